From an optimization exercise on the open Yosys and OpenROAD flow, aimed at small area; shortcuts taken in it are not production practice. Only simulation tests tie the RTL to the original design; equivalence was not proved. Runs are listed by start time; runs that overlapped did not see each other's results, and the first one shown may already differ from the original design. Some runs may be left out. An edit can pass the tests and still lose a function that they never use. The flow treats the clock pin as an ideal source, which a real chip does not have. Power figures rest on the tool's default switching activity, not on a simulated workload.

**flow/design.v**
```verilog
`timescale 1ns / 1ps
module FreqCounter(
    input mclk,
    input rst,
    input signal,
    output [15:0] freq
);
reg [15:0] cnt;      
reg [12:0] fc;       
reg        old;
reg [2:0]  av;
reg [14:0] acc;      
reg [12:0] h7;       
reg [14:0] fq;       
wire gate_end = (cnt == 16'd49999);
wire [12:0] fcn = fc + (signal != old);
always @(posedge mclk) begin
    if (rst) begin
        cnt <= 0; fc <= 0; old <= 0; av <= 0; acc <= 0; h7 <= 0; fq <= 0;
    end else begin
        old <= signal;
        cnt <= gate_end ? 16'd0 : cnt + 16'd1;
        fc  <= gate_end ? 13'd0 : fcn;
        if (gate_end) begin
            av <= av + 3'd1;
            if (av == 3'd7)
                acc <= fcn;
            else
                acc <= acc + fcn;
            if (av == 3'd6) begin
                h7 <= fcn;
                fq <= acc + ((fcn + h7) >> 1);
            end
        end else if (av == 3'd7)
            fq <= acc;
    end
end
assign freq = {1'b0, fq};
endmodule
```
**flow/run.sh**
```bash
#!/bin/bash
# synth_recipe.tcl (not shown) runs the flow's synth.tcl, then flattens the netlist and writes it again
# the make line also repeats each setting of config.mk as NAME=value (left out here)
make -C /OpenROAD-flow-scripts/flow DESIGN_CONFIG=/design/flow/config.mk WORK_HOME=/design/flow/orfs CLKGATE_MAP_FILE= SYNTH_SCRIPT=/design/flow/synth_recipe.tcl finish
```
**flow/config.mk**
```make
export PLATFORM = sky130hd
export DESIGN_NAME = FreqCounter
export DESIGN_NICKNAME = FreqCounter
export VERILOG_FILES = /design/flow/design.v
export SDC_FILE = /design/flow/constraint.sdc
export NUM_CORES = 4
export LEC_CHECK = 0
export CAP_MARGIN = 20
export CORE_MARGIN = 2
export CORE_UTILIZATION = 40
export SLEW_MARGIN = 20
```
**flow/constraint.sdc**
```tcl
create_clock -name core_clock -period 10.0 [get_ports {mclk}]
set_input_delay 2.0000 -clock core_clock [delete_from_list [all_inputs] [get_ports {mclk}]]
set_output_delay 2.0000 -clock core_clock [all_outputs]
set_load 0.01 [all_outputs]
```
==> results of run 1 <==
[flip-flops by register name, summed over array words and instances, names as in the netlist]
signal,flops
cnt,16
acc,15
fq,15
fc,13
h7,13
av,3
old,1
[synthesized netlist by cell type (all sizes together), types with 5 or more instances]
master | instances | area (um2)
or3 | 5 | 31.3
o21a | 7 | 52.6
nand4 | 9 | 56.3
xor2 | 18 | 158
a21oi | 52 | 264
o21ai | 29 | 145
nor3 | 13 | 76.3
a211oi | 23 | 178
and2 | 11 | 68.8
inv | 20 | 75.1
clkbuf | 15 | 56.3
ha | 46 | 576
nand2b | 6 | 37.5
a311oi | 6 | 52.6
buf | 8 | 50.0
a31oi | 7 | 43.8
xnor2 | 32 | 280
a21o | 11 | 82.6
nand2 | 65 | 244
dfxtp | 76 | 1520
nor2 | 72 | 280
and3 | 5 | 31.3
o311ai | 5 | 43.8
nand3 | 16 | 80.1
o211ai | 5 | 37.5
[cells by family after synthesis]
kind of cell | count (synthesis) | share of synthesized area
simple gates | 228 | 0.221
compound gates | 171 | 0.222
flops | 76 | 0.301
xor+xnor | 50 | 0.0866
fa+ha+maj | 49 | 0.126
buf+inv | 44 | 0.0366
mux | 3 | 0.00618
other cells | 1 | 0.000741
[final cells by class]
type	count	area, um2
Multi-Input combinational cell	502	3380
Clock inverter	7	73.8
Inverter	21	78.8
Sequential cell	76	1520
Fill cell	1242	6780
Tap cell	172	215
Timing Repair Buffer	21	195
Clock buffer	9	225
[layer usage]
| layer | global-route usage | routed length (um) | up-vias |
|---|---|---|---|
| li1 | - | - | 2274 |
| met4 | 0.0841 | 236 | 0 |
| met1 | 0.262 | 6230 | 2094 |
| met2 | 0.324 | 5890 | 95 |
| met5 | 0 | 0 | - |
| met3 | 0.0405 | 602 | 18 |
[power breakdown]
part | switching, mW | total, mW | internal (mW)
sequential | 0.00212 | 0.307 | 0.305
clock | 0.138 | 0.333 | 0.194
combinational | 0.0161 | 0.0243 | 0.00814
[through the flow]
step,instance area [um2],power (mW),setup WS (ns)
floorplan,5060,0.332,4.06
global placement,5380,0.338,3.19
detailed placement,5380,0.338,3.05
CTS,5680,0.674,3.39
global route,5690,0.688,2.98
finish,5690,0.664,3.36
[worst paths after layout]
check,end,slack [ns],cells past startpoint
setup / recovery,fq[13],3.36,20
hold reg to reg,cnt[0],0.45,1
hold / removal,cnt[0],0.45,1
setup reg to reg,fq[13],5.19,19
[cells in the final DEF, fill, tap and decap left out, drive strengths merged, types with 4 or more instances in the layout]
| cell | instances |
|---|---|
| dfxtp | 76 |
| nor2 | 72 |
| nand2 | 65 |
| a21oi | 52 |
| ha | 46 |
| xnor2 | 32 |
| o21ai | 29 |
| a211oi | 23 |
| inv | 22 |
| xor2 | 18 |
| nand3 | 16 |
| clkdlybuf4s50 | 16 |
| nor3 | 13 |
| and2 | 11 |
| a21o | 11 |
| nand4 | 9 |
| clkbuf | 9 |
| o21a | 7 |
| a31oi | 7 |
| nand2b | 6 |
| a311oi | 6 |
| and3 | 5 |
| or3 | 5 |
| o211ai | 5 |
| o311ai | 5 |
| buf | 5 |
| and4 | 4 |
| nor2b | 4 |
| o21bai | 4 |
| or4 | 4 |
| clkinv | 4 |
==> impl_metrics.json, run 1 <==
{
  "overflow": 0,
  "fin_hold_ws_ns": 0.450,
  "io_buffers": 17,
  "finalCritPeriodShare": 0.664,
  "post_cts_buffers": 0,
  "layout-drive-gt1-share": 0.0582,
  "critPathMaxStageDelay_ns": 0.53,
  "crit_path_max_fanout": 7,
  "numCtsBuffers": 9,
  "startpoint": "signal",
  "drt_first_pass_iters": 5,
  "drtIter0Drc": 264,
  "start_kind": "primary input",
  "ios": 19,
  "grt_max_degree": 53,
  "p_per_area_mw_per_mm2": 117,
  "rr_startpoint": "old",
  "vias_per_cell": 5.55,
  "cp_common_cell": "ha_1",
  "vdd_drop_max_v": 0.0000594,
  "avgSynthCellArea_um2": 8.13,
  "endpoint_kind": "flip-flop",
  "areaGrowthSynthToFinish_pct": 12.4,
  "clkSinkCount": 76,
  "clk_pin_slew_ns": 0.06,
  "yosys_most_used_dff": "dfxtp_1",
  "leakage_nw": 2.25,
  "cap_viol_max_count": 0,
  "dieArea_mm2": 0.0136,
  "fin_tns_setup_ns": 0,
  "min_path_type": "flip-flop to flip-flop",
  "drt-wirelength-per-cell_um": 16.0,
  "gp_congestion": 0.963,
  "setup_violations": 0,
  "yosys_warnings": 1,
  "hold_viol": 0,
  "timing.fmax_mhz": 151,
  "final_nets": 683,
  "dp.cells": 792,
  "async_flop_share": 0,
  "utilization": 0.456,
  "skew_ns": 0.0131,
  "rsz0062_at_grt": "false",
  "crit_type": "primary input to flip-flop",
  "syn_inst": 622,
  "ctsHtreeMaxLevel": 3,
  "grt_pass1_wl_mm": 20.9,
  "grt_pass1_vias": 4181,
  "routed_wl_mm": 13.0,
  "num_vias": 4481,
  "antenna_cells": 0,
  "ys_seq_elements": 76,
  "clock_latency_ns": 0.35,
  "crit_family": "compound AO/OA/AOI/OAI gates",
  "netlist_area_mm2": 0.00506,
  "cts_root_buffer": "clkbuf_16",
  "slew_viol_final": 0,
  "worst_pin_slew_ns": 0.853,
  "crit_required_ns": 10.27,
  "post-dp-hpwl_mm": 9.61,
  "cts_tree": "built",
  "ctsResizeCount": 0,
  "synth_cell_types": 68,
  "crit_path_cell_trace": "clkdlybuf4s50_1 > xor2_1 > ha_1 > nand3_1 > nor2_1 > nand2_1 > xor2_1 > inv_1 > ha_1 > a21oi_1 > o21ai_0 > o41ai_1 > xnor2_1 > ha_1 > a21o_1 > a221o_1 > a211oi_1 > nor3_4 > xnor2_1 > a211oi_2",
  "cp_num_buf_inv": 2,
  "core_area_mm2": 0.0125,
  "die_w_um": 116,
  "min_period_ns": 6.64,
  "num_rows": 41,
  "fin_cells": 808,
  "antenna_found_initial": 0,
  "maxSlewHeadroom": 0.431,
  "grtUsageTotal": 0.201,
  "die_y_um": 116,
  "drtAntennaViolNets": 0,
  "status": "complete, no violations",
  "max-clock-path-buffers": 2,
  "synth-seq-area-share": 0.301,
  "critPathSlowestCell": "o41ai_1",
  "arrival_ns": 6.91,
  "start_util": 0.406,
  "hp-start": "cnt[0]",
  "ctsHoldBuffers": 0,
  "syn_nets": 674,
  "synth-edff-count": 0,
  "drt_drc_violations_left": 0
}
==> run 2, diff against run 1 <==
==> flow/design.v (replaced) <==
`timescale 1ns / 1ps
module FreqCounter(
    input mclk,
    input rst,
    input signal,
    output [15:0] freq
);
reg [15:0] lfsr;     
reg [12:0] fc;       
reg        old;
reg [2:0]  av;
reg [14:0] sa;
reg [14:0] sm;
reg        p;
reg        m;        
reg [14:0] fq;       
wire gate_end = (lfsr == 16'h9487);
wire e = signal ^ old;
wire in6 = (av == 3'd6);
wire fin = gate_end & in6;
wire [13:0] fci;
inc #(13) i0(.a(fc), .ci(e), .s(fci));
wire wrap = fci[13];
wire [12:0] fcn = fci[12:0];
wire [15:0] sai;
inc #(15) i1(.a(sa), .ci(e), .s(sai));
wire [14:0] san = {sai[14:13] - wrap, sai[12:0]};
wire [15:0] smi;
inc #(15) i2(.a(sm), .ci(in6 ? e & p : e), .s(smi));
wire [14:0] smn = {smi[14:12] - (wrap ? (in6 ? 3'd1 : 3'd2) : 3'd0), smi[11:0]};
always @(posedge mclk) begin
    if (rst) begin
        lfsr <= 0; fc <= 0; old <= 0; av <= 0; sa <= 0; sm <= 0; p <= 0; m <= 0; fq <= 0;
    end else begin
        old <= signal;
        lfsr <= gate_end ? 16'd0 : {lfsr[14:0], ~(lfsr[15] ^ lfsr[14] ^ lfsr[12] ^ lfsr[3])};
        fc  <= gate_end ? 13'd0 : fcn;
        if (gate_end)
            av <= av + 3'd1;
        m <= fin;
        sa <= m ? {14'd0, e} : san;
        if (fin) begin
            sm <= {3'd0, fcn[12:1]};
            p <= fcn[0];
        end else begin
            sm <= smn;
            if (in6)
                p <= p ^ e;
        end
        if (fin)
            fq <= smn;
        else if (m)
            fq <= sa;
    end
end
assign freq = {1'b0, fq};
endmodule
module inc #(parameter W = 8) (input [W-1:0] a, input ci, output [W:0] s);
wire [W:0] c;
assign c[0] = ci;
genvar i;
generate for (i = 0; i < W; i = i + 1) begin : g
    assign s[i] = a[i] ^ c[i];
    assign c[i+1] = a[i] & c[i];
end endgenerate
assign s[W] = c[W];
endmodule
==> run 2 against run 1 <==
  * Sequential power rose by 6%
  * Critical path depth up 4
  * Worst setup slack improved by 0.18 ns
  * First-iteration DRC count shrank 87%
  * Flip-flop and latch count up 4
  * Still clean
  * Non-clock buffer count decreased by 2
  * Total power down 8.4%
  * Clock skew down 0.0022 ns
  * Highest routed layer unchanged
  * Largest cell class unchanged
  * Cell area decreased by 32%
  * Clock power shrank about 20%
==> impl_metrics.json, run 2 <==
{
  "status": "complete, no violations",
  "slew_viol_final": 0,
  "gr-usage-met1": 0.166,
  "r2r_setup_slack_ns": 5.22,
  "cts_root_buffer": "clkbuf_8",
  "finalWorstSetupSlack_ns": 3.54,
  "netlist_area_mm2": 0.00341,
  "crit_path_cell_trace": "clkdlybuf4s50_1 > xnor2_1 > inv_1 > ha_1 > nor2_1 > a21oi_1 > ha_1 > ha_1 > ha_1 > ha_1 > ha_1 > ha_1 > ha_1 > ha_1 > ha_1 > ha_1 > ha_1 > ha_1 > ha_1 > ha_1 > fa_1 > xnor2_1 > xnor2_1 > a211oi_1",
  "fin_hold_ws_ns": 0.452,
  "yosys_most_used_dff": "dfxtp_1",
  "hold_end": "lfsr[12]",
  "avgSynthCellArea_um2": 10.6,
  "worst_pin_slew_ns": 0.930,
  "antenna_cells": 0,
  "hp-start": "lfsr[11]",
  "synth_most_common_cell": "dfxtp_1",
  "r2r_cells": 23,
  "start_kind": "primary input",
  "comb_power_share": 0.030,
  "timing.fmax_mhz": 155,
  "power_frac_clock": 0.436,
  "rr_startpoint": "av[0]",
  "grt_pass1_wl_mm": 9.87,
  "layout_common_cells": "dfxtp_1 (80), ha_1 (47), and2_1 (34)",
  "numCtsBuffers": 9,
  "grt_max_degree": 50,
  "fillers": 806,
  "max-clock-path-buffers": 2,
  "drt_first_pass_iters": 4,
  "critPathSlowestCell": "fa_1",
  "io_buffers": 17,
  "pre_cts_slack_ns": 3.18,
  "crit_required_ns": 10.18,
  "arrival_ns": 6.63,
  "leakage_nw": 1.63,
  "intPower_mw": 0.485,
  "crit_type": "primary input to flip-flop",
  "grtUsageTotal": 0.137,
  "final_nets": 381,
  "skew_ns": 0.0109,
  "routed_wl_mm": 5.59,
  "hold_viol": 0,
  "synth-edff-count": 0,
  "gp_congestion": 0.785,
  "ctsResizeCount": 0,
  "yosys.area.top_type_share": 0.469,
  "grt_pass1_vias": 2224,
  "r2r-end": "fq[14]",
  "whs_path_depth": 1,
  "synth_cell_types": 33,
  "post_cts_buffers": 0,
  "syn_inst": 321,
  "post-dp-hpwl_mm": 3.85,
  "cts_tree": "built",
  "syn_nets": 372,
  "drt-wirelength-per-cell_um": 12.7,
  "vdd_drop_max_v": 0.000111,
  "min_path_type": "flip-flop to flip-flop",
  "antenna_found_initial": 0,
  "rsz0062_at_grt": "false",
  "ys_seq_elements": 80,
  "top_register": "lfsr",
  "use_met2": 0.231,
  "cap_viol_max_count": 0,
  "ctsHoldBuffers": 0,
  "crit_path_max_fanout": 3,
  "largest_register_ffs": 16,
  "place_area_mm2": 0.00362,
  "maxSlewHeadroom": 0.380,
  "die_w_um": 96.4,
  "met3_usage": 0.0462,
  "ios": 19,
  "overflow": 0,
  "p_per_area_mw_per_mm2": 158,
  "switching_share": 0.202,
  "layout-drive-gt1-share": 0.0746,
  "drt_drc_violations_left": 0,
  "yosys-top-cells-area": "dfxtp_1 (47%), ha_1 (17%), and2_1 (6.2%)",
  "setup_violations": 0,
  "drtIter0Drc": 35,
  "start_util": 0.413,
  "final_common_cell": "dfxtp_1",
  "areaGrowthSynthToFinish_pct": 13.1,
  "p_seq_frac": 0.535,
  "clock_latency_ns": 0.34,
  "core_area_mm2": 0.00826,
  "cp_common_cell": "ha_1",
  "endpoint_kind": "flip-flop",
  "num_vias": 2175,
  "synth-seq-area-share": 0.469,
  "clkSinkCount": 80,
  "drtAntennaViolNets": 0,
  "ctsHtreeMaxLevel": 3,
  "synth.largest_area_cell": "dfxtp_1",
  "fin_tns_setup_ns": 0,
  "dieArea_mm2": 0.00929,
  "vias_per_cell": 4.94,
  "post-route-cell-area_mm2": 0.00386,
  "clk_pin_slew_ns": 0.08,
  "die_y_um": 96.4,
  "finalCritPeriodShare": 0.646,
  "p_sw_mw": 0.123,
  "min_period_ns": 6.46,
  "yosys-top-cells-count": "dfxtp_1 (80), ha_1 (47), and2_1 (34)",
  "critPathMaxStageDelay_ns": 0.44,
  "top_usage_layer": "met2",
  "num_rows": 33,
  "yosys_warnings": 1,
  "async_flop_share": 0
}
[run 2: power groups by stage]
stage	Clock, mW	Sequential [mW]	Combinational, mW
detailed placement	0	0.333	0.0183
global placement	0	0.333	0.0181
floorplan	0	0.332	0.0145
finish	0.265	0.325	0.0180
CTS	0.276	0.325	0.0185
global route	0.287	0.326	0.0209
[run 2: critical path: cells and delay by family]
family	cells	cell delay [ns]
adder cells (fa/ha/maj)	16	3.28
AO/OA/AOI/OAI	2	0.14
XOR/XNOR	3	0.58
AND/OR/NAND/NOR	1	0.10
buffers and inverters	2	0.55
[run 2: final cells by class]
class                   count  area, um2  share of cell area
flip-flops and latches     80       1600               0.415
clock inverters             4       76.3              0.0198
multi-input cells         213       1690               0.437
clock buffers              12        155              0.0402
repair buffers             19        180              0.0467
well taps                 105        131              0.0341
inverters                   7       26.3             0.00681
[run 2: layer usage]
layer | wire length [um] | vias up
met2 | 2680 | 23
met4 | 31 | 0
met1 | 2710 | 1004
met5 | 0 | -
li1 | - | 1144
met3 | 165 | 4
[run 2: kinds of logic after synthesis]
group / synth area share
AND/OR/NAND/NOR: 0.167
other: 0.00110
buffers and inverters: 0.0370
XOR/XNOR: 0.0205
multiplexers: 0.0411
flip-flops: 0.469
AO/OA/AOI/OAI: 0.0858
adder cells (fa/ha/maj): 0.178
[run 2: worst max-delay path by stage]
| stage | from | endpoint | slack [ns] | depth (start not counted) |
|---|---|---|---|---|
| after floorplan | signal | fq[14] | 3.87 | 23 |
| after global placement | signal | fq[14] | 3.27 | 24 |
| after detailed placement | signal | fq[14] | 3.18 | 24 |
| after CTS | signal | fq[14] | 3.55 | 24 |
| after global routing | signal | fq[14] | 3.21 | 24 |
| final | signal | fq[14] | 3.54 | 24 |
[run 2: metrics by stage]
stage | utilization | total power, mW | instances
floorplan | - | 0.347 | 321
global route | 0.467 | 0.633 | 440
finish | 0.467 | 0.608 | 440
global placement | 0.439 | 0.351 | 424
CTS | 0.467 | 0.620 | 440
detailed placement | 0.439 | 0.351 | 424
==> run 3, diff against run 2 <==
--- a/flow/config.mk
+++ b/flow/config.mk
@@ -8,4 +8,5 @@
 export CAP_MARGIN = 20
 export CORE_MARGIN = 2
 export CORE_UTILIZATION = 40
+export CTS_BUF_LIST = sky130_fd_sc_hd__clkbuf_4
 export SLEW_MARGIN = 20
==> run 3 against run 2 <==
  * Hold slack gained 0.0085 ns
  * Utilization shrank 0.88 points
  * Non-clock buffer count stayed put
  * Clock power shrank 21%
  * Die area did not move
  * Flip-flop and latch count stayed put
  * Synthesized cell count unchanged
  * Combinational power barely moved
  * Clock skew rose by 0.0053 ns
  * Critical path type unchanged
  * Largest power group unchanged
==> impl_metrics.json, run 3 <==
{
  "ctsHoldBuffers": 0,
  "gr-usage-met1": 0.164,
  "use_met2": 0.232,
  "ys_seq_elements": 80,
  "p_sw_mw": 0.118,
  "yosys_most_used_dff": "dfxtp_1",
  "grtUsageTotal": 0.138,
  "drt_drc_violations_left": 0,
  "crit_required_ns": 10.33,
  "final_common_cell": "dfxtp_1",
  "avgSynthCellArea_um2": 10.6,
  "min_path_type": "flip-flop to flip-flop",
  "drtAntennaViolNets": 0,
  "netlist_area_mm2": 0.00341,
  "synth.largest_area_cell": "dfxtp_1",
  "p_seq_frac": 0.589,
  "vdd_drop_max_v": 0.0000923,
  "grt_pass1_vias": 2223,
  "antenna_cells": 0,
  "arrival_ns": 6.70,
  "routed_wl_mm": 5.59,
  "pre_cts_slack_ns": 3.18,
  "largest_register_ffs": 16,
  "setup_violations": 0,
  "clock_latency_ns": 0.41,
  "yosys-top-cells-count": "dfxtp_1 (80), ha_1 (47), and2_1 (34)",
  "power_frac_clock": 0.378,
  "cap_viol_max_count": 0,
  "synth-edff-count": 0,
  "synth_cell_types": 33,
  "async_flop_share": 0,
  "final_nets": 381,
  "crit_path_max_fanout": 3,
  "dp.cells": 424,
  "vias_per_cell": 4.95,
  "crit_type": "primary input to flip-flop",
  "ctsResizeCount": 0,
  "skew_ns": 0.0162,
  "layout_common_cells": "dfxtp_1 (80), ha_1 (47), and2_1 (34)",
  "gp_congestion": 0.785,
  "die_w_um": 96.4,
  "maxSlewHeadroom": 0.392,
  "fin_cells": 440,
  "leakage_nw": 1.60,
  "status": "complete, no violations",
  "yosys-top-cells-area": "dfxtp_1 (47%), ha_1 (17%), and2_1 (6.2%)",
  "ios": 19,
  "dieArea_mm2": 0.00929,
  "timing.fmax_mhz": 157,
  "finalCritPeriodShare": 0.637,
  "top_register": "lfsr",
  "grt_max_degree": 50,
  "hold_viol": 0,
  "yosys_warnings": 1,
  "max-clock-path-buffers": 2,
  "die_y_um": 96.4,
  "core_area_mm2": 0.00826,
  "clkSinkCount": 80,
  "io_buffers": 17,
  "cts_root_buffer": "clkbuf_4",
  "numCtsBuffers": 9,
  "cts_tree": "built",
  "switching_share": 0.214,
  "syn_nets": 372,
  "syn_inst": 321,
  "drtIter0Drc": 42,
  "antenna_found_initial": 0,
  "synth_most_common_cell": "dfxtp_1",
  "start_util": 0.413,
  "post-dp-hpwl_mm": 3.85,
  "areaGrowthSynthToFinish_pct": 10.9,
  "num_rows": 33,
  "intPower_mw": 0.434,
  "num_vias": 2180,
  "slew_viol_final": 0,
  "comb_power_share": 0.033,
  "ctsHtreeMaxLevel": 3,
  "start_kind": "primary input",
  "top_usage_layer": "met2",
  "p_per_area_mw_per_mm2": 146,
  "synth-seq-area-share": 0.469,
  "overflow": 0,
  "worst_pin_slew_ns": 0.912,
  "post_cts_buffers": 0,
  "clk_pin_slew_ns": 0.12,
  "yosys.area.top_type_share": 0.469,
  "finalWorstSetupSlack_ns": 3.63,
  "min_period_ns": 6.37,
  "endpoint_kind": "flip-flop",
  "rsz0062_at_grt": "false",
  "met3_usage": 0.0486,
  "fin_tns_setup_ns": 0,
  "drt-wirelength-per-cell_um": 12.7,
  "utilization": 0.458,
  "drt_first_pass_iters": 4,
  "grt_pass1_wl_mm": 9.86,
  "layout-drive-gt1-share": 0.0716
}
[run 3: cell type report]
class / count / area [um2]
inverter: 7 / 26.3
multi-input combinational: 213 / 1690
sequential: 80 / 1600
timing repair buffer: 19 / 180
tap: 105 / 131
fill: 811 / 4470
clock inverter: 6 / 83.8
clock buffer: 10 / 75.1
[run 3: path summary, 6_finish.rpt]
kind	from	to	slack (ns)	cells after the start
setup / recovery	signal	fq[14]	3.63	24
hold / removal	lfsr[11]	lfsr[12]	0.46	1
setup reg to reg	av[0]	fq[14]	5.22	23
hold reg to reg	lfsr[11]	lfsr[12]	0.46	1
[run 3: stage by stage]
| step | area [um2] | hold WS (ns) | power (mW) |
|---|---|---|---|
| after floorplan | 3410 | 0.421 | 0.347 |
| after global placement | 3620 | 0.427 | 0.351 |
| after detailed placement | 3620 | 0.434 | 0.351 |
| after CTS | 3780 | 0.467 | 0.562 |
| after global routing | 3780 | 0.489 | 0.577 |
| final | 3780 | 0.460 | 0.552 |
[run 3: cells by family (layout without fill, tap and decap cells)]
kind of cell / count (synthesis) / after routing / synth area share
compound gates: 47 / 47 / 0.0858
xor+xnor: 8 / 8 / 0.0205
fa+ha+maj: 48 / 48 / 0.178
buf+inv: 28 / 42 / 0.0370
flops: 80 / 80 / 0.469
mux: 14 / 14 / 0.0411
other cells: 1 / 1 / 0.00110
simple gates: 95 / 95 / 0.167
[run 3: layer usage]
layer	share of wire	routed length (um)
met3	0.032	177
met5	0	0
met1	0.47	2650
met4	0.015	85
met2	0.48	2670
[run 3: worst max-delay path: stages]
cell and delay [ns]:
clkdlybuf4s50_1 0.43, xnor2_1 0.24, inv_1 0.12, ha_1 0.19
nor2_1 0.10, a21oi_1 0.05, ha_1 0.19, ha_1 0.18
ha_1 0.18, ha_1 0.18, ha_1 0.18, ha_1 0.18
ha_1 0.18, ha_1 0.18, ha_1 0.18, ha_1 0.18
ha_1 0.18, ha_1 0.18, ha_1 0.18, ha_1 0.29
fa_1 0.44, xnor2_1 0.15, xnor2_1 0.14, a211oi_1 0.21
[run 3: power by group through the flow]
stage	clock (mW)	combinational [mW]	sequential, mW
after floorplan	0	0.0145	0.332
after global placement	0	0.0181	0.333
after detailed placement	0	0.0183	0.333
after CTS	0.217	0.0185	0.326
after global routing	0.229	0.0210	0.326
final	0.209	0.0180	0.326
==> run 4, diff against run 3 <==
--- a/flow/config.mk
+++ b/flow/config.mk
@@ -8,5 +8,5 @@
 export CAP_MARGIN = 20
 export CORE_MARGIN = 2
 export CORE_UTILIZATION = 40
-export CTS_BUF_LIST = sky130_fd_sc_hd__clkbuf_4
+export CTS_BUF_LIST = sky130_fd_sc_hd__clkbuf_8
 export SLEW_MARGIN = 20
==> run 4 against run 3 <==
  * Still clean on timing, DRC and antenna
  * Hold slack lost 0.0085 ns
  * Non-clock buffer count unchanged
  * Global-route usage fell by 0.12 points
  * Register-to-register slack about the same
  * Synthesized cell count is the same
  * Combinational power about the same
  * Cell count stayed put
  * Utilization rose by 0.88 points
  * Area after synthesis unchanged
==> impl_metrics.json, run 4 <==
{
  "status": "complete, no violations",
  "slew_viol_final": 0,
  "die_y_um": 96.4,
  "syn_inst": 321,
  "netlist_area_mm2": 0.00341,
  "maxSlewHeadroom": 0.380,
  "cp_common_cell": "ha_1",
  "crit_path_max_fanout": 3,
  "crit_required_ns": 10.18,
  "synth-seq-area-share": 0.469,
  "antenna_found_initial": 0,
  "p_per_area_mw_per_mm2": 157,
  "start_util": 0.413,
  "num_rows": 33,
  "vdd_drop_max_v": 0.000110,
  "leakage_nw": 1.63,
  "fin_tns_setup_ns": 0,
  "drtIter0Drc": 35,
  "numCtsBuffers": 9,
  "yosys_warnings": 1,
  "ios": 19,
  "timing.fmax_mhz": 155,
  "top_register": "lfsr",
  "drt-wirelength-per-cell_um": 12.7,
  "yosys-top-cells-area": "dfxtp_1 (47%), ha_1 (17%), and2_1 (6.2%)",
  "crit_path_cell_trace": "clkdlybuf4s50_1 > xnor2_1 > inv_1 > ha_1 > nor2_1 > a21oi_1 > ha_1 > ha_1 > ha_1 > ha_1 > ha_1 > ha_1 > ha_1 > ha_1 > ha_1 > ha_1 > ha_1 > ha_1 > ha_1 > ha_1 > fa_1 > xnor2_1 > xnor2_1 > a211oi_1",
  "ys_seq_elements": 80,
  "critPathSlowestCell": "fa_1",
  "drt_first_pass_iters": 4,
  "place_area_mm2": 0.00362,
  "io_buffers": 17,
  "arrival_ns": 6.63,
  "grt_pass1_vias": 2224,
  "yosys_most_used_dff": "dfxtp_1",
  "r2r-end": "fq[14]",
  "p_total_mw": 0.607,
  "cts_tree": "built",
  "fin_cells": 440,
  "hold_end": "lfsr[12]",
  "endpoint_kind": "flip-flop",
  "rsz0062_at_grt": "false",
  "yosys-top-cells-count": "dfxtp_1 (80), ha_1 (47), and2_1 (34)",
  "min_path_type": "flip-flop to flip-flop",
  "synth_cell_types": 33,
  "syn_nets": 372,
  "num_vias": 2175,
  "drtAntennaViolNets": 0,
  "grtUsageTotal": 0.137,
  "setup_violations": 0,
  "layout_common_cells": "dfxtp_1 (80), ha_1 (47), and2_1 (34)",
  "r2r_cells": 23,
  "post_cts_buffers": 0,
  "max-clock-path-buffers": 2,
  "cp_num_buf_inv": 2,
  "final_nets": 381,
  "fillers": 806,
  "rr_startpoint": "av[0]",
  "synth.largest_area_cell": "dfxtp_1",
  "ctsResizeCount": 0,
  "layout-drive-gt1-share": 0.0746,
  "antenna_cells": 0,
  "crit_type": "primary input to flip-flop",
  "synth-edff-count": 0,
  "critPathMaxStageDelay_ns": 0.44,
  "skew_ns": 0.0109,
  "post-route-cell-area_mm2": 0.00386,
  "cts_root_buffer": "clkbuf_8",
  "core_area_mm2": 0.00826,
  "largest_register_ffs": 16,
  "async_flop_share": 0,
  "vias_per_cell": 4.94,
  "clkSinkCount": 80,
  "areaGrowthSynthToFinish_pct": 13.1,
  "r2r_setup_slack_ns": 5.22,
  "overflow": 0,
  "ctsHtreeMaxLevel": 3,
  "hold_viol": 0,
  "start_kind": "primary input",
  "clock_latency_ns": 0.34,
  "yosys.area.top_type_share": 0.469,
  "routed_wl_mm": 5.59,
  "multi_input_comb_area_mm2": 0.00169,
  "finalCritPeriodShare": 0.646,
  "worst_pin_slew_ns": 0.930,
  "die_w_um": 96.4,
  "grt_max_degree": 50,
  "clk_pin_slew_ns": 0.08,
  "crit_family": "adder cells",
  "drt_drc_violations_left": 0,
  "seqCellArea_mm2": 0.00160,
  "synth_most_common_cell": "dfxtp_1",
  "avgSynthCellArea_um2": 10.6,
  "hp-start": "lfsr[11]",
  "post-dp-hpwl_mm": 3.85,
  "dp.cells": 424,
  "fin_hold_ws_ns": 0.452,
  "ctsHoldBuffers": 0,
  "grt_pass1_wl_mm": 9.87,
  "cap_viol_max_count": 0,
  "dieArea_mm2": 0.00929,
  "final_common_cell": "dfxtp_1",
  "gp_congestion": 0.785,
  "min_period_ns": 6.46,
  "whs_path_depth": 1
}
[run 4: cell counts after synthesis]
No cell type changed its count.
[run 4: cell type report]
class,instances,area share
clock inverter,5,0.0208
multi-input combinational,213,0.437
inverter,7,0.00681
tap,105,0.0341
sequential,80,0.415
clock buffer,11,0.0392
timing repair buffer,19,0.0467
[run 4: power by group]
group | switching (mW) | internal, mW
Clock | 0.110 | 0.154
Combinational | 0.0108 | 0.00726
Sequential | 0.00203 | 0.323
[run 4: worst max-delay path by stage]
stage	start	depth (start not counted)	slack, ns	end
3_3_place_gp	signal	24	3.27	fq[14]
2_1_floorplan	signal	23	3.87	fq[14]
6_report	signal	24	3.54	fq[14]
3_5_place_dp	signal	24	3.18	fq[14]
4_1_cts	signal	24	3.55	fq[14]
5_1_grt	signal	24	3.21	fq[14]
[run 4: cell families (layout without fill, tap and decap cells)]
logic type | after synthesis | count (layout) | share of synthesized area
AOI/OAI and AO/OA | 47 | 47 | 0.0858
other | 1 | 1 | 0.00110
muxes | 14 | 14 | 0.0411
buffers and inverters | 28 | 42 | 0.0370
and+or+nand+nor | 95 | 95 | 0.167
adders and majority gates | 48 | 48 | 0.178
DFF | 80 | 80 | 0.469
xor gates and xnor gates | 8 | 8 | 0.0205
[run 4: per-layer routing]
metal / vias to the layer above / track usage / part of all wire / routed length (um)
met3: 4 / 0.0462 / 0.030 / 165
met5: - / 0 / 0 / 0
met2: 23 / 0.231 / 0.48 / 2680
met4: 0 / 0.0387 / 0.0055 / 31
li1: 1144 / - / - / -
met1: 1004 / 0.166 / 0.48 / 2710
[run 4: per-stage QoR]
step	setup slack, ns	utilization
6_report	3.54	0.467
5_1_grt	3.21	0.467
4_1_cts	3.55	0.467
3_5_place_dp	3.18	0.439
3_3_place_gp	3.27	0.439
2_1_floorplan	3.87	-
[run 4: worst register-to-register path, delay by kind of cell, from the launching register on]
family,cells,cell delay [ns]
AOI/OAI and AO/OA,2,0.21
and+or+nand+nor,1,0.07
buffers and inverters,2,0.33
adders and majority gates,16,3.31
DFF,1,0.37
xor gates and xnor gates,2,0.34
==> run 5, diff against run 4 <==
--- a/flow/config.mk
+++ b/flow/config.mk
@@ -7,6 +7,8 @@
 export LEC_CHECK = 0
 export CAP_MARGIN = 20
 export CORE_MARGIN = 2
-export CORE_UTILIZATION = 40
+export CORE_UTILIZATION = 70
 export CTS_BUF_LIST = sky130_fd_sc_hd__clkbuf_8
+export CTS_CLUSTER_DIAMETER = 200
+export CTS_CLUSTER_SIZE = 30
 export SLEW_MARGIN = 20
==> run 5 against run 4 <==
  * Clock skew fell by 0.0021 ns
  * Via count rose by 4.7%
  * Die area fell by 41%
  * Cell area fell by 1.3%
  * Combinational power rose by 7%
  * Sequential power barely moved
  * Worst setup slack got worse by 0.0012 ns
  * Critical endpoint unchanged
  * Global-route usage rose by 12 points
  * Total power fell by 1.9%
  * Still clean
  * Hold slack got worse by 0.0033 ns
==> impl_metrics.json, run 5 <==
{
  "status": "complete, no violations",
  "areaGrowthSynthToFinish_pct": 11.6,
  "critPathSlowestCell": "clkdlybuf4s50_1",
  "synth_cell_types": 33,
  "core_area_mm2": 0.00472,
  "cts_tree": "built",
  "layout_common_cells": "dfxtp_1 (80), ha_1 (47), and2_1 (34)",
  "vias_per_cell": 5.65,
  "synth_most_common_cell": "dfxtp_1",
  "ctsHoldBuffers": 0,
  "ctsHtreeMaxLevel": 3,
  "cp_common_cell": "ha_1",
  "drtAntennaViolNets": 0,
  "rsz0062_at_grt": "false",
  "arrival_ns": 6.72,
  "slew_viol_final": 0,
  "gp_congestion": 0.827,
  "grt_pass1_vias": 2261,
  "place_area_mm2": 0.00359,
  "hold_viol": 0,
  "yosys-top-cells-area": "dfxtp_1 (47%), ha_1 (17%), and2_1 (6.2%)",
  "yosys-top-cells-count": "dfxtp_1 (80), ha_1 (47), and2_1 (34)",
  "async_flop_share": 0,
  "max-clock-path-buffers": 2,
  "yosys.area.top_type_share": 0.469,
  "leakage_nw": 1.64,
  "routed_wl_mm": 5.94,
  "cap_viol_max_count": 0,
  "io_buffers": 17,
  "drt_drc_violations_left": 0,
  "largest_register_ffs": 16,
  "syn_nets": 372,
  "grtUsageTotal": 0.253,
  "numCtsBuffers": 9,
  "worst_pin_slew_ns": 0.999,
  "crit_required_ns": 10.26,
  "cts_root_buffer": "clkbuf_8",
  "post-dp-hpwl_mm": 3.91,
  "cp_num_buf_inv": 4,
  "top_register": "lfsr",
  "die_w_um": 73.8,
  "netlist_area_mm2": 0.00341,
  "r2r-end": "fq[14]",
  "grt_pass1_wl_mm": 10.2,
  "fin_cells": 403,
  "grt_max_degree": 50,
  "dieArea_mm2": 0.00545,
  "p_per_area_mw_per_mm2": 157,
  "synth-edff-count": 0,
  "ys_seq_elements": 80,
  "fin_tns_setup_ns": 0,
  "drt-wirelength-per-cell_um": 14.7,
  "avgSynthCellArea_um2": 10.6,
  "ctsResizeCount": 0,
  "timing.fmax_mhz": 155,
  "final_nets": 382,
  "ios": 19,
  "dp.cells": 387,
  "crit_path_max_fanout": 3,
  "antenna_found_initial": 0,
  "rr_startpoint": "av[0]",
  "whs_path_depth": 2,
  "r2r_setup_slack_ns": 5.20,
  "clkSinkCount": 80,
  "drtIter0Drc": 140,
  "min_period_ns": 6.46,
  "crit_family": "adder cells",
  "start_util": 0.722,
  "antenna_cells": 0,
  "synth.largest_area_cell": "dfxtp_1",
  "drt_first_pass_iters": 4,
  "finalCritPeriodShare": 0.646,
  "post-route-cell-area_mm2": 0.00381,
  "overflow": 0,
  "num_vias": 2278,
  "final_common_cell": "dfxtp_1",
  "hp-start": "lfsr[14]",
  "r2r_cells": 25,
  "clk_pin_slew_ns": 0.08,
  "die_y_um": 73.8,
  "setup_violations": 0,
  "start_kind": "primary input",
  "skew_ns": 0.00878,
  "num_rows": 25,
  "maxSlewHeadroom": 0.331,
  "min_path_type": "flip-flop to flip-flop",
  "hold_end": "lfsr[15]",
  "post_cts_buffers": 0,
  "critPathMaxStageDelay_ns": 0.43,
  "clock_latency_ns": 0.35,
  "yosys_most_used_dff": "dfxtp_1",
  "crit_type": "primary input to flip-flop",
  "endpoint_kind": "flip-flop",
  "yosys_warnings": 1,
  "syn_inst": 321,
  "vdd_drop_max_v": 0.000131,
  "synth-seq-area-share": 0.469,
  "layout-drive-gt1-share": 0.0714
}
==> run 5: cell counts after synthesis <==
No cell type changed its count.
==> run 5: worst max path at each step <==
stage | from | to | slack (ns) | cells past startpoint
CTS | signal | fq[14] | 3.51 | 26
finish | signal | fq[14] | 3.54 | 26
detailed placement | signal | fq[14] | 3.15 | 24
global route | signal | fq[14] | 3.23 | 24
floorplan | signal | fq[14] | 3.87 | 23
global placement | signal | fq[14] | 3.32 | 24
==> run 5: where the power goes <==
group	switching (mW)	internal, mW
Clock	0.110	0.141
Combinational	0.0113	0.00790
Sequential	0.00232	0.323
==> run 5: stage by stage <==
step | setup slack (ns) | total power, mW | util | hold WS (ns)
floorplan | 3.87 | 0.347 | - | 0.421
finish | 3.54 | 0.596 | 0.806 | 0.449
detailed placement | 3.15 | 0.352 | 0.760 | 0.439
global placement | 3.32 | 0.351 | 0.760 | 0.425
CTS | 3.51 | 0.598 | 0.806 | 0.453
global route | 3.23 | 0.615 | 0.806 | 0.483
==> run 5: final cells by class <==
type,instances,area (um2)
clock inverter,3,38.8
multi-input combinational,213,1680
sequential,80,1600
fill,326,917
tap,67,83.8
inverter,7,26.3
clock buffer,13,179
timing repair buffer,20,193
==> run 5: logic make-up after synthesis <==
kind of cell | synth area share
AO/OA/AOI/OAI | 0.0858
adder cells (fa/ha/maj) | 0.178
buffers and inverters | 0.0370
XOR/XNOR | 0.0205
AND/OR/NAND/NOR | 0.167
flip-flops | 0.469
other | 0.00110
multiplexers | 0.0411
==> run 5: worst min-delay path: stages, from the launching register on <==
cell and delay, ns:
dfxtp_1 0.30, inv_1 0.06, nor3_1 0.05
==> run 5: metal layers <==
layer	track usage	part of all wire	up-vias	routed length, um
li1	-	-	1144	-
met1	0.295	0.43	1085	2540
met2	0.432	0.52	35	3090
met3	0.0672	0.031	14	187
met4	0.113	0.021	0	127
met5	0	0	-	0
==> run 6, diff against run 5 <==
--- a/flow/config.mk
+++ b/flow/config.mk
@@ -8,7 +8,7 @@
 export CAP_MARGIN = 20
 export CORE_MARGIN = 2
 export CORE_UTILIZATION = 70
-export CTS_BUF_LIST = sky130_fd_sc_hd__clkbuf_8
-export CTS_CLUSTER_DIAMETER = 200
-export CTS_CLUSTER_SIZE = 30
+export CTS_BUF_LIST = sky130_fd_sc_hd__clkbuf_4
+export CTS_CLUSTER_DIAMETER = 100
+export CTS_CLUSTER_SIZE = 20
 export SLEW_MARGIN = 20
==> run 6 against run 5 <==
  * Clock power fell by 29%
  * Critical path depth fell by 2
  * Total power fell by 12%
  * Largest cell class unchanged
  * Flip-flop and latch count did not move
  * Worst setup slack improved by 0.077 ns
  * Die area did not move
  * Global-route usage fell by 1.4 points
  * Largest power group unchanged
  * Register-to-register slack barely moved
  * Area after synthesis did not move
  * Still clean on timing, DRC and antenna
  * Cell area fell by 2.4%
  * Non-clock buffer count did not move
==> impl_metrics.json, run 6 <==
{
  "cp_common_cell": "ha_1",
  "areaGrowthSynthToFinish_pct": 8.84,
  "netlist_area_mm2": 0.00341,
  "layout-drive-gt1-share": 0.0625,
  "ios": 19,
  "synth_cell_types": 33,
  "cap_viol_max_count": 0,
  "start_util": 0.722,
  "clkSinkCount": 80,
  "power_frac_clock": 0.341,
  "place_area_mm2": 0.00359,
  "crit_type": "primary input to flip-flop",
  "ctsHtreeMaxLevel": 3,
  "p_sw_mw": 0.116,
  "fillers": 342,
  "final_nets": 382,
  "ys_seq_elements": 80,
  "hold_viol": 0,
  "skew_ns": 0.0135,
  "ctsResizeCount": 0,
  "post-route-cell-area_mm2": 0.00371,
  "cts_root_buffer": "clkbuf_4",
  "p_seq_frac": 0.623,
  "fin_cells": 403,
  "yosys-top-cells-area": "dfxtp_1 (47%), ha_1 (17%), and2_1 (6.2%)",
  "leakage_nw": 1.59,
  "finalCritPeriodShare": 0.638,
  "post_cts_buffers": 0,
  "die_w_um": 73.8,
  "max-clock-path-buffers": 2,
  "ctsHoldBuffers": 0,
  "comb_power_share": 0.037,
  "drtIter0Drc": 106,
  "maxSlewHeadroom": 0.338,
  "timing.fmax_mhz": 157,
  "worst_pin_slew_ns": 0.989,
  "async_flop_share": 0,
  "grt_pass1_wl_mm": 9.86,
  "yosys.area.top_type_share": 0.469,
  "overflow": 0,
  "critPathMaxStageDelay_ns": 0.45,
  "drtAntennaViolNets": 0,
  "routed_wl_mm": 5.60,
  "yosys_most_used_dff": "dfxtp_1",
  "num_rows": 25,
  "grtUsageTotal": 0.239,
  "drt_drc_violations_left": 0,
  "final_common_cell": "dfxtp_1",
  "rsz0062_at_grt": "false",
  "syn_inst": 321,
  "min_period_ns": 6.38,
  "synth.largest_area_cell": "dfxtp_1",
  "synth-edff-count": 0,
  "vdd_drop_max_v": 0.000101,
  "core_area_mm2": 0.00472,
  "status": "complete, no violations",
  "drt-wirelength-per-cell_um": 13.9,
  "vias_per_cell": 5.63,
  "die_y_um": 73.8,
  "syn_nets": 372,
  "crit_path_cell_trace": "clkdlybuf4s50_1 > xnor2_1 > inv_1 > ha_1 > nor2_1 > a21oi_1 > ha_1 > ha_1 > ha_1 > ha_1 > ha_1 > ha_1 > ha_1 > ha_1 > ha_1 > ha_1 > ha_1 > ha_1 > ha_1 > ha_1 > fa_1 > xnor2_1 > xnor2_1 > a211oi_1",
  "cts_tree": "built",
  "io_buffers": 17,
  "arrival_ns": 6.71,
  "slew_viol_final": 0,
  "crit_required_ns": 10.33,
  "synth-seq-area-share": 0.469,
  "drt_first_pass_iters": 4,
  "clk_pin_slew_ns": 0.12,
  "grt_max_degree": 50,
  "gp_congestion": 0.827,
  "grt_pass1_vias": 2283,
  "antenna_cells": 0,
  "post-dp-hpwl_mm": 3.91,
  "endpoint_kind": "flip-flop",
  "intPower_mw": 0.407,
  "top_register": "lfsr",
  "yosys_warnings": 1,
  "critPathSlowestCell": "fa_1",
  "dieArea_mm2": 0.00545,
  "dp.cells": 387,
  "largest_register_ffs": 16,
  "clock_latency_ns": 0.41,
  "layout_common_cells": "dfxtp_1 (80), ha_1 (47), and2_1 (34)",
  "min_path_type": "flip-flop to flip-flop",
  "crit_path_max_fanout": 3,
  "num_vias": 2270,
  "numCtsBuffers": 9,
  "synth_most_common_cell": "dfxtp_1",
  "yosys-top-cells-count": "dfxtp_1 (80), ha_1 (47), and2_1 (34)",
  "antenna_found_initial": 0,
  "start_kind": "primary input",
  "switching_share": 0.222,
  "fin_tns_setup_ns": 0,
  "p_per_area_mw_per_mm2": 141,
  "setup_violations": 0,
  "avgSynthCellArea_um2": 10.6
}
run 6: changes by cell type in the layout (fill, tap and decap cells not counted):
cell	before	now
clkbuf_8	13	0
inv_1	8	7
clkbuf_4	0	10
clkinv_1	0	4
run 6: final cells by class:
| type | instances | area (um2) | area share |
|---|---|---|---|
| Clock buffer | 10 | 75.1 | 0.0202 |
| Clock inverter | 6 | 50.0 | 0.0135 |
| Inverter | 7 | 26.3 | 0.00708 |
| Multi-Input combinational cell | 213 | 1680 | 0.454 |
| Sequential cell | 80 | 1600 | 0.431 |
| Tap cell | 67 | 83.8 | 0.0226 |
| Timing Repair Buffer | 20 | 193 | 0.0519 |
run 6: power by group through the flow:
| stage | sequential [mW] | clock, mW | combinational (mW) |
|---|---|---|---|
| floorplan | 0.332 | 0 | 0.0145 |
| global placement | 0.333 | 0 | 0.0185 |
| detailed placement | 0.333 | 0 | 0.0194 |
| CTS | 0.326 | 0.180 | 0.0195 |
| global route | 0.326 | 0.194 | 0.0219 |
| finish | 0.326 | 0.178 | 0.0192 |
run 6: layer usage:
layer / vias to the layer above / global-route usage / part of all wire
li1: 1148 / - / -
met1: 1068 / 0.285 / 0.44
met2: 40 / 0.410 / 0.50
met3: 14 / 0.0466 / 0.034
met4: 0 / 0.115 / 0.023
met5: - / 0 / 0
run 6: kinds of logic (layout without fill, tap and decap cells):
family	Yosys count	count (layout)	synth area share
DFF	80	80	0.469
xor gates and xnor gates	8	8	0.0205
other	1	1	0.00110
adders and majority gates	48	48	0.178
buffers and inverters	28	43	0.0370
muxes	14	14	0.0411
AOI/OAI and AO/OA	47	47	0.0858
and+or+nand+nor	95	95	0.167
run 6: final timing paths:
kind / to / start / slack, ns / cells past startpoint
max: fq[14] / signal / 3.62 / 24
min reg2reg: lfsr[15] / lfsr[14] / 0.45 / 2
min: lfsr[15] / lfsr[14] / 0.45 / 2
max reg2reg: fq[14] / av[0] / 5.20 / 23
run 6: per-stage QoR:
| stage | power [mW] | utilization | setup slack (ns) | hold WS [ns] |
|---|---|---|---|---|
| after detailed placement | 0.352 | 0.760 | 3.15 | 0.439 |
| after global placement | 0.351 | 0.760 | 3.32 | 0.425 |
| after CTS | 0.525 | 0.786 | 3.58 | 0.449 |
| after global routing | 0.542 | 0.786 | 3.30 | 0.491 |
| after floorplan | 0.347 | - | 3.87 | 0.421 |
| final | 0.523 | 0.786 | 3.62 | 0.447 |
run 6: worst max-delay path, delay by kind of cell:
kind	cells	cell delay [ns]
AO/OA/AOI/OAI	2	0.28
XOR/XNOR	3	0.52
adder cells (fa/ha/maj)	16	3.28
buffers and inverters	2	0.55
AND/OR/NAND/NOR	1	0.10
==> run 7, diff against run 6 <==
==> flow/flow/run.sh (new file) <==
#!/bin/bash
# Standard ORFS layout, with two changes made through the flow's own variables:
# the port buffers are buf_1 cells, and CTS builds the clock tree from
# clkbuf_4 cells without dummy loads.
set -euo pipefail
export BUFFER_PORTS_ARGS="-buffer_cell sky130_fd_sc_hd__buf_1"
export CTS_ARGS="-sink_clustering_enable -repair_clock_nets -buf_list sky130_fd_sc_hd__clkbuf_4 -dont_use_dummy_load"
bash standard.sh finish > standard_flow.log 2>&1
==> flow/standard.sh (new file) <==
#!/bin/bash
# synth_recipe.tcl (not shown) runs the flow's synth.tcl, then flattens the netlist and writes it again
# the make line also repeats each setting of config.mk as NAME=value (left out here)
make -C /OpenROAD-flow-scripts/flow DESIGN_CONFIG=/design/flow/config.mk WORK_HOME=/design/flow/orfs CLKGATE_MAP_FILE= SYNTH_SCRIPT=/design/flow/synth_recipe.tcl "${@:-finish}"
--- a/flow/config.mk
+++ b/flow/config.mk
@@ -8,7 +8,4 @@
 export CAP_MARGIN = 20
 export CORE_MARGIN = 2
 export CORE_UTILIZATION = 70
-export CTS_BUF_LIST = sky130_fd_sc_hd__clkbuf_4
-export CTS_CLUSTER_DIAMETER = 100
-export CTS_CLUSTER_SIZE = 20
 export SLEW_MARGIN = 20
removed: flow/run.sh
==> run 7 against run 6 <==
  * Flip-flop and latch count is the same
  * Sequential share of layout area is 2.0 points higher
  * Clock power is 24% lower
  * First-iteration DRC count shrank 7.5%
  * Wire length increased by 1.1%
  * Die area is the same
  * Clock skew up 0.016 ns
  * Utilization is 3.5 points lower
  * Cell area fell by 4.5%
  * Total power decreased by 8.4%
  * Still clean
  * Via count shrank 1.8%
  * Clock-buffer cell count is 1 lower
==> impl_metrics.json, run 7 <==
{
  "r2r_setup_slack_ns": 5.16,
  "yosys-top-cells-area": "dfxtp_1 (47%), ha_1 (17%), and2_1 (6.2%)",
  "io_buffers": 17,
  "cap_viol_max_count": 0,
  "pre_cts_slack_ns": 3.50,
  "clkSinkCount": 80,
  "fin_tns_setup_ns": 0,
  "yosys-top-cells-count": "dfxtp_1 (80), ha_1 (47), and2_1 (34)",
  "grt_max_degree": 50,
  "vdd_drop_max_v": 0.0000958,
  "core_area_mm2": 0.00472,
  "largest_register_ffs": 16,
  "num_rows": 25,
  "crit_required_ns": 10.32,
  "leakage_nw": 1.52,
  "p_total_mw": 0.479,
  "drt_first_pass_iters": 4,
  "syn_inst": 321,
  "layout_common_cells": "dfxtp_1 (80), ha_1 (47), and2_1 (34)",
  "final_common_cell": "dfxtp_1",
  "routed.top_layer": "met4",
  "rsz0062_at_grt": "false",
  "num_vias": 2230,
  "finalCritPeriodShare": 0.608,
  "drtAntennaViolNets": 0,
  "status": "complete, no violations",
  "grt_pass1_vias": 2120,
  "wl_met3_um": 162,
  "synth_most_common_cell": "dfxtp_1",
  "dp.cells": 386,
  "areaGrowthSynthToFinish_pct": 3.92,
  "start_kind": "primary input",
  "die_w_um": 73.8,
  "dieArea_mm2": 0.00545,
  "numCtsBuffers": 9,
  "yosys_most_used_dff": "dfxtp_1",
  "antenna_found_initial": 0,
  "ios": 19,
  "hold_viol": 0,
  "routed_wl_mm": 5.66,
  "cts_tree": "built",
  "layout-drive-gt1-share": 0.0579,
  "finalWorstSetupSlack_ns": 3.92,
  "netlist_area_mm2": 0.00341,
  "slew_viol_final": 0,
  "synth_cell_types": 33,
  "avgSynthCellArea_um2": 10.6,
  "yosys.area.top_type_share": 0.469,
  "whs_path_depth": 1,
  "drtIter0Drc": 98,
  "clk_pin_slew_ns": 0.12,
  "crit_type": "primary input to flip-flop",
  "die_y_um": 73.8,
  "min_period_ns": 6.08,
  "overflow": 0,
  "grtUsageTotal": 0.228,
  "maxSlewHeadroom": 0.286,
  "vias_per_cell": 5.65,
  "drt_drc_violations_left": 0,
  "syn_nets": 372,
  "start_util": 0.722,
  "r2r_cells": 23,
  "top_register": "lfsr",
  "gp_congestion": 0.810,
  "fin_hold_ws_ns": 0.464,
  "skew_ns": 0.0296,
  "setup_violations": 0,
  "final_nets": 381,
  "clock_latency_ns": 0.42,
  "post_cts_buffers": 0,
  "synth-edff-count": 0,
  "drt-wirelength-per-cell_um": 14.3,
  "wl_met1_mm": 2.53,
  "ctsResizeCount": 0,
  "max-clock-path-buffers": 2,
  "ys_seq_elements": 80,
  "worst_pin_slew_ns": 1.07,
  "async_flop_share": 0,
  "p_per_area_mw_per_mm2": 135,
  "synth-seq-area-share": 0.469,
  "ctsHoldBuffers": 0,
  "synth.largest_area_cell": "dfxtp_1",
  "cts_root_buffer": "clkbuf_4",
  "arrival_ns": 6.40,
  "route.met2.wl_mm": 2.85,
  "antenna_cells": 0,
  "ctsHtreeMaxLevel": 3,
  "min_path_type": "flip-flop to flip-flop",
  "crit_path_max_fanout": 3,
  "yosys_warnings": 1,
  "grt_pass1_wl_mm": 9.29,
  "timing.fmax_mhz": 164,
  "endpoint_kind": "flip-flop",
  "post-dp-hpwl_mm": 3.82,
  "fin_cells": 395
}
[run 7: final timing paths]
kind / startpoint / endpoint
setup / recovery: signal / fq[14]
hold / removal: lfsr[11] / lfsr[12]
setup reg to reg: av[0] / fq[14]
hold reg to reg: lfsr[11] / lfsr[12]
[run 7: cell families (layout without fill, tap and decap cells)]
family	Yosys count	in the layout	synth area share
and+or+nand+nor	95	95	0.167
other	1	1	0.00110
buffers and inverters	28	35	0.0370
adders and majority gates	48	48	0.178
DFF	80	80	0.469
AOI/OAI and AO/OA	47	47	0.0858
muxes	14	14	0.0411
xor gates and xnor gates	8	8	0.0205
[run 7: final cells by class]
class | instances | area, um2
Multi-Input combinational cell | 213 | 1690
Timing Repair Buffer | 19 | 80.1
Fill cell | 360 | 1180
Inverter | 7 | 26.3
Tap cell | 67 | 83.8
Sequential cell | 80 | 1600
Clock buffer | 9 | 67.6
[run 7: through the flow]
step                      cell area [um2]  utilization
after floorplan                      3410            -
after global placement               3480        0.736
after detailed placement             3480        0.736
after CTS                            3540        0.750
after global routing                 3550        0.751
final                                3550        0.751
[run 7: report_power, final]
group / leakage (nW) / internal [mW] / switching, mW
combinational: 0.833 / 0.00738 / 0.0111
clock: 0.0414 / 0.0419 / 0.0932
sequential: 0.647 / 0.323 / 0.00217
total: 1.52 / 0.373 / 0.106
[run 7: routing by layer]
metal  vias to the layer above  track usage
met5                         -            0
met4                         0        0.121
met3                         9       0.0370
met2                        31        0.390
met1                      1056        0.272
li1                       1134            -
[run 7: critical path, cell delays in order]
cell,delay [ns]
buf_1,0.09
xnor2_1,0.22
inv_1,0.12
ha_1,0.20
nor2_1,0.10
a21oi_1,0.05
ha_1,0.19
ha_1,0.18
ha_1,0.18
ha_1,0.18
ha_1,0.18
ha_1,0.18
ha_1,0.18
ha_1,0.18
ha_1,0.18
ha_1,0.18
ha_1,0.18
ha_1,0.18
ha_1,0.19
ha_1,0.31
fa_1,0.45
xnor2_1,0.19
xnor2_1,0.11
a211oi_1,0.22
==> run 8, diff against run 7 <==
--- a/flow/design.v
+++ b/flow/design.v
@@ -14,7 +14,7 @@
 reg        p;
 reg        m;        
 reg [14:0] fq;       
-wire gate_end = (lfsr == 16'h9487);
+wire gate_end = ({lfsr[15:11], lfsr[8:0]} == {5'b01100, 9'b110001011});
 wire e = signal ^ old;
 wire in6 = (av == 3'd6);
 wire fin = gate_end & in6;
@@ -33,7 +33,7 @@
         lfsr <= 0; fc <= 0; old <= 0; av <= 0; sa <= 0; sm <= 0; p <= 0; m <= 0; fq <= 0;
     end else begin
         old <= signal;
-        lfsr <= gate_end ? 16'd0 : {lfsr[14:0], ~(lfsr[15] ^ lfsr[14] ^ lfsr[12] ^ lfsr[3])};
+        lfsr <= gate_end ? 16'd0 : {lfsr[14:0], ~(lfsr[15] ^ lfsr[12])};
         fc  <= gate_end ? 13'd0 : fcn;
         if (gate_end)
             av <= av + 3'd1;
==> run 8 against run 7 <==
  * Via count is 5.9% lower
  * Utilization decreased by 0.27 points
  * Worst setup slack better by 0.035 ns
==> impl_metrics.json, run 8 <==
{
  "status": "complete, no violations",
  "dieArea_mm2": 0.00539,
  "clk_pin_slew_ns": 0.12,
  "timing.fmax_mhz": 165,
  "post_cts_buffers": 0,
  "die_w_um": 73.4,
  "skew_ns": 0.0280,
  "vdd_drop_max_v": 0.000106,
  "cap_viol_max_count": 0,
  "rsz0062_at_grt": "false",
  "ctsResizeCount": 0,
  "arrival_ns": 6.31,
  "drtIter0Drc": 78,
  "io_buffers": 17,
  "fin_tns_setup_ns": 0,
  "p_per_area_mw_per_mm2": 135,
  "areaGrowthSynthToFinish_pct": 4.04,
  "yosys_most_used_dff": "dfxtp_1",
  "fin_cells": 378,
  "avgSynthCellArea_um2": 10.8,
  "clkSinkCount": 80,
  "maxSlewHeadroom": 0.385,
  "antenna_cells": 0,
  "crit_required_ns": 10.27,
  "drt_first_pass_iters": 2,
  "ctsHtreeMaxLevel": 3,
  "grt_pass1_vias": 2042,
  "largest_register_ffs": 16,
  "min_period_ns": 6.05,
  "synth_cell_types": 33,
  "num_vias": 2098,
  "syn_nets": 362,
  "pre_cts_slack_ns": 3.50,
  "leakage_nw": 1.57,
  "antenna_found_initial": 0,
  "startpoint": "signal",
  "drt_drc_violations_left": 0,
  "overflow": 0,
  "top_register": "lfsr",
  "finalWorstSetupSlack_ns": 3.95,
  "grt_pass1_wl_mm": 8.61,
  "numCtsBuffers": 9,
  "endpoint_kind": "flip-flop",
  "num_rows": 25,
  "hp-start": "lfsr[10]",
  "ctsHoldBuffers": 0,
  "crit_type": "primary input to flip-flop",
  "async_flop_share": 0,
  "yosys_warnings": 1,
  "vias_per_cell": 5.55,
  "syn_inst": 312,
  "layout-drive-gt1-share": 0.0864,
  "post-dp-hpwl_mm": 3.51,
  "synth_most_common_cell": "dfxtp_1",
  "grt_max_degree": 50,
  "r2r-end": "fq[14]",
  "ys_seq_elements": 80,
  "drtAntennaViolNets": 0,
  "crit_path_max_fanout": 3,
  "clock_latency_ns": 0.41,
  "hold_end": "lfsr[11]",
  "finalCritPeriodShare": 0.605,
  "worst_pin_slew_ns": 0.915,
  "ios": 19,
  "synth.largest_area_cell": "dfxtp_1",
  "whs_path_depth": 1,
  "min_path_type": "flip-flop to flip-flop",
  "dp.cells": 369,
  "max-clock-path-buffers": 2,
  "r2r_cells": 23,
  "layout_common_cells": "dfxtp_1 (80), ha_1 (46), and2_1 (34)",
  "drt-wirelength-per-cell_um": 13.1,
  "final_common_cell": "dfxtp_1",
  "start_kind": "primary input",
  "r2r_setup_slack_ns": 5.31,
  "synth-edff-count": 0,
  "core_area_mm2": 0.00469,
  "yosys.area.top_type_share": 0.475,
  "final_nets": 376,
  "gp_congestion": 0.706,
  "netlist_area_mm2": 0.00337,
  "synth-seq-area-share": 0.475,
  "yosys-top-cells-count": "dfxtp_1 (80), ha_1 (46), and2_1 (34)",
  "cts_tree": "built",
  "rr_startpoint": "old",
  "cts_root_buffer": "clkbuf_4",
  "start_util": 0.719,
  "grtUsageTotal": 0.210,
  "setup_violations": 0,
  "die_y_um": 73.4,
  "slew_viol_final": 0,
  "hold_viol": 0,
  "yosys-top-cells-area": "dfxtp_1 (47%), ha_1 (17%), and2_1 (6.3%)",
  "routed_wl_mm": 4.94,
  "utilization": 0.748
}
==> run 8: cell types whose count changed after synthesis, moves of 2 or more <==
cell / delta
a211oi_1: -6
a211oi_2: +8
a221oi_1: -2
buf_1: +2
clkbuf_1: -7
inv_1: -2
nand2_1: +25
nand3_1: -12
nor2_1: +12
nor3_1: -15
nor4_4: +2
o21ai_0: -13
==> run 8: final cells by class <==
cell class / instances / area (um2)
timing repair buffer: 19 / 80.1
sequential: 80 / 1600
fill: 343 / 1180
multi-input combinational: 211 / 1670
inverter: 5 / 18.8
clock buffer: 9 / 67.6
tap: 54 / 67.6
==> run 8: cell families (layout without fill, tap and decap cells) <==
| logic type | count (synthesis) | after routing | synth area share |
|---|---|---|---|
| buffers and inverters | 21 | 33 | 0.0297 |
| DFF | 80 | 80 | 0.475 |
| adders and majority gates | 47 | 47 | 0.177 |
| and+or+nand+nor | 106 | 106 | 0.175 |
| muxes | 14 | 14 | 0.0415 |
| AOI/OAI and AO/OA | 37 | 37 | 0.0853 |
| other | 1 | 1 | 0.00111 |
| xor gates and xnor gates | 6 | 6 | 0.0156 |
==> run 8: how the worst max path moves through the flow <==
| stage | end | slack (ns) | cells after the start |
|---|---|---|---|
| after global placement | fq[14] | 3.59 | 24 |
| after CTS | fq[14] | 3.94 | 24 |
| final | fq[14] | 3.95 | 24 |
| after floorplan | fq[14] | 3.88 | 23 |
| after detailed placement | fq[14] | 3.50 | 24 |
| after global routing | fq[14] | 3.73 | 24 |
==> run 8: routing by layer <==
metal	routed length, um	GRT usage
met1	2320	0.240
met2	2400	0.365
met3	106	0.0453
met4	112	0.109
met5	0	0
==> run 8: per-stage QoR <==
stage               power, mW  cell area (um2)  hold WS (ns)
floorplan               0.346             3370         0.406
CTS                     0.480             3510         0.441
global route            0.495             3510         0.458
global placement        0.350             3440         0.409
finish                  0.475             3510         0.438
detailed placement      0.350             3440         0.414
==> run 8: worst max-delay path, stage by stage <==
cell and delay [ns]:
buf_1 0.09, xnor2_1 0.23, inv_1 0.13, ha_1 0.20, nor2_1 0.10, a21oi_1 0.05, ha_1 0.19, ha_1 0.18
ha_1 0.17, ha_1 0.18, ha_1 0.18, ha_1 0.18, ha_1 0.18, ha_1 0.18, ha_1 0.18, ha_1 0.18
ha_1 0.18, ha_1 0.19, ha_1 0.18, ha_1 0.30, fa_1 0.44, xnor2_1 0.18, xnor2_1 0.16, a211oi_1 0.09
==> run 8: power breakdown <==
part / switching, mW / internal, mW
logic: 0.0108 / 0.00653
registers: 0.00192 / 0.323
clock network: 0.0904 / 0.0419
==> run 9, diff against run 8 <==
--- a/flow/design.v
+++ b/flow/design.v
@@ -5,7 +5,8 @@
     input signal,
     output [15:0] freq
 );
-reg [15:0] lfsr;     
+reg [15:0] lr;       
+wire [15:0] lfsr = lr ^ 16'haaaa;
 reg [12:0] fc;       
 reg        old;
 reg [2:0]  av;
@@ -30,10 +31,10 @@
 wire [14:0] smn = {smi[14:12] - (wrap ? (in6 ? 3'd1 : 3'd2) : 3'd0), smi[11:0]};
 always @(posedge mclk) begin
     if (rst) begin
-        lfsr <= 0; fc <= 0; old <= 0; av <= 0; sa <= 0; sm <= 0; p <= 0; m <= 0; fq <= 0;
+        lr <= 16'haaaa; fc <= 0; old <= 0; av <= 0; sa <= 0; sm <= 0; p <= 0; m <= 0; fq <= 0;
     end else begin
         old <= signal;
-        lfsr <= gate_end ? 16'd0 : {lfsr[14:0], ~(lfsr[15] ^ lfsr[12])};
+        lr <= (gate_end ? 16'd0 : {lfsr[14:0], ~(lfsr[15] ^ lfsr[12])}) ^ 16'haaaa;
         fc  <= gate_end ? 13'd0 : fcn;
         if (gate_end)
             av <= av + 3'd1;
==> run 9 against run 8 <==
  * Critical endpoint unchanged
  * Die area grew 2.5%
  * Area after synthesis grew 2.7%
  * Still clean on timing, DRC and antenna
  * Clock power is essentially flat
  * Cell area grew 2.0%
  * Largest cell class unchanged
  * Cell count grew 4.0%
  * Combinational power grew 13%
==> impl_metrics.json, run 9 <==
{
  "status": "complete, no violations",
  "avgSynthCellArea_um2": 11.0,
  "r2r_setup_slack_ns": 5.38,
  "hold_viol": 0,
  "ctsHtreeMaxLevel": 3,
  "yosys-top-cells-count": "dfxtp_1 (80), ha_1 (46), nand2_1 (26), nor2_1 (26), and2_1 (25)",
  "critPathMaxStageDelay_ns": 0.44,
  "syn_nets": 364,
  "die_w_um": 74.3,
  "place_area_mm2": 0.00348,
  "worst_pin_slew_ns": 1.03,
  "post_cts_buffers": 0,
  "vias_per_cell": 5.30,
  "synth_most_common_cell": "dfxtp_1",
  "synth-edff-count": 0,
  "arrival_ns": 6.30,
  "start_util": 0.728,
  "rsz0062_at_grt": "false",
  "crit_path_cell_trace": "buf_1 > xnor2_1 > inv_1 > ha_1 > nor2_1 > a21oi_1 > ha_1 > ha_1 > ha_1 > ha_1 > ha_1 > ha_1 > ha_1 > ha_1 > ha_1 > ha_1 > ha_1 > ha_1 > ha_1 > ha_1 > fa_1 > xnor2_1 > xnor2_1 > a211oi_2",
  "ctsHoldBuffers": 0,
  "rr_startpoint": "av[0]",
  "clk_pin_slew_ns": 0.12,
  "leakage_nw": 1.61,
  "num_vias": 2082,
  "fin_tns_setup_ns": 0,
  "whs_path_depth": 1,
  "yosys_most_used_dff": "dfxtp_1",
  "yosys-top-cells-area": "dfxtp_1 (46%), ha_1 (17%), and2_1 (4.5%)",
  "largest_register_ffs": 16,
  "netlist_area_mm2": 0.00346,
  "max-clock-path-buffers": 2,
  "num_rows": 25,
  "crit_type": "primary input to flip-flop",
  "r2r-end": "fq[14]",
  "numCtsBuffers": 9,
  "core_area_mm2": 0.00475,
  "routed_wl_mm": 5.09,
  "cts_root_buffer": "clkbuf_4",
  "grt_pass1_wl_mm": 8.54,
  "hp-start": "lr[14]",
  "setup_violations": 0,
  "min_path_type": "flip-flop to flip-flop",
  "hold_end": "lr[15]",
  "clkSinkCount": 80,
  "pre_cts_slack_ns": 3.49,
  "vdd_drop_max_v": 0.000101,
  "cp_common_cell": "ha_1",
  "yosys_warnings": 1,
  "p_per_area_mw_per_mm2": 133,
  "finalCritPeriodShare": 0.603,
  "drtIter0Drc": 56,
  "overflow": 0,
  "top_register": "lr",
  "antenna_found_initial": 0,
  "clock_latency_ns": 0.41,
  "cts_tree": "built",
  "ios": 19,
  "io_buffers": 17,
  "layout_common_cells": "dfxtp_1 (80), ha_1 (46), nand2_1 (26), nor2_1 (26), and2_1 (25)",
  "skew_ns": 0.0268,
  "post-route-cell-area_mm2": 0.00358,
  "gp_congestion": 0.751,
  "synth.largest_area_cell": "dfxtp_1",
  "cap_viol_max_count": 0,
  "crit_required_ns": 10.28,
  "utilization": 0.753,
  "ys_seq_elements": 80,
  "grt_max_degree": 49,
  "post-dp-hpwl_mm": 3.58,
  "multi_input_comb_area_mm2": 0.00170,
  "grtUsageTotal": 0.209,
  "drt_first_pass_iters": 4,
  "seqCellArea_mm2": 0.00160,
  "finalWorstSetupSlack_ns": 3.97,
  "synth-seq-area-share": 0.462,
  "final_common_cell": "dfxtp_1",
  "die_y_um": 74.3,
  "areaGrowthSynthToFinish_pct": 3.36,
  "drt_drc_violations_left": 0,
  "synth_cell_types": 39,
  "async_flop_share": 0,
  "layout-drive-gt1-share": 0.123,
  "crit_path_max_fanout": 3,
  "antenna_cells": 0,
  "p_total_mw": 0.477,
  "grt_pass1_vias": 1971,
  "timing.fmax_mhz": 166,
  "r2r_cells": 23,
  "maxSlewHeadroom": 0.314,
  "critPathSlowestCell": "fa_1",
  "start_kind": "primary input",
  "fillers": 355,
  "drt-wirelength-per-cell_um": 12.9,
  "drtAntennaViolNets": 0,
  "yosys.area.top_type_share": 0.462,
  "dieArea_mm2": 0.00553,
  "final_nets": 378,
  "endpoint_kind": "flip-flop",
  "syn_inst": 314,
  "min_period_ns": 6.03,
  "slew_viol_final": 0,
  "ctsResizeCount": 0
}
-- run 9: cell types whose count changed in the layout (fill, tap and decap cells not counted), sizes merged, moves of 4 or more --
cell and change:
and2 -9, nor2 +5, nand2 +4, nand2b +4, nor2b -4
-- run 9: power by group --
| part | leakage [nW] | internal (mW) | total, mW | switching (mW) |
|---|---|---|---|---|
| Combinational | 0.920 | 0.00754 | 0.0195 | 0.0120 |
| Clock | 0.0414 | 0.0419 | 0.132 | 0.0898 |
| Sequential | 0.647 | 0.323 | 0.325 | 0.00214 |
| Total | 1.61 | 0.373 | 0.477 | 0.104 |
-- run 9: worst max-delay path: cells and delay by family --
family,cells,cell delay (ns)
AOI/OAI and AO/OA,2,0.14
xor gates and xnor gates,3,0.57
adders and majority gates,16,3.29
buffers and inverters,2,0.20
and+or+nand+nor,1,0.10
-- run 9: final cells by class --
| type | instances | area share |
|---|---|---|
| multi-input combinational | 212 | 0.476 |
| tap | 67 | 0.0234 |
| inverter | 6 | 0.00629 |
| timing repair buffer | 19 | 0.0280 |
| sequential | 80 | 0.447 |
| clock buffer | 9 | 0.0189 |
-- run 9: cell families (layout without fill, tap and decap cells) --
| logic type | after synthesis | count (layout) | synth area share |
|---|---|---|---|
| muxes | 14 | 14 | 0.0405 |
| buffers and inverters | 22 | 34 | 0.0455 |
| DFF | 80 | 80 | 0.462 |
| other | 1 | 1 | 0.00108 |
| AOI/OAI and AO/OA | 36 | 36 | 0.0874 |
| and+or+nand+nor | 107 | 107 | 0.173 |
| xor gates and xnor gates | 7 | 7 | 0.0177 |
| adders and majority gates | 47 | 47 | 0.172 |
-- run 9: worst max-delay path by stage --
stage	from	to	depth (start not counted)
finish	signal	fq[14]	24
detailed placement	signal	fq[14]	24
global placement	signal	fq[14]	24
floorplan	signal	fq[14]	23
global route	signal	fq[14]	24
CTS	signal	fq[14]	24
-- run 9: stage by stage --
stage	instances	hold WS, ns
2_1_floorplan	314	0.343
3_3_place_gp	383	0.348
3_5_place_dp	383	0.356
4_1_cts	392	0.382
5_1_grt	393	0.390
6_report	393	0.374
-- run 9: routing by layer --
| metal | vias up | GRT usage | routed length [um] |
|---|---|---|---|
| met5 | - | 0 | 0 |
| met4 | 0 | 0.119 | 136 |
| met3 | 10 | 0.0366 | 99 |
| met2 | 21 | 0.350 | 2460 |
| met1 | 963 | 0.253 | 2390 |
| li1 | 1088 | - | - |
==> run 10, diff against run 9 <==
--- a/flow/design.v
+++ b/flow/design.v
@@ -5,8 +5,7 @@
     input signal,
     output [15:0] freq
 );
-reg [15:0] lr;       
-wire [15:0] lfsr = lr ^ 16'haaaa;
+reg [15:0] lfsr;     
 reg [12:0] fc;       
 reg        old;
 reg [2:0]  av;
@@ -31,10 +30,10 @@
 wire [14:0] smn = {smi[14:12] - (wrap ? (in6 ? 3'd1 : 3'd2) : 3'd0), smi[11:0]};
 always @(posedge mclk) begin
     if (rst) begin
-        lr <= 16'haaaa; fc <= 0; old <= 0; av <= 0; sa <= 0; sm <= 0; p <= 0; m <= 0; fq <= 0;
+        lfsr <= 0; fc <= 0; old <= 0; av <= 0; sa <= 0; sm <= 0; p <= 0; m <= 0; fq <= 0;
     end else begin
         old <= signal;
-        lr <= (gate_end ? 16'd0 : {lfsr[14:0], ~(lfsr[15] ^ lfsr[12])}) ^ 16'haaaa;
+        lfsr <= gate_end ? 16'd0 : {lfsr[14:0], ~(lfsr[15] ^ lfsr[12])};
         fc  <= gate_end ? 13'd0 : fcn;
         if (gate_end)
             av <= av + 3'd1;
==> flow/flow/run.sh (replaced) <==
#!/bin/bash
# Standard ORFS layout, with three changes made through the flow's own
# variables and hooks:
#  - the port buffers are buf_1 cells;
#  - CTS builds the clock tree from clkbuf_4 cells without dummy loads;
#  - after CTS, flow/downsize.tcl moves logic cells to a smaller drive strength
#    wherever timing, slew and capacitance still hold with margin.
set -euo pipefail
export BUFFER_PORTS_ARGS="-buffer_cell sky130_fd_sc_hd__buf_1"
export CTS_ARGS="-sink_clustering_enable -repair_clock_nets -buf_list sky130_fd_sc_hd__clkbuf_4 -dont_use_dummy_load"
export POST_CTS_TCL="$PWD/flow/downsize.tcl"
bash standard.sh finish > standard_flow.log 2>&1
==> flow/flow/downsize.tcl (new file) <==
# Downsize logic cells to drive strength 1 where timing, slew and
# capacitance still hold with margin.
proc ds_ok {} {
  estimate_parasitics -placement
  if {[sta::worst_slack_cmd max] < 0.5e-9} { return 0 }
  if {[sta::worst_slack_cmd min] < 0.05e-9} { return 0 }
  if {[sta::max_slew_violation_count] > 0} { return 0 }
  if {[sta::max_capacitance_violation_count] > 0} { return 0 }
  if {[sta::max_slew_check_slack_limit] < 0.15} { return 0 }
  if {[sta::max_capacitance_check_slack_limit] < 0.15} { return 0 }
  return 1
}
set db [ord::get_db]
set block [ord::get_db_block]
set n 0; set saved 0.0
if {![ds_ok]} { puts "downsize: design not clean before, skipping" } else {
foreach inst [$block getInsts] {
  set m [$inst getMaster]
  set name [$m getName]
  if {![regexp {^(sky130_fd_sc_hd__[a-z0-9]+)_([0-9]+)$} $name -> base drv]} continue
  if {$drv <= 1} continue
  if {[regexp {clkbuf|clkinv|clkdly|dfxtp|dfrtp|tap|fill|decap|conb|dlygate} $base]} continue
  set old_area [expr {[$m getWidth] * [$m getHeight]}]
  foreach d {0 1 2 4} {
    if {$d >= $drv} break
    set cand [$db findMaster ${base}_$d]
    if {$cand eq "NULL" || $cand eq ""} continue
    if {[$cand getWidth] >= [$m getWidth]} continue
    $inst swapMaster $cand
    if {[ds_ok]} {
      incr n
      set saved [expr {$saved + ($old_area - [$cand getWidth] * [$cand getHeight]) / 1e6}]
      puts "downsize: [$inst getName] $name -> [$cand getName]"
      break
    }
    $inst swapMaster $m
  }
}
}
estimate_parasitics -placement
puts "downsize: $n cells, [format %.1f $saved] um2"
==> run 10 against run 9 <==
  * Sequential share of layout area grew 1.8 points
  * Global-route usage grew 0.14 points
  * Clock-buffer cell count is the same
  * Largest power group unchanged
  * Combinational power shrank 14%
  * Total power shrank 0.59%
  * Critical endpoint unchanged
  * Area after synthesis shrank 2.6%
  * Critical path type unchanged
==> impl_metrics.json, run 10 <==
{
  "grtUsageTotal": 0.210,
  "synthMuxAreaShare": 0.0415,
  "avgSynthCellArea_um2": 10.8,
  "p_per_area_mw_per_mm2": 138,
  "drt_first_pass_iters": 4,
  "post-dp-hpwl_mm": 3.51,
  "synth-seq-area-share": 0.475,
  "hold_viol": 0,
  "cp_common_cell": "ha_1",
  "crit_path_cell_trace": "buf_1 > xnor2_1 > inv_1 > ha_1 > nor2_1 > a21oi_1 > ha_1 > ha_1 > ha_1 > ha_1 > ha_1 > ha_1 > ha_1 > ha_1 > ha_1 > ha_1 > ha_1 > ha_1 > ha_1 > ha_1 > fa_1 > xnor2_1 > xnor2_1 > a211oi_1",
  "clock_latency_ns": 0.41,
  "vias_per_cell": 5.57,
  "min_path_type": "flip-flop to flip-flop",
  "gp_congestion": 0.706,
  "synth_top_family_by_area": "adder cells",
  "skew_ns": 0.0271,
  "clkSinkCount": 80,
  "leakage_nw": 1.55,
  "syn_nets": 362,
  "crit_path_max_fanout": 3,
  "synth_cell_types": 33,
  "grt_max_degree": 50,
  "ys_seq_elements": 80,
  "yosys_warnings": 1,
  "antenna_cells": 0,
  "yosys.area.top_type_share": 0.475,
  "final_nets": 376,
  "yosys-top-cells-count": "dfxtp_1 (80), ha_1 (46), and2_1 (34)",
  "core_area_mm2": 0.00469,
  "synth_most_common_cell": "dfxtp_1",
  "clk_pin_slew_ns": 0.11,
  "use_met2": 0.366,
  "crit_required_ns": 10.33,
  "start_kind": "primary input",
  "min_period_ns": 6.05,
  "yosys-top-cells-area": "dfxtp_1 (47%), ha_1 (17%), and2_1 (6.3%)",
  "ios": 19,
  "rsz0062_at_grt": "false",
  "crit_type": "primary input to flip-flop",
  "grt_pass1_wl_mm": 8.63,
  "cap_viol_max_count": 0,
  "cts_tree": "built",
  "largest_register_ffs": 16,
  "drtIter0Drc": 66,
  "worst_pin_slew_ns": 0.923,
  "fillers": 355,
  "drt_drc_violations_left": 0,
  "die_w_um": 73.4,
  "die_y_um": 73.4,
  "final_common_cell": "dfxtp_1",
  "async_flop_share": 0,
  "fin_tns_setup_ns": 0,
  "grt_pass1_vias": 2048,
  "syn_inst": 312,
  "drt-wirelength-per-cell_um": 13.1,
  "num_rows": 25,
  "top_register": "lfsr",
  "yosys_most_used_dff": "dfxtp_1",
  "arrival_ns": 6.38,
  "synthSimpleGateAreaFrac": 0.175,
  "gr-usage-met1": 0.240,
  "yosys.area_share.adder": 0.177,
  "fin_cells": 378,
  "endpoint_kind": "flip-flop",
  "io_buffers": 17,
  "critPathMaxStageDelay_ns": 0.44,
  "top_usage_layer": "met2",
  "synth-edff-count": 0,
  "slew_viol_final": 0,
  "synth_compound_area_frac": 0.0853,
  "status": "complete, no violations",
  "met3_usage": 0.0453,
  "num_vias": 2104,
  "maxSlewHeadroom": 0.380,
  "netlist_area_mm2": 0.00337,
  "dp.cells": 369,
  "layout_common_cells": "dfxtp_1 (80), ha_1 (46), and2_1 (34)",
  "start_util": 0.719,
  "setup_violations": 0,
  "antenna_found_initial": 0,
  "layout-drive-gt1-share": 0.0525,
  "routed_wl_mm": 4.96,
  "finalCritPeriodShare": 0.605,
  "overflow": 0,
  "dieArea_mm2": 0.00539,
  "drtAntennaViolNets": 0,
  "synth_xor_xnor_area_share": 0.0156,
  "critPathSlowestCell": "fa_1",
  "timing.fmax_mhz": 165,
  "synth.largest_area_cell": "dfxtp_1",
  "areaGrowthSynthToFinish_pct": 2.08,
  "vdd_drop_max_v": 0.000106
}
[run 10: cell types whose count changed in the layout (fill, tap and decap cells not counted), moves of 5 or more]
| cell | previous run | this run |
|---|---|---|
| nor2_1 | 26 | 20 |
| a211oi_2 | 11 | 0 |
| a21oi_2 | 5 | 0 |
| nand2_2 | 5 | 0 |
| nor2b_1 | 4 | 9 |
| a211oi_1 | 7 | 20 |
| and2_1 | 25 | 34 |
[run 10: logic make-up (layout without fill, tap and decap cells)]
family / count (synthesis) / in the layout
flip-flops: 80 / 80
multiplexers: 14 / 14
AO/OA/AOI/OAI: 37 / 37
adder cells (fa/ha/maj): 47 / 47
XOR/XNOR: 6 / 6
AND/OR/NAND/NOR: 106 / 106
buffers and inverters: 21 / 33
other: 1 / 1
[run 10: final timing paths]
check	startpoint	endpoint	slack, ns	cells past startpoint
setup / recovery	signal	fq[14]	3.95	24
setup reg to reg	old	fq[14]	5.31	23
hold / removal	lfsr[10]	lfsr[11]	0.44	1
hold reg to reg	lfsr[10]	lfsr[11]	0.44	1
[run 10: critical path, delay by kind of cell]
kind | cells | cell delay (ns)
simple gates | 1 | 0.10
fa+ha+maj | 16 | 3.29
compound gates | 2 | 0.26
buf+inv | 2 | 0.21
xor+xnor | 3 | 0.52
[run 10: area by class of cell]
type                    instances  area, um2  area share
flip-flops and latches         80       1600       0.465
inverters                       5       18.8     0.00545
well taps                      54       67.6      0.0196
repair buffers                 19       73.8      0.0214
multi-input cells             211       1610       0.469
clock buffers                   9       67.6      0.0196
[run 10: routing by layer]
metal  wire, um  part of all wire
met5          0                 0
met4        116             0.023
met2       2380              0.48
met1       2350              0.47
met3        106             0.021
[run 10: where the power goes]
part	internal, mW	switching (mW)
sequential	0.323	0.00190
clock	0.0419	0.0899
combinational	0.00643	0.0104
total	0.372	0.102
[run 10: per-stage QoR]
| stage | hold slack (ns) | cell area, um2 | utilization | setup WS (ns) | total power [mW] |
|---|---|---|---|---|---|
| after floorplan | 0.406 | 3370 | - | 3.88 | 0.346 |
| after global placement | 0.409 | 3440 | 0.733 | 3.59 | 0.350 |
| after detailed placement | 0.414 | 3440 | 0.733 | 3.50 | 0.350 |
| after global routing | 0.458 | 3440 | 0.734 | 3.73 | 0.495 |
| final | 0.438 | 3440 | 0.734 | 3.95 | 0.474 |
==> run 11, diff against run 10 <==
--- a/flow/design.v
+++ b/flow/design.v
@@ -5,7 +5,8 @@
     input signal,
     output [15:0] freq
 );
-reg [15:0] lfsr;     
+reg [15:0] lr;       
+wire [15:0] lfsr = lr ^ 16'haaaa;
 reg [12:0] fc;       
 reg        old;
 reg [2:0]  av;
@@ -30,10 +31,10 @@
 wire [14:0] smn = {smi[14:12] - (wrap ? (in6 ? 3'd1 : 3'd2) : 3'd0), smi[11:0]};
 always @(posedge mclk) begin
     if (rst) begin
-        lfsr <= 0; fc <= 0; old <= 0; av <= 0; sa <= 0; sm <= 0; p <= 0; m <= 0; fq <= 0;
+        lr <= 16'haaaa; fc <= 0; old <= 0; av <= 0; sa <= 0; sm <= 0; p <= 0; m <= 0; fq <= 0;
     end else begin
         old <= signal;
-        lfsr <= gate_end ? 16'd0 : {lfsr[14:0], ~(lfsr[15] ^ lfsr[12])};
+        lr <= (gate_end ? 16'd0 : {lfsr[14:0], ~(lfsr[15] ^ lfsr[12])}) ^ 16'haaaa;
         fc  <= gate_end ? 13'd0 : fcn;
         if (gate_end)
             av <= av + 3'd1;
==> run 11 against run 10 <==
  * Cell count rose by 3.7%
  * Die area rose by 2.5%
  * Hold slack got worse by 0.064 ns
  * Sequential power barely moved
  * Worst setup slack improved by 0.038 ns
  * Critical endpoint unchanged
  * Highest routed layer unchanged
==> impl_metrics.json, run 11 <==
{
  "status": "complete, no violations",
  "crit_cells": 24,
  "min_path_type": "flip-flop to flip-flop",
  "r2r-end": "fq[14]",
  "min_period_ns": 6.01,
  "cp_num_buf_inv": 2,
  "grt_pass1_vias": 1977,
  "final_nets": 377,
  "synthMuxAreaShare": 0.0405,
  "synth_cell_types": 39,
  "rsz0062_at_grt": "false",
  "r2r_setup_slack_ns": 5.40,
  "drtIter0Drc": 52,
  "io_buffers": 17,
  "finalCritPeriodShare": 0.601,
  "yosys-top-cells-count": "dfxtp_1 (80), ha_1 (46), nand2_1 (26), nor2_1 (26), and2_1 (25)",
  "ys_seq_elements": 80,
  "critPathMaxStageDelay_ns": 0.44,
  "netlist_area_mm2": 0.00346,
  "grt_max_degree": 49,
  "setup_violations": 0,
  "num_vias": 2088,
  "dieArea_mm2": 0.00553,
  "leakage_nw": 1.54,
  "die_w_um": 74.3,
  "yosys.area.top_type_share": 0.462,
  "routed_wl_mm": 5.09,
  "crit_required_ns": 10.33,
  "synth_top_family_by_area": "simple AND/OR/NAND/NOR gates",
  "start_kind": "primary input",
  "wl_met3_um": 122,
  "clkSinkCount": 80,
  "antenna_found_initial": 0,
  "start_util": 0.728,
  "hp-start": "lr[14]",
  "clock_latency_ns": 0.41,
  "route.met2.wl_mm": 2.44,
  "skew_ns": 0.0247,
  "slew_viol_final": 0,
  "synth_compound_area_frac": 0.0874,
  "yosys_warnings": 1,
  "arrival_ns": 6.35,
  "utilization": 0.721,
  "synth.largest_area_cell": "dfxtp_1",
  "areaGrowthSynthToFinish_pct": -1.08,
  "synthSimpleGateAreaFrac": 0.173,
  "hold_viol": 0,
  "vias_per_cell": 5.33,
  "p_total_mw": 0.474,
  "cp_common_cell": "ha_1",
  "worst_pin_slew_ns": 1.03,
  "crit_family": "adder cells",
  "ios": 19,
  "crit_path_end": "fq[14]",
  "grtUsageTotal": 0.211,
  "async_flop_share": 0,
  "antenna_cells": 0,
  "maxSlewHeadroom": 0.313,
  "synth-edff-count": 0,
  "avgSynthCellArea_um2": 11.0,
  "drt_first_pass_iters": 4,
  "largest_register_ffs": 16,
  "routed.top_layer": "met4",
  "yosys_most_used_dff": "dfxtp_1",
  "gp_congestion": 0.751,
  "synth-seq-area-share": 0.462,
  "drt-wirelength-per-cell_um": 13.0,
  "synth_xor_xnor_area_share": 0.0177,
  "grt_pass1_wl_mm": 8.67,
  "cts_tree": "built",
  "die_y_um": 74.3,
  "cap_viol_max_count": 0,
  "endpoint_kind": "flip-flop",
  "startpoint": "signal",
  "num_rows": 25,
  "layout-drive-gt1-share": 0.0462,
  "crit_type": "primary input to flip-flop",
  "overflow": 0,
  "fin_hold_ws_ns": 0.374,
  "drtAntennaViolNets": 0,
  "fin_tns_setup_ns": 0,
  "crit_path_max_fanout": 3,
  "drt_drc_violations_left": 0,
  "core_area_mm2": 0.00475,
  "p_per_area_mw_per_mm2": 138,
  "layout_common_cells": "dfxtp_1 (80), ha_1 (46), nand2_1 (31)",
  "yosys.area_share.adder": 0.172,
  "top_register": "lr",
  "syn_inst": 314,
  "r2r_cells": 23,
  "critPathSlowestCell": "fa_1",
  "clk_pin_slew_ns": 0.12,
  "yosys-top-cells-area": "dfxtp_1 (46%), ha_1 (17%), and2_1 (4.5%)",
  "final_common_cell": "dfxtp_1",
  "vdd_drop_max_v": 0.000100,
  "timing.fmax_mhz": 166,
  "syn_nets": 364,
  "post-dp-hpwl_mm": 3.58,
  "synth_most_common_cell": "dfxtp_1",
  "wl_met1_mm": 2.40,
  "crit_path_cell_trace": "buf_1 > xnor2_1 > inv_1 > ha_1 > nor2_1 > a21oi_1 > ha_1 > ha_1 > ha_1 > ha_1 > ha_1 > ha_1 > ha_1 > ha_1 > ha_1 > ha_1 > ha_1 > ha_1 > ha_1 > ha_1 > fa_1 > xnor2_1 > xnor2_1 > a211oi_1",
  "rr_startpoint": "old"
}
-- run 11: cell types whose count changed in the layout (fill, tap and decap cells not counted), sizes merged, moves of 2 or more --
cell,previous run,this run
nand2b,1,5
nor4,2,0
and2,34,25
and4bb,0,2
nand2,27,31
nor2,21,26
nor2b,9,5
a211oi,20,18
-- run 11: worst min-delay path by stage --
| stage | to | slack (ns) | cells after the start |
|---|---|---|---|
| 2_1_floorplan | lr[11] | 0.34 | 1 |
| 3_3_place_gp | lr[11] | 0.35 | 1 |
| 3_5_place_dp | lr[11] | 0.36 | 1 |
| 5_1_grt | lr[11] | 0.39 | 1 |
| 6_report | lr[15] | 0.37 | 1 |
-- run 11: cell families (layout without fill, tap and decap cells) --
family,count (synthesis),in the layout
muxes,14,14
buffers and inverters,22,33
adders and majority gates,47,47
DFF,80,80
and+or+nand+nor,107,107
other,1,1
AOI/OAI and AO/OA,36,36
xor gates and xnor gates,7,7
-- run 11: area by class of cell --
class | count | area [um2]
tap | 67 | 83.8
clock buffer | 9 | 67.6
inverter | 6 | 22.5
timing repair buffer | 18 | 70.1
fill | 378 | 1330
multi-input combinational | 212 | 1580
sequential | 80 | 1600
-- run 11: power breakdown --
part	leakage, nW	total (mW)	switching [mW]	internal, mW
sequential	0.647	0.325	0.00190	0.323
clock	0.0414	0.131	0.0892	0.0419
combinational	0.855	0.0173	0.0106	0.00666
-- run 11: per-layer routing --
layer,global-route usage,vias up
met2,0.350,26
met3,0.0366,10
met1,0.259,963
li1,-,1089
met4,0.119,0
met5,0,-
-- run 11: through the flow --
step | instances | cell area [um2] | setup slack, ns
2_1_floorplan | 314 | 3460 | 3.87
3_3_place_gp | 383 | 3480 | 3.57
3_5_place_dp | 383 | 3480 | 3.49
5_1_grt | 392 | 3430 | 3.69
6_report | 392 | 3430 | 3.99
==> run 12, diff against run 11 <==
--- a/flow/config.mk
+++ b/flow/config.mk
@@ -7,5 +7,6 @@
 export LEC_CHECK = 0
 export CAP_MARGIN = 20
 export CORE_MARGIN = 2
-export CORE_UTILIZATION = 70
+export CORE_UTILIZATION = 85
+export PLACE_DENSITY = 0.9
 export SLEW_MARGIN = 20
==> run 12 against run 11 <==
  * Flip-flop and latch count did not move
  * Clock skew rose by 0.0023 ns
  * Sequential share of layout area rose by 0.086 points
  * First-iteration DRC count rose by 60%
  * Total power rose by 1.5%
  * Area after synthesis did not move
  * Fmax fell by 1.9%
  * Critical path type unchanged
  * Critical endpoint unchanged
  * Largest cell class unchanged
  * Largest power group unchanged
==> impl_metrics.json, run 12 <==
{
  "start_kind": "primary input",
  "io_buffers": 17,
  "cap_viol_max_count": 0,
  "yosys.area.top_type_share": 0.462,
  "arrival_ns": 6.47,
  "final_nets": 378,
  "antenna_found_initial": 0,
  "cts_tree": "built",
  "vdd_drop_max_v": 0.000171,
  "crit_path_max_fanout": 3,
  "largest_register_ffs": 16,
  "num_vias": 2159,
  "core_area_mm2": 0.00397,
  "drt_drc_violations_left": 0,
  "rsz0062_at_grt": "false",
  "yosys-top-cells-area": "dfxtp_1 (46%), ha_1 (17%), and2_1 (4.5%)",
  "rr_startpoint": "old",
  "synth-edff-count": 0,
  "num_rows": 23,
  "place_area_mm2": 0.00346,
  "vias_per_cell": 5.74,
  "drtIter0Drc": 83,
  "syn_nets": 364,
  "p_total_mw": 0.480,
  "met3_usage": 0.100,
  "yosys-top-cells-count": "dfxtp_1 (80), ha_1 (46), nand2_1 (26), nor2_1 (26), and2_1 (25)",
  "status": "complete, no violations",
  "start_util": 0.872,
  "fin_hold_ws_ns": 0.385,
  "drt_first_pass_iters": 4,
  "grt_max_degree": 49,
  "slew_viol_final": 0,
  "synth_cell_types": 39,
  "skew_ns": 0.0270,
  "synth.largest_area_cell": "dfxtp_1",
  "grtUsageTotal": 0.281,
  "top_register": "lr",
  "avgSynthCellArea_um2": 11.0,
  "r2r_setup_slack_ns": 5.24,
  "die_w_um": 67.8,
  "netlist_area_mm2": 0.00346,
  "synth_most_common_cell": "dfxtp_1",
  "post-route-cell-area_mm2": 0.00342,
  "worst_pin_slew_ns": 0.997,
  "yosys_warnings": 1,
  "gr-usage-met1": 0.313,
  "synth-seq-area-share": 0.462,
  "dieArea_mm2": 0.00460,
  "layout-drive-gt1-share": 0.0491,
  "async_flop_share": 0,
  "leakage_nw": 1.55,
  "post-dp-hpwl_mm": 3.99,
  "crit_required_ns": 10.34,
  "utilization": 0.861,
  "r2r-end": "fq[14]",
  "startpoint": "signal",
  "fillers": 220,
  "layout_common_cells": "dfxtp_1 (80), ha_1 (46), nand2_1 (31)",
  "timing.fmax_mhz": 163,
  "fin_cells": 376,
  "hold_viol": 0,
  "finalCritPeriodShare": 0.613,
  "fin_tns_setup_ns": 0,
  "final_common_cell": "dfxtp_1",
  "antenna_cells": 0,
  "dp.cells": 366,
  "drt-wirelength-per-cell_um": 15.5,
  "endpoint_kind": "flip-flop",
  "clk_pin_slew_ns": 0.12,
  "min_path_type": "flip-flop to flip-flop",
  "top_usage_layer": "met2",
  "ys_seq_elements": 80,
  "overflow": 0,
  "drtAntennaViolNets": 0,
  "min_period_ns": 6.13,
  "finalWorstSetupSlack_ns": 3.87,
  "pre_cts_slack_ns": 3.41,
  "clock_latency_ns": 0.43,
  "p_per_area_mw_per_mm2": 141,
  "syn_inst": 314,
  "grt_pass1_wl_mm": 9.21,
  "maxSlewHeadroom": 0.334,
  "areaGrowthSynthToFinish_pct": -1.26,
  "clkSinkCount": 80,
  "setup_violations": 0,
  "crit_type": "primary input to flip-flop",
  "routed_wl_mm": 5.81,
  "die_y_um": 67.8,
  "gp_congestion": 0.723,
  "yosys_most_used_dff": "dfxtp_1",
  "use_met2": 0.504,
  "crit_path_end": "fq[14]",
  "grt_pass1_vias": 2136,
  "ios": 19,
  "r2r_cells": 23
}
## run 12: changes by cell type in the layout (fill, tap and decap cells not counted)
cell and delta:
buf_8 +1
## run 12: layout make-up
type | instances | area (um2) | share of cell area
Clock buffer | 9 | 67.6 | 0.0198
Inverter | 6 | 22.5 | 0.00659
Timing Repair Buffer | 19 | 85.1 | 0.0249
Multi-Input combinational cell | 212 | 1580 | 0.462
Sequential cell | 80 | 1600 | 0.468
Tap cell | 50 | 62.6 | 0.0183
## run 12: critical path: stages
cell	delay [ns]
buf_1	0.09
xnor2_1	0.26
inv_1	0.13
ha_1	0.20
nor2_1	0.11
a21oi_1	0.06
ha_1	0.19
ha_1	0.18
ha_1	0.17
ha_1	0.18
ha_1	0.18
ha_1	0.18
ha_1	0.18
ha_1	0.18
ha_1	0.18
ha_1	0.18
ha_1	0.18
ha_1	0.18
ha_1	0.18
ha_1	0.31
fa_1	0.45
xnor2_1	0.15
xnor2_1	0.15
a211oi_1	0.25
## run 12: worst min-delay path by stage
stage	startpoint	depth (start not counted)	to	slack, ns
finish	lr[10]	1	lr[11]	0.39
global route	lr[10]	1	lr[11]	0.40
detailed placement	lr[10]	1	lr[11]	0.35
global placement	lr[10]	1	lr[11]	0.35
floorplan	lr[10]	1	lr[11]	0.34
## run 12: cell families (layout without fill, tap and decap cells)
group,after synthesis,in the layout,synth area share
and+or+nand+nor,107,107,0.173
DFF,80,80,0.462
adders and majority gates,47,47,0.172
AOI/OAI and AO/OA,36,36,0.0874
buffers and inverters,22,34,0.0455
muxes,14,14,0.0405
xor gates and xnor gates,7,7,0.0177
other,1,1,0.00108
## run 12: power breakdown
group          internal (mW)  switching [mW]
clock network         0.0419          0.0943
registers              0.323         0.00233
logic                0.00702          0.0116
## run 12: metal layers
layer  up-vias  wire length (um)  part of all wire
met3        11               230             0.040
met2        46              2880              0.50
met1      1007              2620              0.45
li1       1095                 -                 -
met5         -                 0                 0
met4         0                84             0.014
==> run 13, diff against run 12 <==
--- a/flow/flow/downsize.tcl
+++ b/flow/flow/downsize.tcl
@@ -6,8 +6,8 @@
   if {[sta::worst_slack_cmd min] < 0.05e-9} { return 0 }
   if {[sta::max_slew_violation_count] > 0} { return 0 }
   if {[sta::max_capacitance_violation_count] > 0} { return 0 }
-  if {[sta::max_slew_check_slack_limit] < 0.15} { return 0 }
-  if {[sta::max_capacitance_check_slack_limit] < 0.15} { return 0 }
+  if {[sta::max_slew_check_slack_limit] < 0.08} { return 0 }
+  if {[sta::max_capacitance_check_slack_limit] < 0.08} { return 0 }
   return 1
 }
 set db [ord::get_db]
==> flow/config.mk (replaced) <==
export PLATFORM = sky130hd
export DESIGN_NAME = FreqCounter
export DESIGN_NICKNAME = FreqCounter
export VERILOG_FILES = /design/flow/design.v
export SDC_FILE = /design/flow/constraint.sdc
export NUM_CORES = 4
export LEC_CHECK = 0
export CAP_MARGIN = 5
export CORE_MARGIN = 2
export CORE_UTILIZATION = 70
export SLEW_MARGIN = 5
==> run 13 against run 12 <==
  * Cell area increased by 0.18%
  * Cell count increased by 4.3%
  * Die area increased by 20%
  * Utilization decreased by 14 points
  * Critical endpoint unchanged
  * Critical path type unchanged
  * Clock-buffer cell count unchanged
  * Synthesized cell count unchanged
  * Still clean on timing, DRC and antenna
==> impl_metrics.json, run 13 <==
{
  "status": "complete, no violations",
  "slew_viol_final": 0,
  "grt_pass1_vias": 1977,
  "yosys.area.top_type_share": 0.462,
  "async_flop_share": 0,
  "synth_top_family_by_area": "simple AND/OR/NAND/NOR gates",
  "start_util": 0.728,
  "fin_cells": 392,
  "areaGrowthSynthToFinish_pct": -1.08,
  "layout_common_cells": "dfxtp_1 (80), ha_1 (46), nand2_1 (31)",
  "whs_path_depth": 1,
  "routed_wl_mm": 5.09,
  "syn_nets": 364,
  "final_nets": 377,
  "grt_pass1_wl_mm": 8.67,
  "endpoint_kind": "flip-flop",
  "io_buffers": 17,
  "synth_most_common_cell": "dfxtp_1",
  "netlist_area_mm2": 0.00346,
  "drtAntennaViolNets": 0,
  "synth_cell_types": 39,
  "worst_pin_slew_ns": 1.03,
  "rsz0062_at_grt": "false",
  "yosys-top-cells-area": "dfxtp_1 (46%), ha_1 (17%), and2_1 (4.5%)",
  "largest_register_ffs": 16,
  "utilization": 0.721,
  "hold_viol": 0,
  "skew_ns": 0.0247,
  "yosys_most_used_dff": "dfxtp_1",
  "dp.cells": 383,
  "timing.fmax_mhz": 166,
  "r2r_setup_slack_ns": 5.40,
  "die_y_um": 74.3,
  "drt_first_pass_iters": 4,
  "min_period_ns": 6.01,
  "layout-drive-gt1-share": 0.0462,
  "drt-wirelength-per-cell_um": 13.0,
  "vdd_drop_max_v": 0.000100,
  "startpoint": "signal",
  "maxSlewHeadroom": 0.313,
  "num_vias": 2088,
  "r2r_cells": 23,
  "leakage_nw": 1.54,
  "yosys_warnings": 1,
  "grtUsageTotal": 0.211,
  "antenna_cells": 0,
  "cap_viol_max_count": 0,
  "synth_compound_area_frac": 0.0874,
  "min_path_type": "flip-flop to flip-flop",
  "yosys-top-cells-count": "dfxtp_1 (80), ha_1 (46), nand2_1 (26), nor2_1 (26), and2_1 (25)",
  "yosys.area_share.adder": 0.172,
  "drtIter0Drc": 52,
  "crit_path_max_fanout": 3,
  "vias_per_cell": 5.33,
  "avgSynthCellArea_um2": 11.0,
  "gp_congestion": 0.751,
  "arrival_ns": 6.35,
  "post-dp-hpwl_mm": 3.58,
  "start_kind": "primary input",
  "final_common_cell": "dfxtp_1",
  "syn_inst": 314,
  "p_per_area_mw_per_mm2": 138,
  "overflow": 0,
  "clock_latency_ns": 0.41,
  "antenna_found_initial": 0,
  "num_rows": 25,
  "synth_xor_xnor_area_share": 0.0177,
  "synth.largest_area_cell": "dfxtp_1",
  "synthMuxAreaShare": 0.0405,
  "die_w_um": 74.3,
  "top_register": "lr",
  "rr_startpoint": "old",
  "fin_tns_setup_ns": 0,
  "clkSinkCount": 80,
  "clk_pin_slew_ns": 0.12,
  "grt_max_degree": 49,
  "cts_tree": "built",
  "setup_violations": 0,
  "drt_drc_violations_left": 0,
  "ios": 19,
  "crit_type": "primary input to flip-flop",
  "ys_seq_elements": 80,
  "synthSimpleGateAreaFrac": 0.173,
  "dieArea_mm2": 0.00553,
  "core_area_mm2": 0.00475,
  "synth-seq-area-share": 0.462,
  "synth-edff-count": 0,
  "hp-start": "lr[14]",
  "finalCritPeriodShare": 0.601,
  "crit_required_ns": 10.33
}
## run 13: path summary, 6_finish.rpt
kind                  to
hold reg to reg   lr[15]
hold / removal    lr[15]
setup reg to reg  fq[14]
setup / recovery  fq[14]
## run 13: report_power, final
group	internal [mW]	switching, mW	total [mW]
Clock	0.0419	0.0892	0.131
Sequential	0.323	0.00190	0.325
Combinational	0.00666	0.0106	0.0173
Total	0.372	0.102	0.474
## run 13: cell families after synthesis
| logic type | after synthesis |
|---|---|
| DFF | 80 |
| other | 1 |
| and+or+nand+nor | 107 |
| muxes | 14 |
| buffers and inverters | 22 |
| adders and majority gates | 47 |
| xor gates and xnor gates | 7 |
| AOI/OAI and AO/OA | 36 |
## run 13: cell type report
type | instances | area (um2)
Sequential cell | 80 | 1600
Multi-Input combinational cell | 212 | 1580
Fill cell | 378 | 1330
Tap cell | 67 | 83.8
Timing Repair Buffer | 18 | 70.1
Clock buffer | 9 | 67.6
Inverter | 6 | 22.5
## run 13: stage by stage
stage	total power, mW	setup WS [ns]	area (um2)	hold WS, ns
finish	0.474	3.99	3430	0.374
global route	0.496	3.69	3430	0.390
detailed placement	0.353	3.49	3480	0.356
global placement	0.352	3.57	3480	0.348
floorplan	0.349	3.87	3460	0.343
## run 13: metal layers
metal | routed length [um] | GRT usage | vias up
met2 | 2440 | 0.350 | 26
li1 | - | - | 1089
met3 | 122 | 0.0366 | 10
met5 | 0 | 0 | -
met1 | 2400 | 0.259 | 963
met4 | 136 | 0.119 | 0
## run 13: critical path: stages
cell and delay [ns]:
buf_1 0.09, xnor2_1 0.23, inv_1 0.11, ha_1 0.19, nor2_1 0.10, a21oi_1 0.05, ha_1 0.19, ha_1 0.18
ha_1 0.18, ha_1 0.19, ha_1 0.18, ha_1 0.18, ha_1 0.18, ha_1 0.18, ha_1 0.18, ha_1 0.18
ha_1 0.19, ha_1 0.18, ha_1 0.18, ha_1 0.29, fa_1 0.44, xnor2_1 0.14, xnor2_1 0.14, a211oi_1 0.21
==> run 14, diff against run 13 <==
--- a/flow/design.v
+++ b/flow/design.v
@@ -12,7 +12,7 @@
 reg [2:0]  av;
 reg [14:0] sa;
 reg [14:0] sm;
-reg        p;
+reg        h0;       
 reg        m;        
 reg [14:0] fq;       
 wire gate_end = ({lfsr[15:11], lfsr[8:0]} == {5'b01100, 9'b110001011});
@@ -27,11 +27,11 @@
 inc #(15) i1(.a(sa), .ci(e), .s(sai));
 wire [14:0] san = {sai[14:13] - wrap, sai[12:0]};
 wire [15:0] smi;
-inc #(15) i2(.a(sm), .ci(in6 ? e & p : e), .s(smi));
+inc #(15) i2(.a(sm), .ci(in6 ? e & (h0 ^ fc[0]) : e), .s(smi));
 wire [14:0] smn = {smi[14:12] - (wrap ? (in6 ? 3'd1 : 3'd2) : 3'd0), smi[11:0]};
 always @(posedge mclk) begin
     if (rst) begin
-        lr <= 16'haaaa; fc <= 0; old <= 0; av <= 0; sa <= 0; sm <= 0; p <= 0; m <= 0; fq <= 0;
+        lr <= 16'haaaa; fc <= 0; old <= 0; av <= 0; sa <= 0; sm <= 0; h0 <= 0; m <= 0; fq <= 0;
     end else begin
         old <= signal;
         lr <= (gate_end ? 16'd0 : {lfsr[14:0], ~(lfsr[15] ^ lfsr[12])}) ^ 16'haaaa;
@@ -42,12 +42,9 @@
         sa <= m ? {14'd0, e} : san;
         if (fin) begin
             sm <= {3'd0, fcn[12:1]};
-            p <= fcn[0];
-        end else begin
+            h0 <= fcn[0];
+        end else
             sm <= smn;
-            if (in6)
-                p <= p ^ e;
-        end
         if (fin)
             fq <= smn;
         else if (m)
--- a/flow/flow/downsize.tcl
+++ b/flow/flow/downsize.tcl
@@ -6,8 +6,8 @@
   if {[sta::worst_slack_cmd min] < 0.05e-9} { return 0 }
   if {[sta::max_slew_violation_count] > 0} { return 0 }
   if {[sta::max_capacitance_violation_count] > 0} { return 0 }
-  if {[sta::max_slew_check_slack_limit] < 0.08} { return 0 }
-  if {[sta::max_capacitance_check_slack_limit] < 0.08} { return 0 }
+  if {[sta::max_slew_check_slack_limit] < 0.15} { return 0 }
+  if {[sta::max_capacitance_check_slack_limit] < 0.15} { return 0 }
   return 1
 }
 set db [ord::get_db]
--- a/flow/config.mk
+++ b/flow/config.mk
@@ -5,7 +5,7 @@
 export SDC_FILE = /design/flow/constraint.sdc
 export NUM_CORES = 4
 export LEC_CHECK = 0
-export CAP_MARGIN = 5
+export CAP_MARGIN = 20
 export CORE_MARGIN = 2
 export CORE_UTILIZATION = 70
-export SLEW_MARGIN = 5
+export SLEW_MARGIN = 20
==> run 14 against run 13 <==
  * Cell area fell by 1.1%
  * Non-clock buffer count grew 2
  * Flip-flop and latch count unchanged
  * Hold slack improved by 0.0032 ns
  * First-iteration DRC count is 42% higher
  * Largest cell class unchanged
  * Highest routed layer unchanged
  * Fmax grew 6.5%
  * Utilization increased by 0.16 points
  * Area after synthesis down 2.3%
  * Combinational power up 4%
  * Critical path type unchanged
  * Via count increased by 1.9%
==> impl_metrics.json, run 14 <==
{
  "routed.top_layer": "met4",
  "timing.fmax_mhz": 177,
  "status": "complete, no violations",
  "maxSlewHeadroom": 0.358,
  "leakage_nw": 1.51,
  "wl_met3_um": 104,
  "antenna_cells": 0,
  "grt_pass1_wl_mm": 9.05,
  "gp_congestion": 0.724,
  "power_frac_clock": 0.278,
  "utilization": 0.722,
  "drt_drc_violations_left": 0,
  "yosys-top-cells-area": "dfxtp_1 (47%), ha_1 (17%), a211oi_2 (4.8%)",
  "r2r-end": "fq[13]",
  "p_per_area_mw_per_mm2": 141,
  "crit_type": "primary input to flip-flop",
  "arrival_ns": 5.88,
  "ios": 19,
  "clkSinkCount": 80,
  "start_util": 0.721,
  "layout_common_cells": "dfxtp_1 (80), ha_1 (45), nand2_1 (32)",
  "hp-start": "lr[10]",
  "antenna_found_initial": 0,
  "io_buffers": 17,
  "fillers": 390,
  "vdd_drop_max_v": 0.000112,
  "final_nets": 376,
  "r2r_cells": 20,
  "yosys-top-cells-count": "dfxtp_1 (80), ha_1 (45), nand2_1 (32)",
  "rr_startpoint": "av[0]",
  "post-dp-hpwl_mm": 3.71,
  "worst_pin_slew_ns": 0.962,
  "drtAntennaViolNets": 0,
  "switching_share": 0.219,
  "slew_viol_final": 0,
  "start_kind": "primary input",
  "synth_cell_types": 36,
  "synth-edff-count": 0,
  "yosys.area.top_type_share": 0.473,
  "largest_register_ffs": 16,
  "crit_path_max_fanout": 3,
  "areaGrowthSynthToFinish_pct": 0.111,
  "p_total_mw": 0.476,
  "drt-wirelength-per-cell_um": 14.0,
  "drt_first_pass_iters": 4,
  "intPower_mw": 0.372,
  "top_register": "lr",
  "rsz0062_at_grt": "false",
  "grt_max_degree": 50,
  "vias_per_cell": 5.61,
  "ys_seq_elements": 80,
  "min_period_ns": 5.65,
  "whs_path_depth": 1,
  "netlist_area_mm2": 0.00338,
  "synth_most_common_cell": "dfxtp_1",
  "fin_tns_setup_ns": 0,
  "layout-drive-gt1-share": 0.0462,
  "yosys_warnings": 1,
  "r2r_setup_slack_ns": 5.63,
  "hold_end": "lr[11]",
  "grt_pass1_vias": 2109,
  "p_seq_frac": 0.684,
  "num_vias": 2128,
  "synth.largest_area_cell": "dfxtp_1",
  "drtIter0Drc": 74,
  "finalCritPeriodShare": 0.565,
  "core_area_mm2": 0.00469,
  "avgSynthCellArea_um2": 10.8,
  "synth-seq-area-share": 0.473,
  "fin_hold_ws_ns": 0.377,
  "grtUsageTotal": 0.217,
  "skew_ns": 0.0176,
  "dieArea_mm2": 0.00541,
  "overflow": 0,
  "cts_tree": "built",
  "p_sw_mw": 0.104,
  "comb_power_share": 0.038,
  "final_common_cell": "dfxtp_1",
  "die_y_um": 73.5,
  "min_path_type": "flip-flop to flip-flop",
  "route.met2.wl_mm": 2.69,
  "die_w_um": 73.5,
  "async_flop_share": 0,
  "endpoint_kind": "flip-flop",
  "cap_viol_max_count": 0,
  "clk_pin_slew_ns": 0.10,
  "syn_nets": 363,
  "setup_violations": 0,
  "yosys_most_used_dff": "dfxtp_1",
  "clock_latency_ns": 0.39,
  "hold_viol": 0,
  "num_rows": 25,
  "syn_inst": 314,
  "wl_met1_mm": 2.43,
  "crit_required_ns": 10.24,
  "routed_wl_mm": 5.29
}
## run 14: cell count changes in the layout (fill, tap and decap cells not counted), moves of 2 or more
cell	previous run	this run
nor2_1	26	28
or2b_1	0	2
nor2b_1	5	3
and4bb_2	2	0
buf_1	16	18
a21oi_1	16	14
## run 14: critical path, cell delays in order
cell and delay [ns]:
buf_1 0.09, xnor2_1 0.27, inv_1 0.12, ha_1 0.20
ha_1 0.18, ha_1 0.18, ha_1 0.18, ha_1 0.18
ha_1 0.18, ha_1 0.18, ha_1 0.18, ha_1 0.18
ha_1 0.18, ha_1 0.18, ha_1 0.18, ha_1 0.21
and3_1 0.19, ha_1 0.17, inv_1 0.07, fa_1 0.42
nor2_1 0.12, a211oi_1 0.07
## run 14: area by class of cell
class,count,area [um2],area share
tap,54,67.6,0.0199
multi-input combinational,211,1560,0.459
clock buffer,9,67.6,0.0199
sequential,80,1600,0.473
timing repair buffer,20,77.6,0.0229
inverter,5,18.8,0.00554
## run 14: worst max path at each step
| stage | to | slack, ns | cells past startpoint | startpoint |
|---|---|---|---|---|
| 2_1_floorplan | fq[13] | 4.32 | 21 | signal |
| 3_3_place_gp | fq[13] | 4.06 | 22 | signal |
| 3_5_place_dp | fq[13] | 3.92 | 22 | signal |
| 5_1_grt | fq[13] | 4.19 | 22 | signal |
| 6_report | fq[13] | 4.35 | 22 | signal |
## run 14: through the flow
| stage | instance area [um2] | cells | worst slack (ns) |
|---|---|---|---|
| 3_3_place_gp | 3420 | 370 | 4.06 |
| 3_5_place_dp | 3420 | 370 | 3.92 |
| 6_report | 3390 | 379 | 4.35 |
| 5_1_grt | 3390 | 379 | 4.19 |
| 2_1_floorplan | 3380 | 314 | 4.32 |
## run 14: per-layer routing
layer	up-vias	GRT usage
li1	1086	-
met1	1013	0.255
met2	22	0.383
met3	7	0.0370
met4	0	0.103
met5	-	0
## run 14: cell families after synthesis
logic type | count (synthesis) | share of synthesized area
flops | 80 | 0.473
xor+xnor | 8 | 0.0207
other cells | 1 | 0.00111
mux | 13 | 0.0384
fa+ha+maj | 46 | 0.172
simple gates | 108 | 0.165
buf+inv | 23 | 0.0425
compound gates | 35 | 0.0865
## run 14: power groups by stage
stage	registers (mW)	clock network (mW)	logic, mW
final	0.326	0.133	0.0180
after global routing	0.326	0.147	0.0209
after detailed placement	0.333	0	0.0192
after global placement	0.333	0	0.0184
after floorplan	0.332	0	0.0152

## port drivers added, routing unchanged
The results above use ideal ports. As a check the final layouts listed here were re-extracted and re-timed, cells and wires unchanged. Step 1 assumes that a clkbuf_16 drives the clock port and a buf_2 every other input. Step 2 adds t to the input delays and takes it off the output delays; t is the mean of the earliest and latest rising clock arrival at the registers after step 1. Input paths then give back, and output paths get back, about the clock's delay inside the block. Three values: no drivers, after step 1, after step 2; two values: the first two.
run	shift t [ns]	setup slack, ns	worst setup path at the end	worst data-port slew with drivers (ns)	pins driven straight from the clock port
run 1	0.389	3.361 / 3.381 / 2.993	input to register	0.03	1
run 2	0.360	3.544 / 3.552 / 3.191	input to register	0.03	1
run 3	0.434	3.628 / 3.635 / 3.201	input to register	0.03	1
run 4	0.360	3.544 / 3.552 / 3.191	input to register	0.03	1
run 5	0.374	3.543 / 3.552 / 3.177	input to register	0.03	1
run 6	0.428	3.620 / 3.623 / 3.195	input to register	0.03	1
run 7	0.430	3.916 / 3.922 / 3.491	input to register	0.03	1
run 8	0.418	3.951 / 3.955 / 3.537	input to register	0.03	1
run 9	0.424	3.974 / 3.979 / 3.554	input to register	0.03	1
run 10	0.418	3.950 / 3.954 / 3.536	input to register	0.03	1
run 11	0.423	3.988 / 3.993 / 3.570	input to register	0.03	1
run 12	0.438	3.870 / 3.875 / 3.437	input to register	0.03	1
run 13	0.423	3.988 / 3.993 / 3.570	input to register	0.03	1
run 14	0.408	4.353 / 4.359 / 3.951	input to register	0.03	1
After both steps setup and hold are still met in every run listed. The setup slack of run 12, which loses most, moves by +0.005 ns with the drivers and by -0.433 ns with both steps.
